What follows belongs to an exercise in optimizing a design on an open flow for small area; a production flow would make more cautious choices. Where RTL was checked, it was by simulation tests only, not by an equivalence proof against the original. The runs stand in the order in which they began. Some may have run side by side, so a run need not build on the results above it, and the first need not be the original design. Some runs may be left out. An edit can pass the tests and still lose a function that they never use. Only the layout flow was run in run 1; the RTL was not checked for function there.

**flow/constraint.sdc**
```tcl
create_clock -name core_clock -period 20.0 [get_ports {clk}]
set_input_delay 4.0000 -clock core_clock [delete_from_list [all_inputs] [get_ports {clk}]]
set_output_delay 4.0000 -clock core_clock [all_outputs]
set_load 0.01 [all_outputs]
```
**flow/design.v**
```verilog
`timescale 1ns / 1ps
module counter 
(
    input  wire clk,
    input  wire reset,
    output wire hSync,
    output wire vSync,
    output reg  bright,
    output reg  [9:0] hCount,
    output reg  [9:0] vCount
);
    always @(posedge clk) 
    begin
        if (reset) 
        begin
            hCount <= 10'd0;
            vCount <= 10'd0;
        end else if (hCount < 10'd799) 
        begin
            hCount <= hCount +1'b1;
        end else if (vCount < 10'd524) 
        begin
            hCount <= 10'd0;
            vCount <= vCount +1'b1;
        end 
        else 
        begin
            hCount <= 10'd0;
            vCount <= 10'd0;
        end
    end
    assign hSync = (hCount < 10'd96 ) ? 1'b1 : 1'b0;
    assign vSync = (vCount < 10'd2 ) ? 1'b1 : 1'b0;
    always @(posedge clk) 
    begin
        if (reset)
            bright <= 1'b0;
        else if (hCount > 10'd143 && hCount < 10'd784 && vCount > 10'd34 && vCount < 10'd516 )
            bright <= 1'b1;
        else
            bright <= 1'b0;
    end
endmodule
`timescale 1ns / 1ps
module display_controller 
(
    input  wire clk,
    input  wire reset,
    input  wire bright,
    input  wire [9:0] hCount,
    input  wire [9:0] vCount,
    input  wire [1:0] edit_row,
    input  wire [1:0] edit_col,
    input  wire cell_locked,
    input  wire sw0,
    input  wire sw1,
    input  wire [63:0] matrix_a,
    input  wire [15:0] vector_v,
    input  wire fsm_done,
    input  wire [7:0] iteration_count,
    input  wire [15:0] v_old,
    input  wire [15:0] v_new,
    output reg  [11:0] rgb
);
    function font_bit;
        input [3:0] digit;
        input [2:0] x;
        input [2:0] y;
        reg [4:0] row_bits;
        begin
            row_bits = 5'b00000;
            case (digit)
                4'd0: case (y)
                    0: row_bits = 5'b01110;
                    1: row_bits = 5'b10001;
                    2: row_bits = 5'b10011;
                    3: row_bits = 5'b10101;
                    4: row_bits = 5'b11001;
                    5: row_bits = 5'b10001;
                    6: row_bits = 5'b01110;
                endcase
                4'd1: case (y)
                    0: row_bits = 5'b00100;
                    1: row_bits = 5'b01100;
                    2: row_bits = 5'b00100;
                    3: row_bits = 5'b00100;
                    4: row_bits = 5'b00100;
                    5: row_bits = 5'b00100;
                    6: row_bits = 5'b01110;
                endcase
                4'd2: case (y)
                    0: row_bits = 5'b01110;
                    1: row_bits = 5'b10001;
                    2: row_bits = 5'b00001;
                    3: row_bits = 5'b00110;
                    4: row_bits = 5'b01000;
                    5: row_bits = 5'b10000;
                    6: row_bits = 5'b11111;
                endcase
                4'd3: case (y)
                    0: row_bits = 5'b11110;
                    1: row_bits = 5'b00001;
                    2: row_bits = 5'b00001;
                    3: row_bits = 5'b01110;
                    4: row_bits = 5'b00001;
                    5: row_bits = 5'b00001;
                    6: row_bits = 5'b11110;
                endcase
                4'd4: case (y)
                    0: row_bits = 5'b00010;
                    1: row_bits = 5'b00110;
                    2: row_bits = 5'b01010;
                    3: row_bits = 5'b10010;
                    4: row_bits = 5'b11111;
                    5: row_bits = 5'b00010;
                    6: row_bits = 5'b00010;
                endcase
                4'd5: case (y)
                    0: row_bits = 5'b11111;
                    1: row_bits = 5'b10000;
                    2: row_bits = 5'b11110;
                    3: row_bits = 5'b00001;
                    4: row_bits = 5'b00001;
                    5: row_bits = 5'b10001;
                    6: row_bits = 5'b01110;
                endcase
                4'd6: case (y)
                    0: row_bits = 5'b01110;
                    1: row_bits = 5'b10000;
                    2: row_bits = 5'b11110;
                    3: row_bits = 5'b10001;
                    4: row_bits = 5'b10001;
                    5: row_bits = 5'b10001;
                    6: row_bits = 5'b01110;
                endcase
                4'd7: case (y)
                    0: row_bits = 5'b11111;
                    1: row_bits = 5'b00001;
                    2: row_bits = 5'b00010;
                    3: row_bits = 5'b00100;
                    4: row_bits = 5'b01000;
                    5: row_bits = 5'b10000;
                    6: row_bits = 5'b10000;
                endcase
                4'd8: case (y)
                    0: row_bits = 5'b01110;
                    1: row_bits = 5'b10001;
                    2: row_bits = 5'b10001;
                    3: row_bits = 5'b01110;
                    4: row_bits = 5'b10001;
                    5: row_bits = 5'b10001;
                    6: row_bits = 5'b01110;
                endcase
                4'd9: case (y)
                    0: row_bits = 5'b01110;
                    1: row_bits = 5'b10001;
                    2: row_bits = 5'b10001;
                    3: row_bits = 5'b01111;
                    4: row_bits = 5'b00001;
                    5: row_bits = 5'b00001;
                    6: row_bits = 5'b01110;
                endcase 
                default: row_bits = 5'b00000;
            endcase
            if ((x < FONT_BASE_W) && (y < FONT_BASE_H))
                font_bit = row_bits[FONT_BASE_W-1- x];
            else
                font_bit = 1'b0;
        end
    endfunction
    function digit_bitmap_pixel;
        input [3:0] digit;
        input [9:0] local_x;
        input [9:0] local_y;
        input [1:0] scale_shift;
        reg [2:0] glyph_x;
        reg [2:0] glyph_y;
        begin
            if ((local_x < (FONT_BASE_W << scale_shift)) && (local_y < (FONT_BASE_H << scale_shift)))
            begin
                glyph_x = local_x >> scale_shift;
                glyph_y = local_y >> scale_shift;
                digit_bitmap_pixel = font_bit(digit, glyph_x, glyph_y);
            end
            else
            begin
                digit_bitmap_pixel = 1'b0;
            end
        end
    endfunction
    parameter BLACK = 12'b0000_0000_0000;
    parameter WHITE = 12'b1111_1111_1111;
    parameter YELLOW = 12'b1111_1111_0000;
    parameter CYAN = 12'b0000_1111_1111;
    parameter GREEN =12'b0000_1111_0000;
    parameter RED = 12'b1111_0000_0000;
    parameter MAGENTA = 12'b1111_0000_1111;
    parameter GRAY =12'b0100_0100_0100;
    parameter BLUE = 12'b0011_0011_1111;
    parameter ORANGE = 12'b1111_1000_0000; 
    localparam integer FONT_BASE_W = 5;
    localparam integer FONT_BASE_H = 7;
    parameter VEC_V_X0 = 20;
    parameter VEC_V_X1 = 120;
    parameter VEC_V_Y0 = 30;
    parameter VEC_V_Y1 = 220;
    parameter VEC_V_CELL_H = 45;
    parameter CHART_X0 = 160;
    parameter CHART_X1 = 620;
    parameter CHART_Y0 = 30;
    parameter CHART_Y1 = 220;
    parameter BAR_WIDTH = 45;
    parameter BAR_SPACING =10;
    parameter BAR_MAX_HEIGHT = 160;
    parameter MATRIX_X0 = 10;
    parameter MATRIX_X1 = 190;
    parameter MATRIX_Y0 = 250;
    parameter MATRIX_Y1 = 470;
    parameter MATRIX_CELL_SIZE =42;
    parameter VEC_NEW_X0 = 220;
    parameter VEC_NEW_X1 = 540;
    parameter VEC_NEW_Y0 = 320;
    parameter VEC_NEW_Y1 = 390;
    parameter VEC_NEW_CELL_W = 75;
    parameter ITER_X0 = 560;
    parameter ITER_Y0 = 340;
    wire [9:0] px = hCount - 10'd144;
    wire [9:0] py_vga = vCount - 10'd35;
    wire [3:0] A [0:3][0:3];
    assign A[0][0] = matrix_a[3:0];
    assign A[0][1] = matrix_a[7:4];
    assign A[0][2] = matrix_a[11:8];
    assign A[0][3] = matrix_a[15:12];
    assign A[1][0] = matrix_a[19:16];
    assign A[1][1] = matrix_a[23:20];
    assign A[1][2] = matrix_a[27:24];
    assign A[1][3] = matrix_a[31:28];
    assign A[2][0] = matrix_a[35:32];
    assign A[2][1] = matrix_a[39:36];
    assign A[2][2] = matrix_a[43:40];
    assign A[2][3] = matrix_a[47:44];
    assign A[3][0] = matrix_a[51:48];
    assign A[3][1] = matrix_a[55:52];
    assign A[3][2] = matrix_a[59:56];
    assign A[3][3] = matrix_a[63:60];
    wire [3:0] v [0:3];
    assign v[0] = vector_v[3:0];
    assign v[1] = vector_v[7:4];
    assign v[2] = vector_v[11:8];
    assign v[3] = vector_v[15:12];
    wire [3:0] vo [0:3];
    assign vo[0] = v_old[3:0];
    assign vo[1] = v_old[7:4];
    assign vo[2] = v_old[11:8];
    assign vo[3] = v_old[15:12];
    wire [3:0] vn [0:3];
    assign vn[0] = v_new[3:0];
    assign vn[1] = v_new[7:4];
    assign vn[2] = v_new[11:8];
    assign vn[3] = v_new[15:12];
    wire state_edit = (sw0 == 1'b0);
    reg [3:0] mat_digit_tens [0:3][0:3];
    reg [3:0] mat_digit_ones [0:3][0:3];
    reg [3:0] vec_digit_tens [0:3];
    reg [3:0] vec_digit_ones [0:3];
    reg [3:0] vnew_digit_tens [0:3];
    reg [3:0] vnew_digit_ones [0:3];
    integer i, j;
    always @(*)
    begin
        for (i = 0; i < 4; i = i + 1)
        begin
            vec_digit_tens[i] = v[i] / 10;
            vec_digit_ones[i] = v[i] % 10;
            vnew_digit_tens[i] = vn[i] / 10;
            vnew_digit_ones[i] = vn[i] % 10;
            for (j = 0; j < 4; j = j + 1)
            begin
                mat_digit_tens[i][j] = A[i][j] / 10;
                mat_digit_ones[i][j] = A[i][j] % 10;
            end
        end
    end
    wire in_vec_v_region = (px >= VEC_V_X0) && (px < VEC_V_X1) &&(py_vga >= VEC_V_Y0) && (py_vga < VEC_V_Y1);
    wire in_chart_region = (px >= CHART_X0) && (px < CHART_X1) && (py_vga >= CHART_Y0) && (py_vga < CHART_Y1);
    wire in_matrix_region = (px >= MATRIX_X0) && (px < MATRIX_X1) && (py_vga >= MATRIX_Y0) && (py_vga < MATRIX_Y1);
    wire in_vec_new_region = (px >= VEC_NEW_X0) && (px < VEC_NEW_X1) && (py_vga >= VEC_NEW_Y0) && (py_vga < VEC_NEW_Y1);
    wire in_iter_region = (px >= ITER_X0) && (px < ITER_X0 + 70) &&(py_vga >= ITER_Y0) && (py_vga < ITER_Y0 + 30);
    wire [9:0] vec_v_local_x = px - VEC_V_X0;
    wire [9:0] vec_v_local_y = py_vga - VEC_V_Y0;
    wire [1:0] vec_v_idx = vec_v_local_y / VEC_V_CELL_H;
    wire [9:0] vec_v_cell_y = vec_v_local_y - (vec_v_idx * VEC_V_CELL_H);
    wire vec_v_valid_idx = (vec_v_idx < 4) && (vec_v_local_y < 4 * VEC_V_CELL_H);
    wire [9:0] vec_v_width = VEC_V_X1 - VEC_V_X0;
    wire [9:0] vec_v_height = 4 * VEC_V_CELL_H;
    wire vec_v_left_bracket = in_vec_v_region && (vec_v_local_x < 8) && vec_v_valid_idx && ((vec_v_local_y < 4) || (vec_v_local_y >= vec_v_height - 4) || (vec_v_local_x < 3));
    wire vec_v_right_bracket = in_vec_v_region && (vec_v_local_x >= vec_v_width - 8) && vec_v_valid_idx && ((vec_v_local_y < 4) || (vec_v_local_y >= vec_v_height - 4) || (vec_v_local_x >= vec_v_width - 3));
    localparam integer VEC_DIGIT_SCALE = 1;
    localparam integer VEC_DIGIT_WIDTH = FONT_BASE_W << VEC_DIGIT_SCALE;
    localparam integer VEC_DIGIT_HEIGHT = FONT_BASE_H << VEC_DIGIT_SCALE;
    localparam integer VEC_DIGIT_SPACING = 3;
    localparam integer VEC_DIGIT_X_START = 18;
    localparam integer VEC_DIGIT_Y_OFF = 10;
    wire vec_digit_band = in_vec_v_region && vec_v_valid_idx && (vec_v_cell_y >= VEC_DIGIT_Y_OFF) && (vec_v_cell_y < VEC_DIGIT_Y_OFF + VEC_DIGIT_HEIGHT);
    wire [9:0] vec_digit_local_y = vec_v_cell_y - VEC_DIGIT_Y_OFF;
    wire vec_digit0_pix = vec_digit_band && (vec_v_local_x >= VEC_DIGIT_X_START) && (vec_v_local_x < VEC_DIGIT_X_START + VEC_DIGIT_WIDTH) && digit_bitmap_pixel(vec_digit_tens[vec_v_idx], vec_v_local_x - VEC_DIGIT_X_START,vec_digit_local_y,VEC_DIGIT_SCALE);
    wire vec_digit1_pix = vec_digit_band && (vec_v_local_x >= VEC_DIGIT_X_START + (VEC_DIGIT_WIDTH + VEC_DIGIT_SPACING)) && (vec_v_local_x < VEC_DIGIT_X_START + (VEC_DIGIT_WIDTH + VEC_DIGIT_SPACING) + VEC_DIGIT_WIDTH) && digit_bitmap_pixel(vec_digit_ones[vec_v_idx], vec_v_local_x - (VEC_DIGIT_X_START + (VEC_DIGIT_WIDTH + VEC_DIGIT_SPACING)), vec_digit_local_y, VEC_DIGIT_SCALE);
    wire vec_digits_on = vec_digit0_pix | vec_digit1_pix;
    wire vec_v_cursor = state_edit && (sw1 == 1'b1) && (vec_v_idx == edit_row) && vec_v_valid_idx;
    wire vec_v_cursor_border = vec_v_cursor && in_vec_v_region && ((vec_v_cell_y < 5) || (vec_v_cell_y >= VEC_V_CELL_H - 5) || (vec_v_local_x < 13) || (vec_v_local_x >= vec_v_width - 13));
    wire [9:0] chart_local_x = px - CHART_X0;
    wire [9:0] chart_local_y = py_vga - CHART_Y0;
    wire [9:0] chart_width = CHART_X1 - CHART_X0;
    wire [9:0] chart_height = CHART_Y1 - CHART_Y0;
    wire [9:0] bar_bottom = chart_height - 15;
    wire [9:0] half_width = chart_width / 2;
    wire in_left_chart = in_chart_region && (chart_local_x < half_width);
    wire in_right_chart = in_chart_region && (chart_local_x >= half_width);
    wire [9:0] left_bar_base_x = 25;
    wire [9:0] right_bar_base_x = half_width + 25;
    wire [9:0] left_bar_offset = chart_local_x - left_bar_base_x;
    wire [9:0] right_bar_offset = chart_local_x - right_bar_base_x;
    wire [2:0] left_bar_idx = left_bar_offset / (BAR_WIDTH +BAR_SPACING);
    wire [2:0] right_bar_idx = right_bar_offset / (BAR_WIDTH + BAR_SPACING);
    wire [9:0] left_bar_local_x =left_bar_offset - (left_bar_idx* (BAR_WIDTH + BAR_SPACING));
    wire [9:0] right_bar_local_x = right_bar_offset- (right_bar_idx * (BAR_WIDTH + BAR_SPACING));
    localparam integer BAR_SCALE = 10;
    wire [9:0] vo_scaled [0:3];
    wire [9:0] vn_scaled [0:3];
    wire [9:0] vo_bar_h [0:3];
    wire [9:0] vn_bar_h [0:3];
    assign vo_scaled[0] = vo[0] * BAR_SCALE;
    assign vo_scaled[1] = vo[1] * BAR_SCALE;
    assign vo_scaled[2] = vo[2] * BAR_SCALE;
    assign vo_scaled[3] = vo[3] * BAR_SCALE;
    assign vn_scaled[0] = vn[0] * BAR_SCALE;
    assign vn_scaled[1] = vn[1] * BAR_SCALE;
    assign vn_scaled[2] = vn[2] * BAR_SCALE;
    assign vn_scaled[3] = vn[3] * BAR_SCALE;
    assign vo_bar_h[0] = (vo_scaled[0] > BAR_MAX_HEIGHT) ? BAR_MAX_HEIGHT : vo_scaled[0];
    assign vo_bar_h[1] = (vo_scaled[1] > BAR_MAX_HEIGHT) ? BAR_MAX_HEIGHT : vo_scaled[1];
    assign vo_bar_h[2] = (vo_scaled[2] > BAR_MAX_HEIGHT) ? BAR_MAX_HEIGHT : vo_scaled[2];
    assign vo_bar_h[3] = (vo_scaled[3] > BAR_MAX_HEIGHT) ? BAR_MAX_HEIGHT : vo_scaled[3];
    assign vn_bar_h[0] = (vn_scaled[0] > BAR_MAX_HEIGHT) ? BAR_MAX_HEIGHT : vn_scaled[0];
    assign vn_bar_h[1] = (vn_scaled[1] > BAR_MAX_HEIGHT) ? BAR_MAX_HEIGHT : vn_scaled[1];
    assign vn_bar_h[2] = (vn_scaled[2] > BAR_MAX_HEIGHT) ? BAR_MAX_HEIGHT : vn_scaled[2];
    assign vn_bar_h[3] = (vn_scaled[3] > BAR_MAX_HEIGHT) ? BAR_MAX_HEIGHT : vn_scaled[3];
    reg in_vo_bar;
    always @(*)
    begin
        in_vo_bar = 1'b0;
        if (in_left_chart && (left_bar_local_x < BAR_WIDTH) && (left_bar_idx < 4))
        begin
            case (left_bar_idx[1:0])
                2'd0: in_vo_bar = (chart_local_y >= bar_bottom - vo_bar_h[0]) && (chart_local_y < bar_bottom);
                2'd1: in_vo_bar = (chart_local_y >= bar_bottom - vo_bar_h[1]) && (chart_local_y < bar_bottom);
                2'd2: in_vo_bar = (chart_local_y >= bar_bottom - vo_bar_h[2]) && (chart_local_y < bar_bottom);
                2'd3: in_vo_bar = (chart_local_y >= bar_bottom - vo_bar_h[3]) && (chart_local_y < bar_bottom);
            endcase
        end
    end
    reg in_vn_bar;
    always @(*)
    begin
        in_vn_bar = 1'b0;
        if (in_right_chart && (right_bar_local_x < BAR_WIDTH) && (right_bar_idx < 4))
        begin
            case (right_bar_idx[1:0])
                2'd0: in_vn_bar = (chart_local_y >= bar_bottom -vn_bar_h[0]) && (chart_local_y < bar_bottom);
                2'd1: in_vn_bar = (chart_local_y >= bar_bottom -vn_bar_h[1]) && (chart_local_y < bar_bottom);
                2'd2: in_vn_bar = (chart_local_y >= bar_bottom -vn_bar_h[2]) && (chart_local_y < bar_bottom);
                2'd3: in_vn_bar = (chart_local_y >= bar_bottom -vn_bar_h[3]) && (chart_local_y < bar_bottom);
            endcase
        end
    end
    wire chart_border = in_chart_region && ((chart_local_x < 2) || (chart_local_x >= chart_width - 2) || (chart_local_y < 2) || (chart_local_y >= chart_height - 2));
    wire chart_divider = in_chart_region && (chart_local_x >= half_width - 1) && (chart_local_x < half_width + 1);
    wire chart_baseline = in_chart_region && (chart_local_y >= bar_bottom) && (chart_local_y < bar_bottom + 2);
    wire [9:0] mat_local_x = px - MATRIX_X0;
    wire [9:0] mat_local_y = py_vga - MATRIX_Y0;
    wire [9:0] mat_width = MATRIX_X1 - MATRIX_X0;
    wire [9:0] mat_height = MATRIX_Y1 - MATRIX_Y0;
    parameter MAT_BRACKET_W = 10;
    wire [9:0] mat_grid_x0 = MAT_BRACKET_W;
    wire [9:0] mat_grid_y0 = 20;
    wire [9:0] mat_grid_w = 4 * MATRIX_CELL_SIZE;
    wire [9:0] mat_grid_h = 4 * MATRIX_CELL_SIZE;
    wire in_mat_grid = in_matrix_region && (mat_local_x >= mat_grid_x0) && (mat_local_x < mat_grid_x0 + mat_grid_w) && (mat_local_y >= mat_grid_y0) && (mat_local_y < mat_grid_y0 + mat_grid_h);
    wire [9:0] mat_grid_rel_x = mat_local_x - mat_grid_x0;
    wire [9:0] mat_grid_rel_y = mat_local_y - mat_grid_y0;
    wire [1:0] mat_row = mat_grid_rel_y / MATRIX_CELL_SIZE;
    wire [1:0] mat_col = mat_grid_rel_x / MATRIX_CELL_SIZE;
    wire [9:0] mat_cell_x = mat_grid_rel_x - (mat_col * MATRIX_CELL_SIZE);
    wire [9:0] mat_cell_y = mat_grid_rel_y - (mat_row * MATRIX_CELL_SIZE);
    wire mat_left_bracket = in_matrix_region && (mat_local_x < MAT_BRACKET_W) && (mat_local_y >= mat_grid_y0) && (mat_local_y < mat_grid_y0 + mat_grid_h) && ((mat_local_y < mat_grid_y0 + 4) || (mat_local_y >= mat_grid_y0 + mat_grid_h - 4) || (mat_local_x < 3));
    wire mat_right_bracket = in_matrix_region && (mat_local_x >= mat_grid_x0 + mat_grid_w) && (mat_local_y >= mat_grid_y0) && (mat_local_y < mat_grid_y0 + mat_grid_h) && ((mat_local_y < mat_grid_y0 + 4) || (mat_local_y >= mat_grid_y0 + mat_grid_h - 4) || (mat_local_x >= mat_grid_x0 + mat_grid_w + MAT_BRACKET_W - 3));
    localparam integer MAT_DIGIT_SCALE = 0;
    localparam integer MAT_DIGIT_WIDTH = FONT_BASE_W << MAT_DIGIT_SCALE;
    localparam integer MAT_DIGIT_HEIGHT = FONT_BASE_H << MAT_DIGIT_SCALE;
    localparam integer MAT_DIGIT_SPACING = 1;
    localparam integer MAT_DIGIT_X_START = 4;
    localparam integer MAT_DIGIT_Y_OFF = 10;
    wire mat_digit_band = in_mat_grid && (mat_cell_y >= MAT_DIGIT_Y_OFF) && (mat_cell_y < MAT_DIGIT_Y_OFF + MAT_DIGIT_HEIGHT);
    wire [9:0] mat_digit_local_y = mat_cell_y - MAT_DIGIT_Y_OFF;
    wire mat_digit0_pix = mat_digit_band && (mat_cell_x >= MAT_DIGIT_X_START) && (mat_cell_x < MAT_DIGIT_X_START + MAT_DIGIT_WIDTH) && digit_bitmap_pixel(mat_digit_tens[mat_row][mat_col], mat_cell_x - MAT_DIGIT_X_START, mat_digit_local_y, MAT_DIGIT_SCALE);
    wire mat_digit1_pix = mat_digit_band && (mat_cell_x >= MAT_DIGIT_X_START + (MAT_DIGIT_WIDTH + MAT_DIGIT_SPACING)) && (mat_cell_x < MAT_DIGIT_X_START + (MAT_DIGIT_WIDTH + MAT_DIGIT_SPACING) + MAT_DIGIT_WIDTH) && digit_bitmap_pixel (mat_digit_ones[mat_row][mat_col], mat_cell_x - (MAT_DIGIT_X_START + (MAT_DIGIT_WIDTH + MAT_DIGIT_SPACING)), mat_digit_local_y, MAT_DIGIT_SCALE);
    wire mat_digits_on = mat_digit0_pix | mat_digit1_pix;
    wire mat_cell_border = in_mat_grid && ((mat_cell_x < 1) || (mat_cell_x >= MATRIX_CELL_SIZE - 1) || (mat_cell_y < 1) || (mat_cell_y >= MATRIX_CELL_SIZE - 1));
    wire mat_cursor = state_edit && (sw1 == 1'b0) && in_mat_grid && (mat_row == edit_row) && (mat_col == edit_col);
    wire mat_cursor_border = mat_cursor && ((mat_cell_x < 5) || (mat_cell_x >= MATRIX_CELL_SIZE - 5) || (mat_cell_y < 5) || (mat_cell_y >= MATRIX_CELL_SIZE - 5));
    wire [9:0] vnew_local_x = px - VEC_NEW_X0;
    wire [9:0] vnew_local_y = py_vga - VEC_NEW_Y0;
    wire [9:0] vnew_width = VEC_NEW_X1 - VEC_NEW_X0;
    wire [9:0] vnew_height = VEC_NEW_Y1 - VEC_NEW_Y0;
    wire [9:0] vnew_grid_x0 = 15;
    wire [2:0] vnew_idx = (vnew_local_x - vnew_grid_x0) / VEC_NEW_CELL_W;
    wire [9:0] vnew_cell_x = (vnew_local_x - vnew_grid_x0) - (vnew_idx * VEC_NEW_CELL_W);
    wire vnew_valid = (vnew_local_x >= vnew_grid_x0) && (vnew_idx < 4);
    wire vnew_left_bracket = in_vec_new_region && (vnew_local_x < 12) && ((vnew_local_y < 5) || (vnew_local_y >= vnew_height - 5) || (vnew_local_x < 3));
    wire vnew_right_bracket = in_vec_new_region && (vnew_local_x >= vnew_width - 12) && ((vnew_local_y < 5) || (vnew_local_y >= vnew_height - 5) || (vnew_local_x >= vnew_width - 3));
    localparam integer VNEW_DIGIT_SCALE = 1;
    localparam integer VNEW_DIGIT_WIDTH = FONT_BASE_W << VNEW_DIGIT_SCALE;
    localparam integer VNEW_DIGIT_HEIGHT = FONT_BASE_H << VNEW_DIGIT_SCALE;
    localparam integer VNEW_DIGIT_SPACING = 3;
    localparam integer VNEW_DIGIT_X_START = 18;
    localparam integer VNEW_DIGIT_Y_OFF = 18;
    wire vnew_digit_band = in_vec_new_region && vnew_valid && (vnew_local_y >= VNEW_DIGIT_Y_OFF) && (vnew_local_y < VNEW_DIGIT_Y_OFF + VNEW_DIGIT_HEIGHT);
    wire [9:0] vnew_digit_local_y = vnew_local_y - VNEW_DIGIT_Y_OFF;
    wire vnew_digit0_pix = vnew_digit_band && (vnew_cell_x >= VNEW_DIGIT_X_START) && (vnew_cell_x < VNEW_DIGIT_X_START + VNEW_DIGIT_WIDTH) && digit_bitmap_pixel(vnew_digit_tens[vnew_idx[1:0]], vnew_cell_x - VNEW_DIGIT_X_START, vnew_digit_local_y, VNEW_DIGIT_SCALE);
    wire vnew_digit1_pix = vnew_digit_band && (vnew_cell_x >= VNEW_DIGIT_X_START + (VNEW_DIGIT_WIDTH + VNEW_DIGIT_SPACING)) && (vnew_cell_x < VNEW_DIGIT_X_START + (VNEW_DIGIT_WIDTH + VNEW_DIGIT_SPACING) + VNEW_DIGIT_WIDTH) && digit_bitmap_pixel(vnew_digit_ones[vnew_idx[1:0]],vnew_cell_x - (VNEW_DIGIT_X_START + (VNEW_DIGIT_WIDTH + VNEW_DIGIT_SPACING)), vnew_digit_local_y, VNEW_DIGIT_SCALE);
    wire vnew_digits_on = vnew_digit0_pix | vnew_digit1_pix;
    wire vnew_border = in_vec_new_region && ((vnew_local_x < 2) || (vnew_local_x >= vnew_width - 2) || (vnew_local_y < 2) || (vnew_local_y >= vnew_height - 2));
    wire [3:0] iter_tens = iteration_count / 10;
    wire [3:0] iter_ones = iteration_count % 10;
    wire [9:0] iter_local_x = px - ITER_X0;
    wire [9:0] iter_local_y = py_vga - ITER_Y0;
    wire in_iter_tens = in_iter_region && (iter_local_x >= 5) && (iter_local_x < 30);
    wire in_iter_ones = in_iter_region && (iter_local_x >= 35) && (iter_local_x < 60);
    wire [9:0] iter_dig_x = in_iter_tens ? (iter_local_x - 5) : (iter_local_x - 35);
    wire [9:0] iter_dig_y = iter_local_y - 5;
    wire in_iter_digit_area = (in_iter_tens || in_iter_ones) && (iter_dig_y < 22);
    wire iter_seg_a = in_iter_digit_area && (iter_dig_y < 3) && (iter_dig_x >= 3) && (iter_dig_x < 20);
    wire iter_seg_b = in_iter_digit_area && (iter_dig_x >= 20) && (iter_dig_y >= 1) && (iter_dig_y < 10);
    wire iter_seg_c = in_iter_digit_area && (iter_dig_x >= 20) && (iter_dig_y >= 12) && (iter_dig_y < 21);
    wire iter_seg_d = in_iter_digit_area && (iter_dig_y >= 19) && (iter_dig_x >= 3) && (iter_dig_x < 20);
    wire iter_seg_e = in_iter_digit_area && (iter_dig_x < 3) && (iter_dig_y >= 12) && (iter_dig_y < 21);
    wire iter_seg_f = in_iter_digit_area && (iter_dig_x < 3) && (iter_dig_y >= 1) && (iter_dig_y < 10);
    wire iter_seg_g = in_iter_digit_area && (iter_dig_y >= 9) && (iter_dig_y < 13) && (iter_dig_x >= 3) && (iter_dig_x < 20);
    wire [3:0] iter_curr_digit = in_iter_tens ? iter_tens : iter_ones;
    reg [6:0] iter_seg_en;
    always @(*)
    begin
        case (iter_curr_digit)
            4'd0: iter_seg_en = 7'b1111110;
            4'd1: iter_seg_en = 7'b0110000;
            4'd2: iter_seg_en = 7'b1101101;
            4'd3: iter_seg_en = 7'b1111001;
            4'd4: iter_seg_en = 7'b0110011;
            4'd5: iter_seg_en = 7'b1011011;
            4'd6: iter_seg_en = 7'b1011111;
            4'd7: iter_seg_en = 7'b1110000;
            4'd8: iter_seg_en = 7'b1111111;
            4'd9: iter_seg_en = 7'b1111011;
            default: iter_seg_en = 7'b0000000;
        endcase
    end
    wire iter_digit_pixel = (iter_seg_en[6] && iter_seg_a) || (iter_seg_en[5] && iter_seg_b) || (iter_seg_en[4] && iter_seg_c) || (iter_seg_en[3] && iter_seg_d) || (iter_seg_en[2] && iter_seg_e) || (iter_seg_en[1] && iter_seg_f) || (iter_seg_en[0] && iter_seg_g);
    wire in_v_label = (px >= VEC_V_X0 + 35) && (px < VEC_V_X0 + 65) && (py_vga >= VEC_V_Y0 - 18) && (py_vga < VEC_V_Y0 - 5);
    wire in_A_label = (px >= MATRIX_X0 + 80) && (px < MATRIX_X0 +110) && (py_vga >= MATRIX_Y0 - 18) && (py_vga < MATRIX_Y0 - 5);
    wire in_vo_label = (px >= CHART_X0 + 70) && (px < CHART_X0 + 150) && (py_vga >= CHART_Y0 - 18) && (py_vga < CHART_Y0 - 5);
    wire in_vn_chart_label = (px >= CHART_X0 + half_width + 70) && (px < CHART_X0 + half_width + 150) && (py_vga >= CHART_Y0 - 18) && (py_vga < CHART_Y0 - 5);
    wire in_result_label = (px >= VEC_NEW_X0 +100) && (px < VEC_NEW_X0 + 200) && (py_vga >= VEC_NEW_Y0 - 18) && (py_vga < VEC_NEW_Y0 - 5);
    wire in_iter_label = (px >= ITER_X0) && (px < ITER_X0 + 50) && (py_vga >= ITER_Y0 - 18) && (py_vga < ITER_Y0 - 5);
    wire in_mode_area = (px >= 550) && (px < 630) && (py_vga >= 5) && (py_vga < 22);
    wire edit_pos_indicator = state_edit && ( 
        ((px >= 2) && (px < 6) && (py_vga >= 240 + edit_row * 10) && (py_vga < 248 + edit_row * 10)) ||
        ((sw1 == 1'b0) && (px >= 200 + edit_col * 10) && (px < 208 + edit_col * 10) && (py_vga >= 240) && (py_vga < 244))
    );
    wire sw0_indicator = (px >= 10) && (px < 60) && (py_vga >= 5) && (py_vga < 20);
    wire sw1_indicator = (px >= 70) && (px < 120) && (py_vga >= 5) && (py_vga < 20);
    wire row0_bar = (px >= 3) && (px < 8) && (py_vga >= 60) && (py_vga < 80) && (edit_row == 2'd0);
    wire row1_bar = (px >= 3) && (px < 8) && (py_vga >= 90) && (py_vga < 110) && (edit_row == 2'd1);
    wire row2_bar = (px >= 3) && (px < 8) && (py_vga >=120) && (py_vga < 140) && (edit_row == 2'd2);
    wire row3_bar = (px >= 3) && (px < 8) && (py_vga >= 150) && (py_vga < 170) && (edit_row == 2'd3);
    wire row_indicator = row0_bar || row1_bar || row2_bar || row3_bar;
    wire col0_bar = (px >= 200) && (px < 220) && (py_vga >= 235) && (py_vga < 240) && (edit_col == 2'd0);
    wire col1_bar = (px >= 230) && (px < 250) && (py_vga >= 235) && (py_vga < 240) && (edit_col == 2'd1);
    wire col2_bar = (px >= 260) && (px < 280) && (py_vga >= 235) && (py_vga < 240) && (edit_col ==  2'd2);
    wire col3_bar = (px >= 290) && (px <  310) && (py_vga >= 235) && (py_vga < 240) && (edit_col == 2'd3);
    wire col_indicator = col0_bar || col1_bar || col2_bar || col3_bar;
    wire vec_v_cursor_fill = vec_v_cursor && in_vec_v_region;
    wire mat_cursor_fill = mat_cursor && in_mat_grid;
    reg [19:0] blink_counter;
    wire cursor_blink;
    wire fast_blink;
    always @(posedge clk)
    begin
        if (reset)
            blink_counter <= 20'd0;
        else
            blink_counter <= blink_counter + 1'b1;
    end
    assign cursor_blink = blink_counter[19];
    assign fast_blink = blink_counter[18];
    wire blink_indicator = (px >= 630) && (px < 638) && (py_vga >= 2) && (py_vga < 10);
    wire test_cursor_pos = (px >= MATRIX_X0 + 5) && (px < MATRIX_X0 +15) && (py_vga >= MATRIX_Y0 + 5) && (py_vga < MATRIX_Y0 + 15);
    wire edit_row_debug = (py_vga >= 430) && (py_vga < 440) && (px >= 10 + edit_row * 20) && (px < 18 + edit_row * 20);
    wire edit_col_debug = (py_vga >= 450) && (py_vga <  460) && (px >= 10 + edit_col * 20) && (px < 18 + edit_col * 20);
    always @(posedge clk)
    begin
        if (~bright)
            rgb <= BLACK;
        else if (blink_indicator && fast_blink)
            rgb <= RED;
        else if (test_cursor_pos)
            rgb <= BLUE;
        else if (edit_row_debug)
            rgb <= CYAN;
        else if (edit_col_debug)
            rgb <= MAGENTA;
        else if (sw0_indicator)
            rgb <= sw0 ? GREEN : RED;
        else if (sw1_indicator)
            rgb <= sw1 ? CYAN : MAGENTA;
        else if (row_indicator)
            rgb <= YELLOW;
        else if (col_indicator)
            rgb <= YELLOW;
        else if ((vec_v_cursor_fill || mat_cursor_fill) && cell_locked)
            rgb <= GREEN;
        else if ((vec_v_cursor_fill || mat_cursor_fill) && cursor_blink)
            rgb <= YELLOW;
        else if (vec_v_cursor_border || mat_cursor_border)
            rgb <= cell_locked ? GREEN : ORANGE;
        else if (edit_pos_indicator)
            rgb <= ORANGE;
        else if (in_vo_bar)
            rgb <= CYAN;
        else if (in_vn_bar)
            rgb <= GREEN;
        else if (chart_border || chart_divider || chart_baseline)
            rgb <= GRAY;
        else if (vec_v_left_bracket || vec_v_right_bracket)
            rgb <= WHITE;
        else if (mat_left_bracket || mat_right_bracket)
            rgb <= WHITE;
        else if (vnew_left_bracket || vnew_right_bracket)
            rgb <= WHITE;
        else if (mat_cell_border)
            rgb <= GRAY;
        else if (vnew_border)
            rgb <= GRAY;
        else if (vec_digits_on)
            rgb <= CYAN;
        else if (mat_digits_on)
            rgb <= WHITE;
        else if (vnew_digits_on)
            rgb <= GREEN;
        else if (iter_digit_pixel)
            rgb <= MAGENTA;
        else if (in_v_label || in_A_label || in_vo_label || in_vn_chart_label || in_result_label || in_iter_label)
            rgb <= GRAY;
        else if (in_mode_area)
            rgb <= state_edit ? ORANGE : (fsm_done ? GREEN : RED);
        else
            rgb <= BLACK;
    end
endmodule
`timescale 1ns / 1ps
module vga_renderer (
    input  wire        clk,
    input  wire        reset,
    input  wire [1:0]  edit_row,
    input  wire [1:0]  edit_col,
    input  wire        cell_locked,
    input  wire        sw0,
    input  wire        sw1,
    input  wire [63:0] matrix_a,
    input  wire [15:0] vector_v,
    input  wire        fsm_done,
    input  wire [7:0]  iteration_count,
    input  wire [15:0] v_old,
    input  wire [15:0] v_new,
    output wire        vga_hsync,
    output wire        vga_vsync,
    output wire [3:0]  vga_red,
    output wire [3:0]  vga_green,
    output wire [3:0]  vga_blue
);
    wire bright;
    wire [9:0] hCount, vCount;
    wire [11:0] rgb;
    counter vga_counter (
        .clk(clk),
        .reset(reset),
        .hSync(vga_hsync),
        .vSync(vga_vsync),
        .bright(bright),
        .hCount(hCount),
        .vCount(vCount)
    );
    display_controller renderer (
        .clk(clk),
        .reset(reset),
        .bright(bright),
        .hCount(hCount),
        .vCount(vCount),
        .edit_row(edit_row),
        .edit_col(edit_col),
        .cell_locked(cell_locked),
        .sw0(sw0),
        .sw1(sw1),
        .matrix_a(matrix_a),
        .vector_v(vector_v),
        .fsm_done(fsm_done),
        .iteration_count(iteration_count),
        .v_old(v_old),
        .v_new(v_new),
        .rgb(rgb)
    );
    assign vga_red = rgb[11:8];
    assign vga_green = rgb[7:4];
    assign vga_blue = rgb[3:0];
endmodule
```
**flow/run.sh**
```bash
#!/bin/bash
# synth_recipe.tcl (not shown) runs the flow's synth.tcl, then flattens the netlist and writes it again
# the make line also repeats each setting of config.mk as NAME=value (left out here)
make -C /OpenROAD-flow-scripts/flow DESIGN_CONFIG=/design/flow/config.mk WORK_HOME=/design/flow/orfs CLKGATE_MAP_FILE= SYNTH_SCRIPT=/design/flow/synth_recipe.tcl finish
```
**flow/config.mk**
```make
export PLATFORM = sky130hd
export DESIGN_NAME = vga_renderer
export DESIGN_NICKNAME = vga_renderer
export VERILOG_FILES = /design/flow/design.v
export SDC_FILE = /design/flow/constraint.sdc
export NUM_CORES = 4
export LEC_CHECK = 0
export CAP_MARGIN = 20
export CORE_MARGIN = 2
export CORE_UTILIZATION = 40
export SLEW_MARGIN = 20
```
==> results of run 1 <==
kinds of logic after synthesis:
| family | synth area share, % |
|---|---|
| AOI/OAI and AO/OA | 33.31 |
| xor gates and xnor gates | 9.096 |
| adders and majority gates | 18.74 |
| buffers and inverters | 5.841 |
| DFF | 3.661 |
| muxes | 2.372 |
| other | 0.01399 |
| and+or+nand+nor | 26.97 |
registers in the layout, summed over array words and instances, names as in the netlist:
signal	count
renderer.blink_counter	20
vga_counter.hCount	10
vga_counter.vCount	10
renderer.rgb	8
vga_counter.bright	1
cells in the mapped netlist (all sizes together) (24+ instances only):
cell type  number
and2           38
o2111ai        24
nor2          325
buf            65
o21a           29
nand4          47
dfxtp          49
o22ai          28
xor2           79
clkbuf         98
o211ai         58
and3           39
nand2         392
nand2b         76
o31ai          31
a211oi         59
a21o           72
a31oi          75
a21oi         312
nor2b          88
mux2i          41
nor3          119
nand3         141
or3            36
xnor2         186
o21ai         273
ha            359
nor4           43
or2            35
inv           182
path summary, 6_finish.rpt:
check / cells past startpoint / slack (ps) / endpoint / start
worst max-delay path: 55 / 3900 / renderer.rgb[9]$_SDFF_PN0_ / vga_counter.vCount[1]$_SDFFE_PP0P_
worst min-delay path: 1 / 450 / renderer.blink_counter[0]$_SDFF_PP0_ / renderer.blink_counter[0]$_SDFF_PP0_
worst max register to register: 55 / 3900 / renderer.rgb[9]$_SDFF_PN0_ / vga_counter.vCount[1]$_SDFFE_PP0P_
worst min register to register: 1 / 450 / renderer.blink_counter[0]$_SDFF_PP0_ / renderer.blink_counter[0]$_SDFF_PP0_
through the flow:
stage          setup slack [ps]  util [%]  cells  hold slack [ps]  instance area, µm²
5_1_grt                    2811     44.08   4799            478.4               29140
6_report                   3901     44.08   4799            448.0               29140
3_3_place_gp               4692     43.84   4791            427.8               28980
2_1_floorplan              7713         -   3888            413.2               26820
3_5_place_dp               4336     43.84   4791            435.4               28980
4_1_cts                    4277     44.07   4799            452.4               29130
routing by layer:
layer | GRT usage [%] | up-vias | part of all wire, %
met5 | 0 | - | 0.012
met4 | 8.680 | 2 | 2.9
met3 | 4.535 | 176 | 7.6
met2 | 44.58 | 1307 | 44
met1 | 38.50 | 14360 | 46
li1 | - | 14640 | -
area by class of cell:
type	instances	share of cell area (%)
multi-input combinational	3484	83.46
timing repair buffer	202	6.433
tap	864	3.710
sequential	49	3.367
inverter	192	2.499
clock buffer	5	0.4294
clock inverter	3	0.09876
==> impl_metrics.yaml, run 1 <==
status:
  status: "finished clean"
cts:
  insertion_delay_ps: 350
  ctsResizeCount: 0
  htree_num_levels: 2
  cts_tree: "built"
  path_clk_slew_ps: 90
  cts_buffer_depth: 2
  cts-root-buf: "clkbuf_16"
  cts_hold_buf: 0
  cts_sinks: 49
  postCtsSetupBuffers: 0
  cts_buffers: 5
critical_path:
  worstSetupPathType: "flop to flop"
  critPathRequiredTime_ps: 20230
  crit_top_cell: "ha_1"
  path_buf_inv: 7
  path_max_fanout: 27
  cp-start-kind: "flop"
  worst_setup_path_end_kind: "flop"
  worstPathArrival_ps: 16320
  slowest_delay_ps: 880
  slowest_stage: "dfxtp_1"
  crit_family: "compound AO/OA/AOI/OAI gates"
grt:
  grt_max_degree: 34
  grt.overflow.total: 0
  antenna_found_initial: 2
  grt_pass1_wl_um: 158300
  grt_pass1_vias: 27750
  grt.total_usage_pct: 28.00
detailed_routing:
  drt_iter0_markers: 3491
  post_drt_wl_per_cell_um: 21.14
  drtAntennaViolNets: 0
  drt_pass1_iterations: 8
  via_per_inst: 6.351
  drc: 0
  vias: 30480
  routed_wirelength_um: 101500
run:
  maxCapViolations: 0
layout:
  mostFrequentLayoutCells: "nand2_1 (385), ha_1 (359), nor2_1 (324), a21oi_1 (308), o21ai_0 (250)"
  area_delta_synth_final_pct: 8.736
  drive_above_1_share_pct: 5.718
  seqCellArea_um2: 980.9
  nFillCells: 6995
  n_antenna_cell: 0
  final_common_cell: "nand2_1"
  multi_input_area_um2: 24320
  num-nets-final: 4445
die:
  initial_core_util_pct: 40.54
  row_count: 94
  die_area_um2: 69080
  core_um2: 66100
  dieWidth_um: 262.8
  pin_count: 144
  die_y_um: 262.8
timing:
  maxSlewViolCount: 0
  final-hold-violation-count: 0
  max_freq_ghz: 0.06211
  min_period_ps: 16100
  relSlewSlack_pct: 24.20
  fin_skew_ps: 18.65
  rsz0062_at_grt: "false"
  worst_pin_slew_ps: 1123
  fin_setup_tns_ps: 0
  finalCritPeriodShare_pct: 80.50
  finalSetupViolCount: 0
yosys:
  synth_area_um2: 26800
  synth_top_area_cell: "ha_1"
  synth-edff-count: 0
  yosysWarnings: 8
  ys_seq_elements: 49
  async_reset_ff_share_pct: 0
  yosys_most_used_dff: "dfxtp_1"
  netlist.area_leader.share_pct: 16.76
  ys_types: 138
  syn_inst: 3881
  ys_seq_area_share_pct: 3.661
  netlist_top_cells_area: "ha_1 (17%), xnor2_1 (5.9%), a21oi_1 (5.8%)"
  syn_area_per_cell_um2: 6.905
place:
  io_buffer_count: 143
  place_congestion: 1.039
  hpwl_um: 80010
min_path:
  min_path_type: "flop to flop"
Power of run 1 is not shown: the default activity estimate is doubtful for this run.
==> run 2: changes to the inputs <==
==> flow/design.v (replaced) <==
`timescale 1ns / 1ps
module counter
(
    input  wire clk,
    input  wire reset,
    output wire hSync,
    output wire vSync,
    output reg  [9:0] hCount,
    output reg  [9:0] vCount,
    output wire fast_blink,
    output wire cursor_blink
);
    reg [14:0] blink_hi;
    wire h_end = hCount[9] & hCount[8] & (&hCount[4:0]);    
    wire v_end = vCount[9] & vCount[3] & vCount[2];         
    always @(posedge clk)
    begin
        if (reset)
        begin
            hCount <= 10'd0;
            vCount <= 10'd0;
        end
        else if (h_end)
        begin
            hCount <= 10'd0;
            vCount <= v_end ? 10'd0 : vCount + 1'b1;
        end
        else
            hCount <= hCount + 1'b1;
    end
    always @(posedge clk)
    begin
        if (reset)
            blink_hi <= 15'd0;
        else if (&hCount[4:0])
            blink_hi <= blink_hi + 1'b1;
    end
    assign hSync = (hCount < 10'd96);
    assign vSync = (vCount < 10'd2);
    assign cursor_blink = blink_hi[14];
    assign fast_blink = blink_hi[13];
endmodule
`timescale 1ns / 1ps
module display_controller
(
    input  wire [9:0]  hCount,
    input  wire [9:0]  vCount,
    input  wire        fast_blink,
    input  wire        cursor_blink,
    input  wire [1:0]  edit_row,
    input  wire [1:0]  edit_col,
    input  wire        cell_locked,
    input  wire        sw0,
    input  wire        sw1,
    input  wire [63:0] matrix_a,
    input  wire [15:0] vector_v,
    input  wire        fsm_done,
    input  wire [7:0]  iteration_count,
    input  wire [15:0] v_old,
    input  wire [15:0] v_new,
    output wire [3:0]  code
);
    wire [9:0] h = hCount;
    wire [9:0] v = vCount;
    function automatic inr;
        input [9:0] x;
        input integer a;
        input integer b;
        begin
            inr = ({22'd0, x} >= a) && ({22'd0, x} < b);
        end
    endfunction
    function automatic [4:0] font_row;
        input       tens;
        input [3:0] val;
        input [2:0] y;
        reg   [3:0] d;
        begin
            if (tens)
                d = (val >= 4'd10) ? 4'd1 : 4'd0;
            else
                d = (val >= 4'd10) ? val - 4'd10 : val;
            font_row = 5'b00000;
            case (d)
                4'd0: case (y)
                    0: font_row = 5'b01110; 1: font_row = 5'b10001; 2: font_row = 5'b10011;
                    3: font_row = 5'b10101; 4: font_row = 5'b11001; 5: font_row = 5'b10001;
                    6: font_row = 5'b01110; default: font_row = 5'b00000;
                endcase
                4'd1: case (y)
                    0: font_row = 5'b00100; 1: font_row = 5'b01100; 2: font_row = 5'b00100;
                    3: font_row = 5'b00100; 4: font_row = 5'b00100; 5: font_row = 5'b00100;
                    6: font_row = 5'b01110; default: font_row = 5'b00000;
                endcase
                4'd2: case (y)
                    0: font_row = 5'b01110; 1: font_row = 5'b10001; 2: font_row = 5'b00001;
                    3: font_row = 5'b00110; 4: font_row = 5'b01000; 5: font_row = 5'b10000;
                    6: font_row = 5'b11111; default: font_row = 5'b00000;
                endcase
                4'd3: case (y)
                    0: font_row = 5'b11110; 1: font_row = 5'b00001; 2: font_row = 5'b00001;
                    3: font_row = 5'b01110; 4: font_row = 5'b00001; 5: font_row = 5'b00001;
                    6: font_row = 5'b11110; default: font_row = 5'b00000;
                endcase
                4'd4: case (y)
                    0: font_row = 5'b00010; 1: font_row = 5'b00110; 2: font_row = 5'b01010;
                    3: font_row = 5'b10010; 4: font_row = 5'b11111; 5: font_row = 5'b00010;
                    6: font_row = 5'b00010; default: font_row = 5'b00000;
                endcase
                4'd5: case (y)
                    0: font_row = 5'b11111; 1: font_row = 5'b10000; 2: font_row = 5'b11110;
                    3: font_row = 5'b00001; 4: font_row = 5'b00001; 5: font_row = 5'b10001;
                    6: font_row = 5'b01110; default: font_row = 5'b00000;
                endcase
                4'd6: case (y)
                    0: font_row = 5'b01110; 1: font_row = 5'b10000; 2: font_row = 5'b11110;
                    3: font_row = 5'b10001; 4: font_row = 5'b10001; 5: font_row = 5'b10001;
                    6: font_row = 5'b01110; default: font_row = 5'b00000;
                endcase
                4'd7: case (y)
                    0: font_row = 5'b11111; 1: font_row = 5'b00001; 2: font_row = 5'b00010;
                    3: font_row = 5'b00100; 4: font_row = 5'b01000; 5: font_row = 5'b10000;
                    6: font_row = 5'b10000; default: font_row = 5'b00000;
                endcase
                4'd8: case (y)
                    0: font_row = 5'b01110; 1: font_row = 5'b10001; 2: font_row = 5'b10001;
                    3: font_row = 5'b01110; 4: font_row = 5'b10001; 5: font_row = 5'b10001;
                    6: font_row = 5'b01110; default: font_row = 5'b00000;
                endcase
                4'd9: case (y)
                    0: font_row = 5'b01110; 1: font_row = 5'b10001; 2: font_row = 5'b10001;
                    3: font_row = 5'b01111; 4: font_row = 5'b00001; 5: font_row = 5'b00001;
                    6: font_row = 5'b01110; default: font_row = 5'b00000;
                endcase
                default: font_row = 5'b00000;
            endcase
        end
    endfunction
    wire state_edit = ~sw0;
    wire blink_ind = inr(h, (630) + 144, (638) + 144) & inr(v, (2) + 35, (10) + 35) & fast_blink;           
    wire test_pos  = inr(h, (15) + 144, (25) + 144) & inr(v, (255) + 35, (265) + 35);                        
    wire dbg_row_y = inr(v, (430) + 35, (440) + 35);
    wire dbg_col_y = inr(v, (450) + 35, (460) + 35);
    wire [1:0] dbg_sel = dbg_row_y ? edit_row : edit_col;
    reg dbg_x;
    always @(*)
        case (dbg_sel)
            2'd0: dbg_x = inr(h, (10) + 144, (18) + 144);
            2'd1: dbg_x = inr(h, (30) + 144, (38) + 144);
            2'd2: dbg_x = inr(h, (50) + 144, (58) + 144);
            default: dbg_x = inr(h, (70) + 144, (78) + 144);
        endcase
    wire dbg = (dbg_row_y | dbg_col_y) & dbg_x;                       
    wire sw_y = inr(v, (5) + 35, (20) + 35);
    wire sw0_ind = inr(h, (10) + 144, (60) + 144) & sw_y;                                  
    wire sw1_ind = inr(h, (70) + 144, (120) + 144) & sw_y;                                 
    reg row_y;
    always @(*)
        case (edit_row)
            2'd0: row_y = inr(v, (60) + 35, (80) + 35);
            2'd1: row_y = inr(v, (90) + 35, (110) + 35);
            2'd2: row_y = inr(v, (120) + 35, (140) + 35);
            default: row_y = inr(v, (150) + 35, (170) + 35);
        endcase
    reg col_x;
    always @(*)
        case (edit_col)
            2'd0: col_x = inr(h, (200) + 144, (220) + 144);
            2'd1: col_x = inr(h, (230) + 144, (250) + 144);
            2'd2: col_x = inr(h, (260) + 144, (280) + 144);
            default: col_x = inr(h, (290) + 144, (310) + 144);
        endcase
    wire rowcol_ind = (inr(h, (3) + 144, (8) + 144) & row_y) | (inr(v, (235) + 35, (240) + 35) & col_x);    
    reg ep_y;
    always @(*)
        case (edit_row)
            2'd0: ep_y = inr(v, (240) + 35, (248) + 35);
            2'd1: ep_y = inr(v, (250) + 35, (258) + 35);
            2'd2: ep_y = inr(v, (260) + 35, (268) + 35);
            default: ep_y = inr(v, (270) + 35, (278) + 35);
        endcase
    reg ep_x;
    always @(*)
        case (edit_col)
            2'd0: ep_x = inr(h, (200) + 144, (208) + 144);
            2'd1: ep_x = inr(h, (210) + 144, (218) + 144);
            2'd2: ep_x = inr(h, (220) + 144, (228) + 144);
            default: ep_x = inr(h, (230) + 144, (238) + 144);
        endcase
    wire edit_pos = state_edit & ((inr(h, (2) + 144, (6) + 144) & ep_y) | (~sw1 & inr(v, (240) + 35, (244) + 35) & ep_x));  
    reg vec_y;
    always @(*)
        case (edit_row)
            2'd0: vec_y = inr(v, (30) + 35, (75) + 35);
            2'd1: vec_y = inr(v, (75) + 35, (120) + 35);
            2'd2: vec_y = inr(v, (120) + 35, (165) + 35);
            default: vec_y = inr(v, (165) + 35, (210) + 35);
        endcase
    reg mat_y;
    always @(*)
        case (edit_row)
            2'd0: mat_y = inr(v, (270) + 35, (312) + 35);
            2'd1: mat_y = inr(v, (312) + 35, (354) + 35);
            2'd2: mat_y = inr(v, (354) + 35, (396) + 35);
            default: mat_y = inr(v, (396) + 35, (438) + 35);
        endcase
    reg mat_x;
    always @(*)
        case (edit_col)
            2'd0: mat_x = inr(h, (20) + 144, (62) + 144);
            2'd1: mat_x = inr(h, (62) + 144, (104) + 144);
            2'd2: mat_x = inr(h, (104) + 144, (146) + 144);
            default: mat_x = inr(h, (146) + 144, (188) + 144);
        endcase
    wire vec_edge_y = inr(v, (30) + 35, (35) + 35) | inr(v, (70) + 35, (80) + 35) | inr(v, (115) + 35, (125) + 35) | inr(v, (160) + 35, (170) + 35) | inr(v, (205) + 35, (210) + 35);
    wire mat_edge_y = inr(v, (270) + 35, (275) + 35) | inr(v, (307) + 35, (317) + 35) | inr(v, (349) + 35, (359) + 35) | inr(v, (391) + 35, (401) + 35) | inr(v, (433) + 35, (438) + 35);
    wire vec_edge_x = inr(h, (20) + 144, (33) + 144) | inr(h, (107) + 144, (120) + 144);
    wire mat_edge_x = inr(h, (20) + 144, (25) + 144) | inr(h, (57) + 144, (67) + 144) | inr(h, (99) + 144, (109) + 144) | inr(h, (141) + 144, (151) + 144) | inr(h, (183) + 144, (188) + 144);
    wire upper = ~v[9] & ~v[8];    
    wire cur_fill = state_edit & ~dbg &
                    (sw1 ? (vec_y & inr(h, (20) + 144, (120) + 144)) : (mat_y & mat_x));
    wire cur_edge = vec_edge_y | mat_edge_y | (upper ? vec_edge_x : mat_edge_x);
    wire cur_green  = cur_fill & cell_locked;
    wire cur_yellow = cur_fill & ~cell_locked & cursor_blink;
    wire cur_orange = cur_fill & ~cell_locked & ~cursor_blink & cur_edge;
    wire cur_any    = cur_green | cur_yellow | cur_orange;
    wire [3:0] bl0 = v_old[3:0],   bl1 = v_old[7:4],  bl2 = v_old[11:8],  bl3 = v_old[15:12];
    wire [3:0] br0 = v_new[3:0],   br1 = v_new[7:4],  br2 = v_new[11:8],  br3 = v_new[15:12];
    wire xl0 = inr(h, (185) + 144, (230) + 144), xl1 = inr(h, (240) + 144, (285) + 144), xl2 = inr(h, (295) + 144, (340) + 144), xl3 = inr(h, (350) + 144, (390) + 144);
    wire xr0 = inr(h, (415) + 144, (460) + 144), xr1 = inr(h, (470) + 144, (515) + 144), xr2 = inr(h, (525) + 144, (570) + 144), xr3 = inr(h, (580) + 144, (620) + 144);
    wire bar_left = xl0 | xl1 | xl2 | xl3;
    wire bar_right = xr0 | xr1 | xr2 | xr3;
    wire [3:0] bar_val = ({4{xl0}} & bl0) | ({4{xl1}} & bl1) | ({4{xl2}} & bl2) | ({4{xl3}} & bl3) |
                         ({4{xr0}} & br0) | ({4{xr1}} & br1) | ({4{xr2}} & br2) | ({4{xr3}} & br3);
    wire [15:0] bar_t;
    genvar gj;
    generate
        for (gj = 0; gj < 15; gj = gj + 1) begin : g_bar_t
            assign bar_t[gj] = (v >= 90 + 10 * gj);
        end
    endgenerate
    assign bar_t[15] = 1'b0;
    wire bar_on = bar_t[~bar_val] & inr(v, (55) + 35, (205) + 35);
    wire bar_cyan  = bar_on & bar_left;
    wire bar_green = bar_on & bar_right;
    wire chart = inr(h, (160) + 144, (620) + 144) & inr(v, (30) + 35, (220) + 35);
    wire chart_line = chart & (inr(h, (160) + 144, (162) + 144) | inr(h, (618) + 144, (620) + 144) | inr(v, (30) + 35, (32) + 35) | inr(v, (218) + 35, (220) + 35) |
                               inr(h, (389) + 144, (391) + 144) | inr(v, (205) + 35, (207) + 35)) & ~(bar_on & (bar_left | bar_right));
    wire vec_br = inr(v, (30) + 35, (210) + 35) & ((inr(h, (20) + 144, (28) + 144) & (inr(v, (30) + 35, (34) + 35) | inr(v, (206) + 35, (210) + 35) | inr(h, (20) + 144, (23) + 144))) |
                                 (inr(h, (112) + 144, (120) + 144) & (inr(v, (30) + 35, (34) + 35) | inr(v, (206) + 35, (210) + 35) | inr(h, (117) + 144, (120) + 144))));
    wire mat_br_y = inr(v, (270) + 35, (274) + 35) | inr(v, (434) + 35, (438) + 35);
    wire mat_br = (inr(h, (10) + 144, (20) + 144) & inr(v, (270) + 35, (438) + 35) & (mat_br_y | inr(h, (10) + 144, (13) + 144))) |
                  (inr(h, (188) + 144, (190) + 144) & mat_br_y);
    wire vn_area = inr(h, (220) + 144, (540) + 144) & inr(v, (320) + 35, (390) + 35);
    wire vn_br_y = inr(v, (320) + 35, (325) + 35) | inr(v, (385) + 35, (390) + 35);
    wire vn_br = vn_area & ((inr(h, (220) + 144, (232) + 144) & (vn_br_y | inr(h, (220) + 144, (223) + 144))) |
                            (inr(h, (528) + 144, (540) + 144) & (vn_br_y | inr(h, (537) + 144, (540) + 144))));
    wire vn_border = vn_area & (inr(h, (220) + 144, (222) + 144) | inr(h, (538) + 144, (540) + 144) | inr(v, (320) + 35, (322) + 35) | inr(v, (388) + 35, (390) + 35));
    wire mat_line = inr(h, (20) + 144, (188) + 144) & inr(v, (270) + 35, (438) + 35) &
                    (inr(h, (20) + 144, (21) + 144) | inr(h, (61) + 144, (63) + 144) | inr(h, (103) + 144, (105) + 144) | inr(h, (145) + 144, (147) + 144) | inr(h, (187) + 144, (188) + 144) |
                     inr(v, (270) + 35, (271) + 35) | inr(v, (311) + 35, (313) + 35) | inr(v, (353) + 35, (355) + 35) | inr(v, (395) + 35, (397) + 35) | inr(v, (437) + 35, (438) + 35));
    reg        row_vec, row_mat, row_vn;
    reg [1:0]  row_idx;
    reg [3:0]  offy;
    always @(*)
    begin
        row_vec = 1'b0; row_mat = 1'b0; row_vn = 1'b0; row_idx = 2'd0; offy = 4'd0;
        if (inr(v, (40) + 35, (54) + 35))        begin row_vec = 1'b1; row_idx = 2'd0; offy = 4'd11; end
        else if (inr(v, (85) + 35, (99) + 35))   begin row_vec = 1'b1; row_idx = 2'd1; offy = 4'd8;  end
        else if (inr(v, (130) + 35, (144) + 35)) begin row_vec = 1'b1; row_idx = 2'd2; offy = 4'd5;  end
        else if (inr(v, (175) + 35, (189) + 35)) begin row_vec = 1'b1; row_idx = 2'd3; offy = 4'd2;  end
        else if (inr(v, (280) + 35, (287) + 35)) begin row_mat = 1'b1; row_idx = 2'd0; offy = 4'd3;  end
        else if (inr(v, (322) + 35, (329) + 35)) begin row_mat = 1'b1; row_idx = 2'd1; offy = 4'd5;  end
        else if (inr(v, (364) + 35, (371) + 35)) begin row_mat = 1'b1; row_idx = 2'd2; offy = 4'd7;  end
        else if (inr(v, (406) + 35, (413) + 35)) begin row_mat = 1'b1; row_idx = 2'd3; offy = 4'd1;  end
        else if (inr(v, (338) + 35, (352) + 35)) begin row_vn  = 1'b1; row_idx = 2'd0; offy = 4'd5;  end
    end
    reg        col_on, col_tens;
    reg [1:0]  col_idx;
    reg [3:0]  offx;
    always @(*)
    begin
        col_on = 1'b0; col_tens = 1'b0; col_idx = 2'd0; offx = 4'd0;
        if (row_vec)
        begin
            if (inr(h, (38) + 144, (48) + 144))      begin col_on = 1'b1; col_tens = 1'b1; offx = 4'd6; end
            else if (inr(h, (51) + 144, (61) + 144)) begin col_on = 1'b1; col_tens = 1'b0; offx = 4'd3; end
        end
        else if (row_mat)
        begin
            if (inr(h, (24) + 144, (29) + 144))        begin col_on = 1'b1; col_tens = 1'b1; col_idx = 2'd0; offx = 4'd0; end
            else if (inr(h, (30) + 144, (35) + 144))   begin col_on = 1'b1; col_tens = 1'b0; col_idx = 2'd0; offx = 4'd6; end
            else if (inr(h, (66) + 144, (71) + 144))   begin col_on = 1'b1; col_tens = 1'b1; col_idx = 2'd1; offx = 4'd2; end
            else if (inr(h, (72) + 144, (77) + 144))   begin col_on = 1'b1; col_tens = 1'b0; col_idx = 2'd1; offx = 4'd0; end
            else if (inr(h, (108) + 144, (113) + 144)) begin col_on = 1'b1; col_tens = 1'b1; col_idx = 2'd2; offx = 4'd4; end
            else if (inr(h, (114) + 144, (119) + 144)) begin col_on = 1'b1; col_tens = 1'b0; col_idx = 2'd2; offx = 4'd2; end
            else if (inr(h, (150) + 144, (155) + 144)) begin col_on = 1'b1; col_tens = 1'b1; col_idx = 2'd3; offx = 4'd6; end
            else if (inr(h, (156) + 144, (161) + 144)) begin col_on = 1'b1; col_tens = 1'b0; col_idx = 2'd3; offx = 4'd4; end
        end
        else if (row_vn)
        begin
            if (inr(h, (253) + 144, (263) + 144))      begin col_on = 1'b1; col_tens = 1'b1; col_idx = 2'd0; offx = 4'd13; end
            else if (inr(h, (266) + 144, (276) + 144)) begin col_on = 1'b1; col_tens = 1'b0; col_idx = 2'd0; offx = 4'd10; end
            else if (inr(h, (328) + 144, (338) + 144)) begin col_on = 1'b1; col_tens = 1'b1; col_idx = 2'd1; offx = 4'd8;  end
            else if (inr(h, (341) + 144, (351) + 144)) begin col_on = 1'b1; col_tens = 1'b0; col_idx = 2'd1; offx = 4'd5;  end
            else if (inr(h, (403) + 144, (413) + 144)) begin col_on = 1'b1; col_tens = 1'b1; col_idx = 2'd2; offx = 4'd3;  end
            else if (inr(h, (416) + 144, (426) + 144)) begin col_on = 1'b1; col_tens = 1'b0; col_idx = 2'd2; offx = 4'd0;  end
            else if (inr(h, (478) + 144, (488) + 144)) begin col_on = 1'b1; col_tens = 1'b1; col_idx = 2'd3; offx = 4'd14; end
            else if (inr(h, (491) + 144, (501) + 144)) begin col_on = 1'b1; col_tens = 1'b0; col_idx = 2'd3; offx = 4'd11; end
        end
    end
    wire [3:0] dx = h[3:0] - offx;
    wire [3:0] dy = v[3:0] - offy;
    wire       scale2 = ~row_mat;
    wire [2:0] gx = scale2 ? dx[3:1] : dx[2:0];
    wire [2:0] gy = scale2 ? dy[3:1] : dy[2:0];
    reg  [3:0] dval;
    always @(*)
    begin
        if (row_vec)
            dval = vector_v[4*row_idx +: 4];
        else if (row_mat)
            dval = matrix_a[16*row_idx + 4*col_idx +: 4];
        else
            dval = v_new[4*col_idx +: 4];
    end
    wire [4:0] frow = font_row(col_tens, dval, gy);
    wire       fbit = frow[3'd4 - gx];
    wire       digit_on = col_on & fbit;
    wire vec_dig = digit_on & row_vec & ~cur_any;        
    wire mat_dig = digit_on & row_mat & ~cur_any;        
    wire vn_dig  = digit_on & row_vn;                    
    wire [3:0] it_tens = iteration_count / 8'd10;
    wire [3:0] it_ones = iteration_count % 8'd10;
    wire       it_t = inr(h, (565) + 144, (590) + 144);
    wire       it_o = inr(h, (595) + 144, (620) + 144);
    wire [3:0] it_digit = it_t ? it_tens : it_ones;
    reg  [6:0] seg;
    always @(*)
        case (it_digit)
            4'd0: seg = 7'b1111110;
            4'd1: seg = 7'b0110000;
            4'd2: seg = 7'b1101101;
            4'd3: seg = 7'b1111001;
            4'd4: seg = 7'b0110011;
            4'd5: seg = 7'b1011011;
            4'd6: seg = 7'b1011111;
            4'd7: seg = 7'b1110000;
            4'd8: seg = 7'b1111111;
            4'd9: seg = 7'b1111011;
            default: seg = 7'b0000000;
        endcase
    wire sL = inr(h, (565) + 144, (568) + 144) | inr(h, (595) + 144, (598) + 144);
    wire sM = inr(h, (568) + 144, (585) + 144) | inr(h, (598) + 144, (615) + 144);
    wire sR = inr(h, (585) + 144, (590) + 144) | inr(h, (615) + 144, (620) + 144);
    wire iter_dig =
        (seg[6] & sM & inr(v, (345) + 35, (348) + 35)) |
        (seg[5] & sR & inr(v, (346) + 35, (355) + 35)) |
        (seg[4] & sR & inr(v, (357) + 35, (366) + 35)) |
        (seg[3] & sM & inr(v, (364) + 35, (367) + 35)) |
        (seg[2] & sL & inr(v, (357) + 35, (366) + 35)) |
        (seg[1] & sL & inr(v, (346) + 35, (355) + 35)) |
        (seg[0] & sM & inr(v, (354) + 35, (358) + 35));                           
    wire lab_y = inr(v, (12) + 35, (25) + 35);
    wire labels = (lab_y & (inr(h, (55) + 144, (85) + 144) | inr(h, (230) + 144, (310) + 144) | inr(h, (460) + 144, (540) + 144))) |
                  (inr(h, (90) + 144, (120) + 144) & inr(v, (232) + 35, (245) + 35)) | (inr(h, (320) + 144, (420) + 144) & inr(v, (302) + 35, (315) + 35)) |
                  (inr(h, (560) + 144, (610) + 144) & inr(v, (322) + 35, (335) + 35));
    wire label_gray = labels & ~sw0_ind & ~sw1_ind;
    wire mode = inr(h, (550) + 144, (630) + 144) & inr(v, (5) + 35, (22) + 35);
    wire c_red     = blink_ind | (sw0_ind & ~sw0) | (mode & ~state_edit & ~fsm_done);
    wire c_blue    = test_pos;
    wire c_cyan    = (dbg & dbg_row_y) | (sw1_ind & sw1) | bar_cyan | vec_dig;
    wire c_magenta = (dbg & ~dbg_row_y) | (sw1_ind & ~sw1) | iter_dig;
    wire c_green   = (sw0_ind & sw0) | cur_green | bar_green | vn_dig | (mode & ~state_edit & fsm_done);
    wire c_yellow  = rowcol_ind | cur_yellow;
    wire c_orange  = cur_orange | edit_pos | (mode & state_edit);
    wire c_white   = (vec_br & ~cur_any) | (mat_br & ~dbg) | vn_br | mat_dig;
    wire c_gray    = chart_line | (mat_line & ~cur_any & ~dbg) | (vn_border & ~vn_br) | label_gray;
    assign code[3] = c_red | c_magenta | c_white | c_yellow | c_orange;    
    assign code[2] = c_green | c_cyan | c_white | c_yellow;                
    assign code[1] = c_cyan | c_magenta | c_white | c_blue;                
    assign code[0] = c_gray | c_blue | c_orange;                           
endmodule
`timescale 1ns / 1ps
module vga_renderer (
    input  wire        clk,
    input  wire        reset,
    input  wire [1:0]  edit_row,
    input  wire [1:0]  edit_col,
    input  wire        cell_locked,
    input  wire        sw0,
    input  wire        sw1,
    input  wire [63:0] matrix_a,
    input  wire [15:0] vector_v,
    input  wire        fsm_done,
    input  wire [7:0]  iteration_count,
    input  wire [15:0] v_old,
    input  wire [15:0] v_new,
    output wire        vga_hsync,
    output wire        vga_vsync,
    output wire [3:0]  vga_red,
    output wire [3:0]  vga_green,
    output wire [3:0]  vga_blue
);
    wire [9:0] hCount, vCount;
    wire fast_blink, cursor_blink;
    wire [3:0] code_next;
    reg  [3:0] code;
    counter vga_counter (
        .clk(clk),
        .reset(reset),
        .hSync(vga_hsync),
        .vSync(vga_vsync),
        .hCount(hCount),
        .vCount(vCount),
        .fast_blink(fast_blink),
        .cursor_blink(cursor_blink)
    );
    display_controller renderer (
        .hCount(hCount),
        .vCount(vCount),
        .fast_blink(fast_blink),
        .cursor_blink(cursor_blink),
        .edit_row(edit_row),
        .edit_col(edit_col),
        .cell_locked(cell_locked),
        .sw0(sw0),
        .sw1(sw1),
        .matrix_a(matrix_a),
        .vector_v(vector_v),
        .fsm_done(fsm_done),
        .iteration_count(iteration_count),
        .v_old(v_old),
        .v_new(v_new),
        .code(code_next)
    );
    always @(posedge clk)
        code <= code_next;
    wire rf = code[3], gf = code[2], bf = code[1], x = code[0];
    wire gray = x & ~rf & ~bf;
    wire r_low = rf | (x & bf);
    wire g_low = gf | (x & bf);
    assign vga_red   = {rf, rf | gray, r_low, r_low};
    assign vga_green = {gf | (x & rf), gf | gray, g_low, g_low};
    assign vga_blue  = {bf, bf | gray, bf, bf};
endmodule
==> run 2 against run 1 <==
Non-clock buffer count shrank 23. Maximum frequency grew 88%. Clock-buffer cell count is the same. Critical path depth shrank 37. Hold slack gained 36 ps. Utilization grew 4.3 points. Die area shrank 65%. Synthesized cell count shrank 63%. First-iteration DRC count shrank 48%. Largest cell class unchanged.
==> impl_metrics.yaml, run 2 <==
timing:
  hold_ws_ps: 484.1
  finalSetupViolCount: 0
  fin_skew_ps: 6.446
  rsz0062_at_grt: "false"
  relSlewSlack_pct: 25.34
  fin_setup_tns_ps: 0
  maxSlewViolCount: 0
  finalCritPeriodShare_pct: 42.76
  final-hold-violation-count: 0
  min_period_ps: 8552
  worst_pin_slew_ps: 1113
  max_freq_ghz: 0.1169
layout:
  largest_reg_flops: 15
  nFillCells: 2433
  n_antenna_cell: 0
  drive_above_1_share_pct: 6.449
  top_regs: "vga_counter.blink_hi x15, vga_counter.hCount x10, vga_counter.vCount x10"
  num-nets-final: 1656
  regMostFlops: "vga_counter.blink_hi"
  stdcell_count: 1789
  final_common_cell: "nand2_1"
  area_delta_synth_final_pct: 18.27
  mostFrequentLayoutCells: "nand2_1 (160), nor2_1 (146), clkdlybuf4s50_1 (143), o21ai_0 (109), a21oi_1 (99)"
  fin_area_um2: 10980
run:
  maxCapViolations: 0
yosys:
  yosys_most_used_dff: "dfxtp_1"
  synthAdderAreaFrac_pct: 3.261
  synth_compound_gate_area_share_pct: 38.44
  synthMuxAreaShare_pct: 4.178
  synth_top_area_cell: "dfxtp_1"
  netlist.area_leader.share_pct: 8.410
  netlist_top_cells_area: "dfxtp_1 (8.4%), nand2_1 (6.5%), nor2_1 (5.9%)"
  yosys-top-cells-count: "nand2_1 (160), nor2_1 (146), o21ai_0 (109)"
  synth-edff-count: 0
  ys_types: 103
  synth_top_family_by_area: "compound AO/OA/AOI/OAI gates"
  yosysWarnings: 3
  syn_area_per_cell_um2: 6.452
  yosysMostFrequentCell: "nand2_1"
  synth_area_um2: 9284
  ys_seq_area_share_pct: 8.410
  syn_inst: 1439
  synth_simple_gate_area_share_pct: 35.05
  async_reset_ff_share_pct: 0
  ys_seq_elements: 39
  synth_xor_area_share_pct: 3.113
critical_path:
  rr_endpoint: "code[2]$_DFF_P_"
  worst_setup_path_end_kind: "flop"
  cp-start-kind: "input pin"
  r2r_slack_ps: 12600
  path_max_fanout: 11
  ff2ff_path_depth: 21
  endpoint: "code[3]$_DFF_P_"
  crit_start: "iteration_count[5]"
  worstPathArrival_ps: 8730
  critPathRequiredTime_ps: 20180
  worstSetupPathType: "input pin to flop"
  worst_r2r_startpoint: "vga_counter.vCount[1]$_SDFFE_PP0P_"
status:
  status: "finished clean"
min_path:
  min_path_type: "flop to flop"
cts:
  cts_hold_buf: 0
  cts_sinks: 39
  path_clk_slew_ps: 80
  postCtsSetupBuffers: 0
  ctsResizeCount: 0
  cts_tree: "built"
  cts_buffers: 5
  insertion_delay_ps: 310
  cts_buffer_depth: 2
  cts-root-buf: "clkbuf_16"
  htree_num_levels: 2
place:
  place_congestion: 1.049
  numPlacedInstances: 1781
  placed_area_um2: 10780
  hpwl_um: 35440
  io_buffer_count: 143
detailed_routing:
  drc: 0
  via_per_inst: 6.965
  drt_pass1_iterations: 8
  drt_iter0_markers: 1819
  routed_wirelength_um: 46030
  vias: 12460
  post_drt_wl_per_cell_um: 25.73
  drtAntennaViolNets: 0
die:
  die_area_um2: 24440
  core_um2: 22710
  die_y_um: 156.3
  initial_core_util_pct: 40.88
  dieWidth_um: 156.3
  pin_count: 144
  row_count: 55
grt:
  grt_pass1_vias: 11240
  grt.overflow.total: 0
  grt_pass1_wl_um: 69190
  grt_max_degree: 49
  antenna_found_initial: 0
  grt.total_usage_pct: 36.48
[run 2: changes by cell type after synthesis, moves of 141 or more]
cell and delta:
ha_1 -338, nand2_1 -225, a21oi_1 -209, nor2_1 -178, xnor2_1 -159, o21ai_0 -141
[run 2: final cells by class]
type	count	area, µm²	area share [%]
well taps	285	356.6	3.248
clock inverters	3	71.32	0.6495
flip-flops and latches	39	780.7	7.110
clock buffers	5	125.1	1.139
repair buffers	179	1702	15.50
inverters	38	142.6	1.299
multi-input cells	1240	7802	71.06
[run 2: cells by family (layout without fill, tap and decap cells)]
family | Yosys count | in the layout
adder cells (fa/ha/maj) | 23 | 23
AND/OR/NAND/NOR | 634 | 634
flip-flops | 39 | 39
AO/OA/AOI/OAI | 515 | 515
multiplexers | 35 | 35
XOR/XNOR | 33 | 33
buffers and inverters | 160 | 225
[run 2: worst max-delay path, cell delays in order]
cell and delay (ps):
clkdlybuf4s50_1 680, nand2b_1 170, nor3b_1 310, o21ai_0 130, o221ai_1 120, o21ai_0 170, xnor2_1 270, o21ai_0 180
and3_1 220, o31ai_1 430, ha_1 330, and2_1 140, o311ai_0 270, a31oi_1 130, a41o_1 210, a221o_1 390
nor4_1 450, o21ai_1 130
[run 2: how the worst min path moves through the flow]
stage	startpoint	end	slack, ps	depth (start not counted)
after global routing	vga_counter.blink_hi[5]$_SDFFE_PP0P_	vga_counter.blink_hi[5]$_SDFFE_PP0P_	520	2
after floorplan	vga_counter.blink_hi[7]$_SDFFE_PP0P_	vga_counter.blink_hi[7]$_SDFFE_PP0P_	450	2
after CTS	vga_counter.blink_hi[5]$_SDFFE_PP0P_	vga_counter.blink_hi[5]$_SDFFE_PP0P_	490	2
after global placement	vga_counter.blink_hi[5]$_SDFFE_PP0P_	vga_counter.blink_hi[5]$_SDFFE_PP0P_	460	2
final	vga_counter.blink_hi[5]$_SDFFE_PP0P_	vga_counter.blink_hi[5]$_SDFFE_PP0P_	480	2
after detailed placement	vga_counter.blink_hi[5]$_SDFFE_PP0P_	vga_counter.blink_hi[5]$_SDFFE_PP0P_	480	2
[run 2: through the flow]
stage | setup WS, ps | util (%)
floorplan | 12310 | -
global placement | 11470 | 47.49
detailed placement | 11290 | 47.49
CTS | 11550 | 48.35
global route | 11160 | 48.35
finish | 11450 | 48.35
[run 2: routing by layer]
metal,vias to the layer above,track usage (%),wire length (µm)
met4,0,16.03,2421
met2,865,53.85,19330
met3,164,7.366,4964
met5,-,0,0
met1,5835,51.01,19320
li1,5596,-,-
Power of run 2 is not shown: the default activity estimate is doubtful for this run.
==> run 3: changes to the inputs <==
==> flow/flow/run.sh (new file) <==
#!/bin/bash
# Standard ORFS layout, except that synthesis maps the logic with an
# area-oriented ABC script (flow/abc_area.script) instead of ORFS's speed
# script. Everything before ABC (and so every register, its name and cell)
# is the standard synthesis's. Each tool's output goes to a log file here.
set -euo pipefail
W=$(pwd)
S=$FLOW_HOME/scripts
# synth.tcl with only its ABC call changed to use our script
sed 's|log_cmd abc {\*}$abc_args|log_cmd abc -script '"$W"'/flow/abc_area.script {*}[lrange $abc_args 2 end]|' \
    $S/synth.tcl > $W/own_synth_core.tcl
grep -q "flow/abc_area.script" $W/own_synth_core.tcl
# The standard flow's synthesis script, sourcing that copy
sed 's|source $::env(SCRIPTS_DIR)/synth.tcl|source '"$W"'/own_synth_core.tcl|' \
    $W/synth_recipe.tcl > $W/own_synth.tcl
grep -q "own_synth_core.tcl" $W/own_synth.tcl
bash $W/standard.sh SYNTH_SCRIPT=$W/own_synth.tcl finish > $W/orfs_flow.log 2>&1
==> flow/flow/abc_area.script (new file) <==
strash
dc2
dch -f
amap
topo
==> flow/standard.sh (new file) <==
#!/bin/bash
# synth_recipe.tcl (not shown) runs the flow's synth.tcl, then flattens the netlist and writes it again
# the make line also repeats each setting of config.mk as NAME=value (left out here)
make -C /OpenROAD-flow-scripts/flow DESIGN_CONFIG=/design/flow/config.mk WORK_HOME=/design/flow/orfs CLKGATE_MAP_FILE= SYNTH_SCRIPT=/design/flow/synth_recipe.tcl "${@:-finish}"
removed: flow/run.sh
==> run 3 against run 2 <==
Still clean. Non-clock buffer count shrank 17. Cell count grew 0.28%. Sequential cell count is the same. Maximum frequency shrank 14%. Highest routed layer unchanged. Clock skew grew 6.7 ps. Utilization grew 2.6 points. Worst setup slack lost 1400 ps.
==> impl_metrics.yaml, run 3 <==
layout:
  largest_reg_flops: 15
  multi_input_area_um2: 6351
  final_util_pct: 50.97
  num-nets-final: 1681
  top_regs: "vga_counter.blink_hi x15, vga_counter.hCount x10, vga_counter.vCount x10"
  final_common_cell: "nor2_1"
  mostFrequentLayoutCells: "nor2_1 (334), clkinv_1 (172), clkdlybuf4s50_1 (143), nor3_1 (104), o21ai_0 (96)"
  seqCellArea_um2: 780.7
  nFillCells: 2076
  drive_above_1_share_pct: 1.962
  area_delta_synth_final_pct: 26.05
  stdcell_count: 1794
  n_antenna_cell: 0
  regMostFlops: "vga_counter.blink_hi"
grt:
  grt_pass1_vias: 11310
  grt_pass1_wl_um: 65870
  grt_max_degree: 42
  grt.total_usage_pct: 41.96
  grt.overflow.total: 0
  antenna_found_initial: 1
detailed_routing:
  vias: 12340
  via_per_inst: 6.878
  post_drt_wl_per_cell_um: 24.92
  drtAntennaViolNets: 0
  drt_iter0_markers: 2043
  drt_pass1_iterations: 8
  drc: 0
  routed_wirelength_um: 44710
cts:
  cts_tree: "built"
  postCtsSetupBuffers: 0
  cts_buffers: 5
  path_clk_slew_ps: 80
  cts_buffer_depth: 2
  ctsResizeCount: 0
  cts_hold_buf: 0
  htree_num_levels: 2
  insertion_delay_ps: 310
  cts_sinks: 39
  cts-root-buf: "clkbuf_16"
timing:
  finalCritPeriodShare_pct: 50.01
  maxSlewViolCount: 0
  max_freq_ghz: 0.09999
  rsz0062_at_grt: "false"
  final-hold-violation-count: 0
  finalSetupViolCount: 0
  fin_setup_tns_ps: 0
  fin_skew_ps: 13.15
  worst_pin_slew_ps: 1266
  min_period_ps: 10000
  relSlewSlack_pct: 15.07
yosys:
  syn_area_per_cell_um2: 5.720
  synth_area_um2: 7819
  synth_simple_gate_area_share_pct: 39.14
  synthMuxAreaShare_pct: 0
  yosysMostFrequentCell: "nor2_1"
  synth_top_family_by_area: "simple AND/OR/NAND/NOR gates"
  yosysWarnings: 3
  netlist.area_leader.share_pct: 16.03
  async_reset_ff_share_pct: 0
  synth_xor_area_share_pct: 0.1120
  syn_inst: 1367
  yosys_most_used_dff: "dfxtp_1"
  synth_compound_gate_area_share_pct: 37.86
  yosys-top-cells-count: "nor2_1 (334), clkinv_1 (172), nor3_1 (105)"
  synth-edff-count: 0
  netlist_top_cells_area: "nor2_1 (16%), dfxtp_1 (10%), clkinv_1 (8.3%)"
  ys_seq_elements: 39
  ys_types: 50
  synth_top_area_cell: "nor2_1"
  ys_seq_area_share_pct: 9.986
  synthAdderAreaFrac_pct: 3.873
run:
  maxCapViolations: 0
critical_path:
  crit_start: "iteration_count[5]"
  crit_top_cell: "nor2_1"
  slowest_delay_ps: 500
  slowest_stage: "or4b_1"
  cp-start-kind: "input pin"
  path_max_fanout: 5
  worst_r2r_startpoint: "vga_counter.hCount[5]$_SDFF_PP0_"
  r2r_slack_ps: 10870
  worst_setup_path_end_kind: "flop"
  critPathRequiredTime_ps: 20190
  worstSetupPathType: "input pin to flop"
  worstPathArrival_ps: 10190
die:
  pin_count: 144
  die_y_um: 143.8
  row_count: 51
  die_area_um2: 20680
  initial_core_util_pct: 40.44
  dieWidth_um: 143.8
  core_um2: 19330
place:
  io_buffer_count: 143
  numPlacedInstances: 1786
  hpwl_um: 35410
  place_congestion: 1.200
min_path:
  min_path_type: "flop to flop"
  holdCritStartpoint: "vga_counter.blink_hi[2]$_SDFFE_PP0P_"
status:
  status: "finished clean"
run 3: cell types whose count changed after synthesis, sizes merged, moves of 33 or more:
cell and change:
nor3 +52, nand2b -33, nand3 -33, buf -46, clkbuf -68, clkinv +172, nand2 -69, inv -38
nor2 +187
run 3: worst max-delay path: cells and delay by family:
kind	cells	cell delay, ps
AND/OR/NAND/NOR	12	1930
buffers and inverters	6	1200
AO/OA/AOI/OAI	14	2810
adder cells (fa/ha/maj)	1	240
run 3: per-layer routing:
| metal | part of all wire, % | global-route usage (%) | vias to the layer above |
|---|---|---|---|
| met5 | 0 | 0 | - |
| met4 | 7.7 | 24.41 | 0 |
| met3 | 15 | 13.53 | 283 |
| met2 | 41 | 64.99 | 1071 |
| met1 | 37 | 50.88 | 5577 |
| li1 | - | - | 5408 |
run 3: worst paths after layout:
path / depth (start not counted) / endpoint
worst max-delay path: 33 / code[3]$_DFF_P_
worst min register to register: 1 / vga_counter.blink_hi[2]$_SDFFE_PP0P_
worst max register to register: 35 / code[2]$_DFF_P_
worst min-delay path: 1 / vga_counter.blink_hi[2]$_SDFFE_PP0P_
run 3: final cells by class:
type,count,share of cell area [%]
clock buffers,5,1.270
clock inverters,3,0.4824
inverters,172,6.551
multi-input cells,1148,64.44
flip-flops and latches,39,7.922
well taps,265,3.364
repair buffers,162,15.97
run 3: cell families after synthesis:
group,count (synthesis)
compound gates,442
flops,39
simple gates,682
fa+ha+maj,23
buf+inv,180
xor+xnor,1
run 3: metrics by stage:
step                hold slack (ps)  worst slack, ps  area, µm²
global route                  511.4             9533       9856
CTS                           479.8            10230       9854
floorplan                     431.9             9188       7819
global placement              447.7            10410       9682
detailed placement            463.1             9934       9682
finish                        476.8             9999       9856
Power of run 3 is not shown: the default activity estimate is doubtful for this run.
==> run 4: changes to the inputs <==
--- a/flow/design.v
+++ b/flow/design.v
@@ -224,14 +224,11 @@
     wire cur_yellow = cur_fill & ~cell_locked & cursor_blink;
     wire cur_orange = cur_fill & ~cell_locked & ~cursor_blink & cur_edge;
     wire cur_any    = cur_green | cur_yellow | cur_orange;
-    wire [3:0] bl0 = v_old[3:0],   bl1 = v_old[7:4],  bl2 = v_old[11:8],  bl3 = v_old[15:12];
-    wire [3:0] br0 = v_new[3:0],   br1 = v_new[7:4],  br2 = v_new[11:8],  br3 = v_new[15:12];
     wire xl0 = inr(h, (185) + 144, (230) + 144), xl1 = inr(h, (240) + 144, (285) + 144), xl2 = inr(h, (295) + 144, (340) + 144), xl3 = inr(h, (350) + 144, (390) + 144);
     wire xr0 = inr(h, (415) + 144, (460) + 144), xr1 = inr(h, (470) + 144, (515) + 144), xr2 = inr(h, (525) + 144, (570) + 144), xr3 = inr(h, (580) + 144, (620) + 144);
     wire bar_left = xl0 | xl1 | xl2 | xl3;
     wire bar_right = xr0 | xr1 | xr2 | xr3;
-    wire [3:0] bar_val = ({4{xl0}} & bl0) | ({4{xl1}} & bl1) | ({4{xl2}} & bl2) | ({4{xl3}} & bl3) |
-                         ({4{xr0}} & br0) | ({4{xr1}} & br1) | ({4{xr2}} & br2) | ({4{xr3}} & br3);
+    wire bar_y = inr(v, (55) + 35, (205) + 35);
     wire [15:0] bar_t;
     genvar gj;
     generate
@@ -240,12 +237,12 @@
         end
     endgenerate
     assign bar_t[15] = 1'b0;
-    wire bar_on = bar_t[~bar_val] & inr(v, (55) + 35, (205) + 35);
+    wire bar_on;       
     wire bar_cyan  = bar_on & bar_left;
     wire bar_green = bar_on & bar_right;
     wire chart = inr(h, (160) + 144, (620) + 144) & inr(v, (30) + 35, (220) + 35);
     wire chart_line = chart & (inr(h, (160) + 144, (162) + 144) | inr(h, (618) + 144, (620) + 144) | inr(v, (30) + 35, (32) + 35) | inr(v, (218) + 35, (220) + 35) |
-                               inr(h, (389) + 144, (391) + 144) | inr(v, (205) + 35, (207) + 35)) & ~(bar_on & (bar_left | bar_right));
+                               inr(h, (389) + 144, (391) + 144) | inr(v, (205) + 35, (207) + 35)) & ~bar_on;
     wire vec_br = inr(v, (30) + 35, (210) + 35) & ((inr(h, (20) + 144, (28) + 144) & (inr(v, (30) + 35, (34) + 35) | inr(v, (206) + 35, (210) + 35) | inr(h, (20) + 144, (23) + 144))) |
                                  (inr(h, (112) + 144, (120) + 144) & (inr(v, (30) + 35, (34) + 35) | inr(v, (206) + 35, (210) + 35) | inr(h, (117) + 144, (120) + 144))));
     wire mat_br_y = inr(v, (270) + 35, (274) + 35) | inr(v, (434) + 35, (438) + 35);
@@ -314,16 +311,27 @@
     wire       scale2 = ~row_mat;
     wire [2:0] gx = scale2 ? dx[3:1] : dx[2:0];
     wire [2:0] gy = scale2 ? dy[3:1] : dy[2:0];
-    reg  [3:0] dval;
+    wire hleft  = (h < 150 + 144);      
+    wire hright = (h >= 400 + 144);     
+    wire sel_v  = row_vec & hleft;
+    wire sel_o  = bar_y & ~hleft & ~hright;
+    wire sel_n  = row_vn | (bar_y & ~hleft & hright);
+    wire [3:0] sel_a = {4{row_mat}} & (4'b0001 << row_idx);
+    wire [15:0] cand = ({16{sel_a[0]}} & matrix_a[15:0])  | ({16{sel_a[1]}} & matrix_a[31:16]) |
+                       ({16{sel_a[2]}} & matrix_a[47:32]) | ({16{sel_a[3]}} & matrix_a[63:48]) |
+                       ({16{sel_v}} & vector_v) | ({16{sel_o}} & v_old) | ({16{sel_n}} & v_new);
+    reg [1:0] vsel;
     always @(*)
     begin
-        if (row_vec)
-            dval = vector_v[4*row_idx +: 4];
-        else if (row_mat)
-            dval = matrix_a[16*row_idx + 4*col_idx +: 4];
+        if (row_mat | row_vn)
+            vsel = col_idx;
+        else if (hleft)
+            vsel = row_idx;
         else
-            dval = v_new[4*col_idx +: 4];
+            vsel = {xl2 | xl3 | xr2 | xr3, xl1 | xl3 | xr1 | xr3};
     end
+    wire [3:0] dval = cand[4*vsel +: 4];
+    assign bar_on = bar_t[~dval] & bar_y & (bar_left | bar_right);
     wire [4:0] frow = font_row(col_tens, dval, gy);
     wire       fbit = frow[3'd4 - gx];
     wire       digit_on = col_on & fbit;
--- a/flow/flow/run.sh
+++ b/flow/flow/run.sh
@@ -14,4 +14,4 @@
 sed 's|source $::env(SCRIPTS_DIR)/synth.tcl|source '"$W"'/own_synth_core.tcl|' \
     $W/synth_recipe.tcl > $W/own_synth.tcl
 grep -q "own_synth_core.tcl" $W/own_synth.tcl
-bash $W/standard.sh SYNTH_SCRIPT=$W/own_synth.tcl finish > $W/orfs_flow.log 2>&1
+bash $W/standard.sh SYNTH_SCRIPT=$W/own_synth.tcl "BUFFER_PORTS_ARGS=-buffer_cell sky130_fd_sc_hd__buf_1" finish > $W/orfs_flow.log 2>&1
==> flow/flow/abc_area.script (replaced) <==
strash
&get -n
&st
&deepsyn -T 120
&put
dch -f
amap -F 200 -A 50 -m
topo
--- a/flow/config.mk
+++ b/flow/config.mk
@@ -7,5 +7,5 @@
 export LEC_CHECK = 0
 export CAP_MARGIN = 20
 export CORE_MARGIN = 2
-export CORE_UTILIZATION = 40
+export CORE_UTILIZATION = 45
 export SLEW_MARGIN = 20
==> run 4 against run 3 <==
Sequential cell count unchanged. Die area shrank 27%. Still clean. Synthesized cell count down 21%. Via count decreased by 20%.
==> impl_metrics.yaml, run 4 <==
detailed_routing:
  drt_iter0_markers: 1702
  drtAntennaViolNets: 0
  via_per_inst: 6.982
  post_drt_wl_per_cell_um: 24.23
  drt_pass1_iterations: 15
  vias: 9845
  routed_wirelength_um: 34160
  drc: 0
grt:
  grt_max_degree: 24
  grt_pass1_vias: 8832
  grt.total_usage_pct: 43.79
  grt_pass1_wl_um: 50010
  grt.overflow.total: 0
  antenna_found_initial: 0
timing:
  final-hold-violation-count: 0
  max_freq_ghz: 0.1094
  rsz0062_at_grt: "false"
  relSlewSlack_pct: 22.25
  finalCritPeriodShare_pct: 45.71
  finalSetupViolCount: 0
  hold_ws_ps: 459.7
  maxSlewViolCount: 0
  min_period_ps: 9142
  worst_pin_slew_ps: 1156
  fin_skew_ps: 5.117
  fin_setup_tns_ps: 0
layout:
  regMostFlops: "vga_counter.blink_hi"
  final_common_cell: "nor2_1"
  top_regs: "vga_counter.blink_hi x15, vga_counter.hCount x10, vga_counter.vCount x10"
  drive_above_1_share_pct: 2.114
  area_delta_synth_final_pct: 15.61
  largest_reg_flops: 15
  fin_area_um2: 7403
  n_antenna_cell: 0
  num-nets-final: 1382
  mostFrequentLayoutCells: "nor2_1 (201), clkinv_1 (167), buf_1 (143), o21ai_0 (117), nand2_1 (82)"
critical_path:
  ff2ff_path_depth: 36
  worst_r2r_startpoint: "vga_counter.vCount[6]$_SDFFE_PP0P_"
  worstSetupPathType: "input pin to flop"
  r2r_slack_ps: 11130
  worst_setup_path_end_kind: "flop"
  cp-start-kind: "input pin"
  worstPathArrival_ps: 9320
  rr_endpoint: "code[1]$_DFF_P_"
  path_max_fanout: 5
  critPathRequiredTime_ps: 20170
cts:
  postCtsSetupBuffers: 0
  cts-root-buf: "clkbuf_16"
  cts_buffer_depth: 2
  path_clk_slew_ps: 70
  cts_buffers: 5
  htree_num_levels: 2
  ctsResizeCount: 0
  insertion_delay_ps: 290
  cts_sinks: 39
  cts_tree: "built"
  cts_hold_buf: 0
yosys:
  async_reset_ff_share_pct: 0
  yosys-top-cells-count: "nor2_1 (202), clkinv_1 (167), o21ai_0 (118)"
  ys_types: 55
  ys_seq_area_share_pct: 12.19
  netlist_top_cells_area: "dfxtp_1 (12%), nor2_1 (12%), clkinv_1 (9.8%)"
  ys_seq_elements: 39
  synth_area_um2: 6404
  yosysMostFrequentCell: "nor2_1"
  yosysWarnings: 3
  netlist.area_leader.share_pct: 12.19
  synth-edff-count: 0
  yosys_most_used_dff: "dfxtp_1"
  synth_top_area_cell: "dfxtp_1"
  syn_area_per_cell_um2: 5.962
  syn_inst: 1074
run:
  maxCapViolations: 0
die:
  initial_core_util_pct: 46.13
  row_count: 43
  die_area_um2: 15200
  die_y_um: 123.3
  core_um2: 13880
  dieWidth_um: 123.3
  pin_count: 144
min_path:
  holdCritStartpoint: "vga_counter.blink_hi[8]$_SDFFE_PP0P_"
  holdPathStages: 1
  hold_end: "vga_counter.blink_hi[8]$_SDFFE_PP0P_"
  min_path_type: "flop to flop"
status:
  status: "finished clean"
place:
  place_congestion: 1.128
  placed_area_um2: 7223
  io_buffer_count: 143
  hpwl_um: 26890
## run 4: changes by cell type in the layout (fill, tap and decap cells not counted), moves of 17 or more
cell	change
or3_1	-23
a21oi_1	-22
nor2_1	-133
o22ai_1	-18
buf_1	+143
a222oi_1	+17
nor3_1	-55
clkdlybuf4s50_1	-143
o21ai_0	+21
## run 4: cell families (layout without fill, tap and decap cells)
| kind of cell | Yosys count | after routing | share of synthesized area (%) |
|---|---|---|---|
| AO/OA/AOI/OAI | 404 | 404 | 42.40 |
| AND/OR/NAND/NOR | 432 | 432 | 29.82 |
| buffers and inverters | 175 | 331 | 10.73 |
| adder cells (fa/ha/maj) | 23 | 23 | 4.728 |
| XOR/XNOR | 1 | 1 | 0.1368 |
| flip-flops | 39 | 39 | 12.19 |
## run 4: worst max path at each step
stage | start | slack [ps] | end
4_1_cts | iteration_count[6] | 11140 | code[1]$_DFF_P_
6_report | iteration_count[6] | 10860 | code[1]$_DFF_P_
3_3_place_gp | iteration_count[6] | 11010 | code[1]$_DFF_P_
3_5_place_dp | iteration_count[6] | 10840 | code[1]$_DFF_P_
5_1_grt | iteration_count[6] | 10450 | code[1]$_DFF_P_
2_1_floorplan | iteration_count[6] | 11900 | code[1]$_DFF_P_
## run 4: worst max-delay path, cell delays in order
cell and delay (ps):
buf_1 100, clkinv_1 130, nor2_1 270, o21a_1 200, nor2_1 80, or3_1 360, a31oi_1 290, clkinv_1 200
nor2_1 180, o22ai_1 120, o21ai_0 370, nor2_1 120, a21oi_1 170, a31oi_1 60, a31oi_1 420, clkinv_1 230
ha_1 340, nor2_1 130, nor2_1 60, a31oi_1 140, a211oi_1 60, nor3_1 180, o21ai_0 230, a221oi_1 470
or3b_1 400
## run 4: layer usage
layer  global-route usage (%)  vias to the layer above  wire length, µm
met5                        0                        -                0
li1                         -                     4354                -
met1                    51.35                     4277            11970
met3                    13.38                      284             4943
met4                    33.52                        0             3295
met2                    66.48                      930            13940
## run 4: area by class of cell
cell class	count	area, µm²
fill	1452	6477
inverter	167	626.9
multi-input combinational	860	4959
timing repair buffer	156	634.4
clock buffer	6	138.9
sequential	39	780.7
tap	180	225.2
clock inverter	2	38.79
## run 4: through the flow
stage | std cells | utilization, % | setup slack, ps
floorplan | 1074 | - | 11900
global placement | 1402 | 52.04 | 11010
detailed placement | 1402 | 52.04 | 10840
CTS | 1410 | 53.32 | 11140
global route | 1410 | 53.34 | 10450
finish | 1410 | 53.34 | 10860
Power of run 4 is not shown: the default activity estimate is doubtful for this run.
==> run 5: changes to the inputs <==
==> flow/config.mk (replaced) <==
export PLATFORM = sky130hd
export DESIGN_NAME = vga_renderer
export DESIGN_NICKNAME = vga_renderer
export VERILOG_FILES = /design/flow/design.v
export SDC_FILE = /design/flow/constraint.sdc
export NUM_CORES = 4
export LEC_CHECK = 0
export CAP_MARGIN = 10
export CORE_MARGIN = 2
export CORE_UTILIZATION = 50
export CTS_BUF_LIST = sky130_fd_sc_hd__clkbuf_8
export SLEW_MARGIN = 10
==> run 5 against run 4 <==
Still clean on timing, DRC and antenna. Clock skew is 2.9 ps higher. Register-to-register slack better by 40 ps. Synthesized area stayed put. Maximum frequency is 2.2% higher. Non-clock buffer count stayed put.
==> impl_metrics.yaml, run 5 <==
status:
  status: "finished clean"
critical_path:
  path_buf_inv: 5
  slowest_delay_ps: 440
  r2r_slack_ps: 11170
  ff2ff_path_depth: 31
  worstPathArrival_ps: 9140
  crit_family: "compound AO/OA/AOI/OAI gates"
  path_max_fanout: 5
  worst_setup_path_end_kind: "flop"
  cp-start-kind: "input pin"
  worstSetupPathType: "input pin to flop"
  critPathRequiredTime_ps: 20200
  slowest_stage: "a221oi_1"
  rr_endpoint: "code[2]$_DFF_P_"
  worst_r2r_startpoint: "vga_counter.hCount[5]$_SDFF_PP0_"
  crit_top_cell: "nor2_1"
die:
  die_y_um: 117.2
  die_area_um2: 13730
  initial_core_util_pct: 50.95
  core_um2: 12570
  row_count: 41
  dieWidth_um: 117.2
  pin_count: 144
yosys:
  ys_seq_area_share_pct: 12.19
  yosys-top-cells-count: "nor2_1 (202), clkinv_1 (167), o21ai_0 (118)"
  synth_top_area_cell: "dfxtp_1"
  yosysWarnings: 3
  async_reset_ff_share_pct: 0
  yosys_most_used_dff: "dfxtp_1"
  netlist_top_cells_area: "dfxtp_1 (12%), nor2_1 (12%), clkinv_1 (9.8%)"
  ys_seq_elements: 39
  syn_inst: 1074
  syn_area_per_cell_um2: 5.962
  netlist.area_leader.share_pct: 12.19
  yosysMostFrequentCell: "nor2_1"
  synth_area_um2: 6404
  synth-edff-count: 0
  ys_types: 55
layout:
  regMostFlops: "vga_counter.blink_hi"
  num-nets-final: 1382
  seqCellArea_um2: 780.7
  mostFrequentLayoutCells: "nor2_1 (202), clkinv_1 (167), buf_1 (143), o21ai_0 (117), nand2_1 (82)"
  multi_input_area_um2: 4956
  area_delta_synth_final_pct: 14.83
  top_regs: "vga_counter.blink_hi x15, vga_counter.hCount x10, vga_counter.vCount x10"
  largest_reg_flops: 15
  n_antenna_cell: 0
  nFillCells: 1286
  drive_above_1_share_pct: 2.033
  final_common_cell: "nor2_1"
cts:
  insertion_delay_ps: 310
  cts_tree: "built"
  path_clk_slew_ps: 90
  cts_buffers: 5
  htree_num_levels: 2
  cts_buffer_depth: 2
  cts-root-buf: "clkbuf_8"
  cts_hold_buf: 0
  ctsResizeCount: 0
  postCtsSetupBuffers: 0
  cts_sinks: 39
detailed_routing:
  vias: 10190
  post_drt_wl_per_cell_um: 24.22
  drtAntennaViolNets: 0
  drc: 0
  drt_iter0_markers: 1914
  via_per_inst: 7.271
  routed_wirelength_um: 33960
  drt_pass1_iterations: 13
grt:
  grt_pass1_wl_um: 48930
  grt_max_degree: 24
  grt_pass1_vias: 8801
  grt.overflow.total: 0
  antenna_found_initial: 0
  grt.total_usage_pct: 47.28
timing:
  fin_skew_ps: 8.048
  final-hold-violation-count: 0
  finalCritPeriodShare_pct: 44.72
  rsz0062_at_grt: "false"
  min_period_ps: 8945
  fin_setup_tns_ps: 0
  max_freq_ghz: 0.1118
  maxSlewViolCount: 0
  worst_pin_slew_ps: 1401
  finalSetupViolCount: 0
  relSlewSlack_pct: 5.724
place:
  hpwl_um: 26500
  io_buffer_count: 143
  place_congestion: 1.198
min_path:
  holdCritStartpoint: "vga_counter.blink_hi[8]$_SDFFE_PP0P_"
  min_path_type: "flop to flop"
  holdPathStages: 1
  hold_end: "vga_counter.blink_hi[8]$_SDFFE_PP0P_"
run:
  maxCapViolations: 0
-- run 5: cell counts after synthesis --
Identical to the previous run, type by type.
-- run 5: area by class of cell --
cell class                 instances  area share (%)
tap                              172           2.927
inverter                         167           8.525
clock inverter                     3          0.9699
timing repair buffer             156           8.627
sequential                        39           10.62
multi-input combinational        860           67.40
clock buffer                       5          0.9359
-- run 5: layer usage --
layer / GRT usage (%) / part of all wire (%) / vias up
li1: - / - / 4353
met1: 56.76 / 34 / 4481
met2: 70.88 / 41 / 1049
met3: 16.84 / 16 / 311
met4: 31.69 / 9.1 / 0
met5: 0 / 0 / -
-- run 5: worst max-delay path by stage --
stage,start,endpoint,cells after the start
detailed placement,iteration_count[6],code[1]$_DFF_P_,25
finish,iteration_count[6],code[1]$_DFF_P_,29
global placement,iteration_count[6],code[1]$_DFF_P_,25
global route,vga_counter.vCount[6]$_SDFFE_PP0P_,code[2]$_DFF_P_,38
CTS,iteration_count[6],code[1]$_DFF_P_,29
floorplan,iteration_count[6],code[1]$_DFF_P_,25
-- run 5: logic make-up (layout without fill, tap and decap cells) --
group                    Yosys count  in the layout  share of synthesized area (%)
AO/OA/AOI/OAI                    404            404                          42.40
XOR/XNOR                           1              1                         0.1368
adder cells (fa/ha/maj)           23             23                          4.728
buffers and inverters            175            331                          10.73
flip-flops                        39             39                          12.19
AND/OR/NAND/NOR                  432            432                          29.82
-- run 5: through the flow --
step	instances	worst slack [ps]	utilization, %	cell area (µm²)	hold WS [ps]
finish	1402	11060	58.51	7353	470.3
global route	1402	10640	58.51	7353	493.8
CTS	1402	11280	58.51	7353	468.7
detailed placement	1394	10970	57.39	7213	454.1
global placement	1394	11270	57.39	7213	444.6
floorplan	1074	11900	-	6404	431.4
Power of run 5 is not shown: the default activity estimate is doubtful for this run.
==> run 6: changes to the inputs <==
--- a/flow/flow/run.sh
+++ b/flow/flow/run.sh
@@ -14,4 +14,4 @@
 sed 's|source $::env(SCRIPTS_DIR)/synth.tcl|source '"$W"'/own_synth_core.tcl|' \
     $W/synth_recipe.tcl > $W/own_synth.tcl
 grep -q "own_synth_core.tcl" $W/own_synth.tcl
-bash $W/standard.sh SYNTH_SCRIPT=$W/own_synth.tcl "BUFFER_PORTS_ARGS=-buffer_cell sky130_fd_sc_hd__buf_1" finish > $W/orfs_flow.log 2>&1
+bash $W/standard.sh SYNTH_SCRIPT=$W/own_synth.tcl "BUFFER_PORTS_ARGS=-buffer_cell sky130_fd_sc_hd__buf_1" SYNTH_INSBUF=0 finish > $W/orfs_flow.log 2>&1
==> run 6 against run 5 <==
Critical path type unchanged. Global-route usage fell by 0.15 points. Worst setup slack improved by 88 ps. Still clean on timing, DRC and antenna. Routed wire length fell by 3.3%. Clock skew rose by 21 ps. Cell count barely moved. Critical endpoint unchanged. Synthesized cell count fell by 0.74%. Sequential share of layout area rose by 0.051 points.
==> impl_metrics.yaml, run 6 <==
layout:
  top_regs: "vga_counter.blink_hi x15, vga_counter.hCount x10, vga_counter.vCount x10"
  stdcell_count: 1401
  area_delta_synth_final_pct: 15.36
  regMostFlops: "vga_counter.blink_hi"
  drive_above_1_share_pct: 1.953
  mostFrequentLayoutCells: "nor2_1 (202), clkinv_1 (167), buf_1 (143), o21ai_0 (117), nand2_1 (82)"
  nFillCells: 1232
  multi_input_area_um2: 4956
  num-nets-final: 1381
  largest_reg_flops: 15
  fin_area_um2: 7318
  n_antenna_cell: 0
  final_common_cell: "nor2_1"
  seqCellArea_um2: 780.7
critical_path:
  slowest_stage: "a31oi_1"
  crit_family: "compound AO/OA/AOI/OAI gates"
  crit_top_cell: "nor2_1"
  cp-start-kind: "input pin"
  critPathRequiredTime_ps: 20200
  slowest_delay_ps: 460
  worst_setup_path_end_kind: "flop"
  worstSetupPathType: "input pin to flop"
  worstPathArrival_ps: 9060
  path_buf_inv: 5
  path_max_fanout: 5
place:
  numPlacedInstances: 1393
  placed_area_um2: 7206
  place_congestion: 1.149
  io_buffer_count: 143
  hpwl_um: 25910
die:
  core_um2: 12520
  row_count: 41
  pin_count: 144
  die_y_um: 116.6
  dieWidth_um: 116.6
  die_area_um2: 13600
  initial_core_util_pct: 50.68
grt:
  grt.overflow.total: 0
  antenna_found_initial: 0
  grt_pass1_vias: 9029
  grt_max_degree: 24
  grt.total_usage_pct: 47.12
  grt_pass1_wl_um: 48710
yosys:
  yosys-top-cells-count: "nor2_1 (202), clkinv_1 (167), o21ai_0 (118)"
  async_reset_ff_share_pct: 0
  synth_area_um2: 6344
  yosysWarnings: 3
  ys_seq_area_share_pct: 12.31
  yosysMostFrequentCell: "nor2_1"
  synth-edff-count: 0
  netlist.area_leader.share_pct: 12.31
  syn_inst: 1066
  ys_types: 54
  yosys_most_used_dff: "dfxtp_1"
  ys_seq_elements: 39
  synth_top_area_cell: "dfxtp_1"
  netlist_top_cells_area: "dfxtp_1 (12%), nor2_1 (12%), clkinv_1 (9.9%)"
  syn_area_per_cell_um2: 5.951
timing:
  fin_skew_ps: 28.98
  finalCritPeriodShare_pct: 44.28
  worst_pin_slew_ps: 1056
  relSlewSlack_pct: 29.21
  rsz0062_at_grt: "false"
  max_freq_ghz: 0.1129
  finalSetupViolCount: 0
  min_period_ps: 8856
  maxSlewViolCount: 0
  final-hold-violation-count: 0
  fin_setup_tns_ps: 0
cts:
  htree_num_levels: 2
  cts_buffers: 5
  insertion_delay_ps: 320
  cts_buffer_depth: 2
  postCtsSetupBuffers: 0
  cts-root-buf: "clkbuf_8"
  cts_tree: "built"
  cts_hold_buf: 0
  path_clk_slew_ps: 100
  ctsResizeCount: 0
  cts_sinks: 39
detailed_routing:
  drc: 0
  drt_pass1_iterations: 12
  via_per_inst: 7.193
  drt_iter0_markers: 1923
  post_drt_wl_per_cell_um: 23.44
  routed_wirelength_um: 32830
  drtAntennaViolNets: 0
  vias: 10080
run:
  maxCapViolations: 0
status:
  status: "finished clean"
min_path:
  min_path_type: "flop to flop"
[run 6: cell types whose count changed after synthesis]
cell / delta
buf_4: -8
[run 6: final timing paths]
kind / slack, ps / startpoint / depth (start not counted) / end
worst min-delay path: 470 / vga_counter.blink_hi[4]$_SDFFE_PP0P_ / 1 / vga_counter.blink_hi[4]$_SDFFE_PP0P_
worst max-delay path: 11140 / iteration_count[6] / 29 / code[1]$_DFF_P_
worst max register to register: 11330 / vga_counter.vCount[6]$_SDFFE_PP0P_ / 35 / code[1]$_DFF_P_
worst min register to register: 470 / vga_counter.blink_hi[4]$_SDFFE_PP0P_ / 1 / vga_counter.blink_hi[4]$_SDFFE_PP0P_
[run 6: logic make-up after synthesis]
kind of cell | Yosys count | synth area share, %
AO/OA/AOI/OAI | 404 | 42.80
flip-flops | 39 | 12.31
XOR/XNOR | 1 | 0.1381
buffers and inverters | 167 | 9.882
AND/OR/NAND/NOR | 432 | 30.10
adder cells (fa/ha/maj) | 23 | 4.773
[run 6: cell type report]
type,instances,share of cell area (%)
Timing Repair Buffer,155,8.566
Clock buffer,5,0.9403
Tap cell,172,2.941
Sequential cell,39,10.67
Multi-Input combinational cell,860,67.72
Clock inverter,3,0.5984
Inverter,167,8.566
[run 6: routing by layer]
metal	vias to the layer above	track usage, %	wire [µm]
met3	285	19.82	5312
li1	4355	-	-
met5	-	0	0
met4	0	30.75	2912
met1	4427	54.92	11500
met2	1010	70.93	13110
[run 6: stage by stage]
stage,setup slack [ps],hold WS [ps],util [%]
6_report,11140,471.4,58.47
5_1_grt,10660,486.3,58.47
4_1_cts,11360,474.4,58.47
3_5_place_dp,11050,461.7,57.57
3_3_place_gp,11420,444.8,57.57
2_1_floorplan,11900,431.4,-
Power of run 6 is not shown: the default activity estimate is doubtful for this run.
==> run 7: changes to the inputs <==
--- a/flow/flow/run.sh
+++ b/flow/flow/run.sh
@@ -14,4 +14,4 @@
 sed 's|source $::env(SCRIPTS_DIR)/synth.tcl|source '"$W"'/own_synth_core.tcl|' \
     $W/synth_recipe.tcl > $W/own_synth.tcl
 grep -q "own_synth_core.tcl" $W/own_synth.tcl
-bash $W/standard.sh SYNTH_SCRIPT=$W/own_synth.tcl "BUFFER_PORTS_ARGS=-buffer_cell sky130_fd_sc_hd__buf_1" SYNTH_INSBUF=0 finish > $W/orfs_flow.log 2>&1
+bash $W/standard.sh SYNTH_SCRIPT=$W/own_synth.tcl "BUFFER_PORTS_ARGS=-buffer_cell sky130_fd_sc_hd__buf_1" SYNTH_INSBUF=0 "CTS_ARGS=-sink_clustering_enable -repair_clock_nets -buf_list sky130_fd_sc_hd__clkbuf_8 -dont_use_dummy_load" finish > $W/orfs_flow.log 2>&1
--- a/flow/config.mk
+++ b/flow/config.mk
@@ -9,4 +9,5 @@
 export CORE_MARGIN = 2
 export CORE_UTILIZATION = 50
 export CTS_BUF_LIST = sky130_fd_sc_hd__clkbuf_8
+export GPL_TIMING_DRIVEN = 0
 export SLEW_MARGIN = 10
==> run 7 against run 6 <==
Clock-buffer cell count did not move. First-iteration DRC count up 2.6%. Sequential cell count unchanged. Utilization decreased by 0.48 points. Largest cell class unchanged.
==> impl_metrics.yaml, run 7 <==
yosys:
  ys_seq_elements: 39
  ys_types: 54
  synthMuxAreaShare_pct: 0
  syn_inst: 1066
  ys_seq_area_share_pct: 12.31
  synth_xor_area_share_pct: 0.1381
  yosysWarnings: 3
  synth_simple_gate_area_share_pct: 30.10
  syn_area_per_cell_um2: 5.951
  yosys_most_used_dff: "dfxtp_1"
  netlist.area_leader.share_pct: 12.31
  synth_top_family_by_area: "compound AO/OA/AOI/OAI gates"
  synth-edff-count: 0
  yosys-top-cells-count: "nor2_1 (202), clkinv_1 (167), o21ai_0 (118)"
  synth_area_um2: 6344
  async_reset_ff_share_pct: 0
  synthAdderAreaFrac_pct: 4.773
  synth_top_area_cell: "dfxtp_1"
  netlist_top_cells_area: "dfxtp_1 (12%), nor2_1 (12%), clkinv_1 (9.9%)"
  yosysMostFrequentCell: "nor2_1"
  synth_compound_gate_area_share_pct: 42.80
cts:
  cts_sinks: 39
  cts_hold_buf: 0
  cts-root-buf: "clkbuf_8"
  cts_tree: "built"
  insertion_delay_ps: 320
  cts_buffer_depth: 2
  htree_num_levels: 2
  path_clk_slew_ps: 90
  ctsResizeCount: 0
  cts_buffers: 5
  postCtsSetupBuffers: 0
detailed_routing:
  post_drt_wl_per_cell_um: 23.89
  drc: 0
  via_per_inst: 7.130
  drtAntennaViolNets: 0
  routed_wirelength_um: 33380
  drt_iter0_markers: 1973
  drt_pass1_iterations: 12
  vias: 9960
layout:
  regMostFlops: "vga_counter.blink_hi"
  num-nets-final: 1375
  mostFrequentLayoutCells: "nor2_1 (202), clkinv_1 (167), buf_1 (143), o21ai_0 (117), nand2_1 (82)"
  drive_above_1_share_pct: 1.311
  area_delta_synth_final_pct: 14.42
  largest_reg_flops: 15
  top_regs: "vga_counter.blink_hi x15, vga_counter.hCount x10, vga_counter.vCount x10"
  final_common_cell: "nor2_1"
timing:
  fin_skew_ps: 18.13
  finalSetupViolCount: 0
  maxSlewViolCount: 0
  worst_pin_slew_ps: 1342
  relSlewSlack_pct: 9.696
  fin_setup_tns_ps: 0
  max_freq_ghz: 0.09788
  final-hold-violation-count: 0
  finalCritPeriodShare_pct: 51.08
  rsz0062_at_grt: "false"
  min_period_ps: 10220
grt:
  grt.total_usage_pct: 47.11
  antenna_found_initial: 2
  grt_pass1_wl_um: 48670
  grt_pass1_vias: 8881
  grt_max_degree: 24
  grt.overflow.total: 0
die:
  row_count: 41
  dieWidth_um: 116.6
  core_um2: 12520
  initial_core_util_pct: 50.68
  die_area_um2: 13600
  die_y_um: 116.6
  pin_count: 144
critical_path:
  cp-start-kind: "flop"
  crit_family: "simple AND/OR/NAND/NOR gates"
  crit_top_cell: "clkinv_1"
  path_buf_inv: 8
  slowest_stage: "dfxtp_1"
  critPathRequiredTime_ps: 20240
  worst_setup_path_end_kind: "flop"
  slowest_delay_ps: 850
  worstSetupPathType: "flop to flop"
  worstPathArrival_ps: 10450
  path_max_fanout: 16
run:
  maxCapViolations: 0
status:
  status: "finished clean"
min_path:
  min_path_type: "flop to flop"
place:
  hpwl_um: 26100
  place_congestion: 1.141
  io_buffer_count: 143
## run 7: cell counts after synthesis
Identical to the previous run, type by type.
## run 7: kinds of logic (layout without fill, tap and decap cells)
group                    Yosys count  in the layout
AND/OR/NAND/NOR                  432            432
other                              0              5
AO/OA/AOI/OAI                    404            404
XOR/XNOR                           1              1
buffers and inverters            167            321
adder cells (fa/ha/maj)           23             23
flip-flops                        39             39
## run 7: metrics by stage
step           util [%]  area [µm²]  std cells  hold WS, ps  setup slack [ps]
2_1_floorplan         -        6344       1066        431.4             11900
3_3_place_gp      56.69        7096       1381        444.9              9547
3_5_place_dp      57.24        7164       1386        460.4              9926
4_1_cts           57.79        7233       1391        474.9              9898
5_1_grt           57.93        7251       1394        494.3              9302
6_report          57.99        7258       1397        479.5              9784
## run 7: worst paths after layout
check	cells after the start	end	slack [ps]	startpoint
hold reg to reg	1	vga_counter.blink_hi[3]$_SDFFE_PP0P_	480	vga_counter.blink_hi[3]$_SDFFE_PP0P_
setup / recovery	35	code[2]$_DFF_P_	9780	vga_counter.vCount[6]$_SDFFE_PP0P_
setup reg to reg	35	code[2]$_DFF_P_	9780	vga_counter.vCount[6]$_SDFFE_PP0P_
hold / removal	1	vga_counter.blink_hi[3]$_SDFFE_PP0P_	480	vga_counter.blink_hi[3]$_SDFFE_PP0P_
## run 7: metal layers
metal	wire length [µm]	global-route usage, %
met4	2719	29.41
met3	5341	19.15
met1	11710	55.43
met5	46	0.7407
met2	13570	71.36
## run 7: layout make-up
cell class | instances | area, µm²
fill | 1259 | 5259
multi-input combinational | 860 | 4971
sequential | 39 | 780.7
inverter | 167 | 626.9
timing repair buffer | 149 | 583.1
tap | 172 | 215.2
clock buffer | 5 | 68.82
antenna | 5 | 12.51
Power of run 7 is not shown: the default activity estimate is doubtful for this run.
==> run 8: changes to the inputs <==
--- a/flow/flow/run.sh
+++ b/flow/flow/run.sh
@@ -1,8 +1,13 @@
 #!/bin/bash
-# Standard ORFS layout, except that synthesis maps the logic with an
-# area-oriented ABC script (flow/abc_area.script) instead of ORFS's speed
-# script. Everything before ABC (and so every register, its name and cell)
-# is the standard synthesis's. Each tool's output goes to a log file here.
+# Standard ORFS layout with these changes, all aimed at cell area:
+#  - synthesis maps the logic with an area-oriented ABC script
+#    (flow/abc_area.script) instead of ORFS's speed script; everything before
+#    ABC (so every register, its name and cell) is the standard synthesis's;
+#  - no pass-through buffers in synthesis (SYNTH_INSBUF=0): the ports get
+#    their buffers from buffer_ports, as in the standard flow, here buf_1;
+#  - clock tree of clkbuf_8 without dummy loads.
+# make's output (every tool's) goes to orfs_flow.log here; ORFS also keeps
+# each step's log under orfs/logs.
 set -euo pipefail
 W=$(pwd)
 S=$FLOW_HOME/scripts
==> run 8 against run 7 <==
Synthesized area unchanged. Highest routed layer unchanged. Largest cell class unchanged. Worst setup slack stayed put. Critical path depth unchanged. Utilization stayed put. Routed wire length is the same. First-iteration DRC count is the same. Critical endpoint unchanged. Hold slack stayed put. Die area stayed put. Clock skew is the same.
==> impl_metrics.yaml, run 8 <==
grt:
  grt_pass1_wl_um: 48670
  grt_max_degree: 24
  antenna_found_initial: 2
  grt.total_usage_pct: 47.11
  grt.overflow.total: 0
  grt_pass1_vias: 8881
cts:
  postCtsSetupBuffers: 0
  cts_buffers: 5
  ctsResizeCount: 0
  cts_buffer_depth: 2
  cts-root-buf: "clkbuf_8"
  insertion_delay_ps: 320
  cts_sinks: 39
  cts_hold_buf: 0
  cts_tree: "built"
  htree_num_levels: 2
  path_clk_slew_ps: 90
timing:
  max_freq_ghz: 0.09788
  rsz0062_at_grt: "false"
  worst_pin_slew_ps: 1342
  relSlewSlack_pct: 9.696
  finalCritPeriodShare_pct: 51.08
  finalSetupViolCount: 0
  min_period_ps: 10220
  maxSlewViolCount: 0
  fin_setup_tns_ps: 0
  hold_ws_ps: 479.5
  final-hold-violation-count: 0
  fin_skew_ps: 18.13
critical_path:
  rr_endpoint: "code[2]$_DFF_P_"
  worst_setup_path_end_kind: "flop"
  crit_top_cell: "clkinv_1"
  ff2ff_path_depth: 35
  cp-start-kind: "flop"
  slowest_stage: "dfxtp_1"
  worstSetupPathType: "flop to flop"
  worstPathArrival_ps: 10450
  worst_r2r_startpoint: "vga_counter.vCount[6]$_SDFFE_PP0P_"
  r2r_slack_ps: 9780
  critPathRequiredTime_ps: 20240
  slowest_delay_ps: 850
  path_max_fanout: 16
die:
  die_y_um: 116.6
  die_area_um2: 13600
  dieWidth_um: 116.6
  initial_core_util_pct: 50.68
  core_um2: 12520
  pin_count: 144
  row_count: 41
place:
  hpwl_um: 26100
  place_congestion: 1.141
  io_buffer_count: 143
  numPlacedInstances: 1386
yosys:
  netlist_top_cells_area: "dfxtp_1 (12%), nor2_1 (12%), clkinv_1 (9.9%)"
  yosys_most_used_dff: "dfxtp_1"
  syn_area_per_cell_um2: 5.951
  synth-edff-count: 0
  synth_top_area_cell: "dfxtp_1"
  yosysMostFrequentCell: "nor2_1"
  syn_inst: 1066
  synth_area_um2: 6344
  async_reset_ff_share_pct: 0
  yosys-top-cells-count: "nor2_1 (202), clkinv_1 (167), o21ai_0 (118)"
  ys_types: 54
  yosysWarnings: 3
  ys_seq_elements: 39
  ys_seq_area_share_pct: 12.31
  netlist.area_leader.share_pct: 12.31
layout:
  regMostFlops: "vga_counter.blink_hi"
  drive_above_1_share_pct: 1.311
  largest_reg_flops: 15
  nFillCells: 1259
  num-nets-final: 1375
  top_regs: "vga_counter.blink_hi x15, vga_counter.hCount x10, vga_counter.vCount x10"
  stdcell_count: 1397
  area_delta_synth_final_pct: 14.42
  mostFrequentLayoutCells: "nor2_1 (202), clkinv_1 (167), buf_1 (143), o21ai_0 (117), nand2_1 (82)"
  final_common_cell: "nor2_1"
run:
  maxCapViolations: 0
min_path:
  holdCritStartpoint: "vga_counter.blink_hi[3]$_SDFFE_PP0P_"
  min_path_type: "flop to flop"
  hold_end: "vga_counter.blink_hi[3]$_SDFFE_PP0P_"
  holdPathStages: 1
detailed_routing:
  drt_pass1_iterations: 12
  drt_iter0_markers: 1973
  drtAntennaViolNets: 0
  post_drt_wl_per_cell_um: 23.89
  drc: 0
  via_per_inst: 7.130
  routed_wirelength_um: 33380
  vias: 9960
status:
  status: "finished clean"
-- run 8: cell counts after synthesis --
Identical to the previous run, type by type.
-- run 8: layout make-up --
| class | instances | area (µm²) | share of cell area [%] |
|---|---|---|---|
| antenna | 5 | 12.51 | 0.1724 |
| clock buffer | 5 | 68.82 | 0.9481 |
| inverter | 167 | 626.9 | 8.636 |
| multi-input combinational | 860 | 4971 | 68.49 |
| sequential | 39 | 780.7 | 10.76 |
| tap | 172 | 215.2 | 2.965 |
| timing repair buffer | 149 | 583.1 | 8.033 |
-- run 8: metrics by stage --
| stage | setup WS (ps) | cell area (µm²) | util (%) |
|---|---|---|---|
| CTS | 9898 | 7233 | 57.79 |
| global placement | 9547 | 7096 | 56.69 |
| global route | 9302 | 7251 | 57.93 |
| finish | 9784 | 7258 | 57.99 |
| detailed placement | 9926 | 7164 | 57.24 |
| floorplan | 11900 | 6344 | - |
-- run 8: worst max path at each step --
stage,start,to,slack (ps),depth (start not counted)
after floorplan,iteration_count[6],code[1]$_DFF_P_,11900,25
after global placement,vga_counter.vCount[6]$_SDFFE_PP0P_,code[2]$_DFF_P_,9550,35
after detailed placement,vga_counter.vCount[6]$_SDFFE_PP0P_,code[1]$_DFF_P_,9930,35
after CTS,vga_counter.vCount[6]$_SDFFE_PP0P_,code[1]$_DFF_P_,9900,35
after global routing,vga_counter.vCount[6]$_SDFFE_PP0P_,code[1]$_DFF_P_,9300,32
final,vga_counter.vCount[6]$_SDFFE_PP0P_,code[2]$_DFF_P_,9780,35
-- run 8: routing by layer --
| layer | wire (µm) | up-vias | GRT usage (%) |
|---|---|---|---|
| li1 | - | 4349 | - |
| met1 | 11710 | 4404 | 55.43 |
| met2 | 13570 | 969 | 71.36 |
| met3 | 5341 | 236 | 19.15 |
| met4 | 2719 | 2 | 29.41 |
| met5 | 46 | - | 0.7407 |
-- run 8: critical path, delay by kind of cell, from the launching register on --
kind / cells / cell delay (ps)
simple gates: 12 / 3440
compound gates: 15 / 3420
buf+inv: 8 / 2410
flops: 1 / 850
-- run 8: cell families (layout without fill, tap and decap cells) --
group	count (synthesis)	after routing	synth area share [%]
AND/OR/NAND/NOR	432	432	30.10
AO/OA/AOI/OAI	404	404	42.80
buffers and inverters	167	321	9.882
flip-flops	39	39	12.31
adder cells (fa/ha/maj)	23	23	4.773
XOR/XNOR	1	1	0.1381
other	0	5	0
Power of run 8 is not shown: the default activity estimate is doubtful for this run.
==> run 9: changes to the inputs <==
==> flow/flow/abc_area.script (replaced) <==
strash
&get -n
&st
&deepsyn -T 200
&put
dch -f
amap -F 200 -A 50 -m
strash
dch -f
amap -F 200 -A 50 -m
topo
==> run 9 against run 8 <==
Sequential cell count did not move. Register-to-register slack got worse by 170 ps. Non-clock buffer count fell by 2. Still clean. Hold slack got worse by 15 ps. Worst setup slack got worse by 170 ps.
==> impl_metrics.yaml, run 9 <==
layout:
  regMostFlops: "vga_counter.blink_hi"
  num-nets-final: 1353
  final_common_cell: "nor2_1"
  drive_above_1_share_pct: 1.085
  nFillCells: 1267
  mostFrequentLayoutCells: "nor2_1 (189), clkinv_1 (170), buf_1 (143), o21ai_0 (112), a21oi_1 (70)"
  area_delta_synth_final_pct: 13.96
  top_regs: "vga_counter.blink_hi x15, vga_counter.hCount x10, vga_counter.vCount x10"
  largest_reg_flops: 15
timing:
  maxSlewViolCount: 0
  final-hold-violation-count: 0
  finalCritPeriodShare_pct: 51.91
  rsz0062_at_grt: "false"
  min_period_ps: 10380
  finalSetupViolCount: 0
  worst_pin_slew_ps: 1217
  fin_setup_tns_ps: 0
  fin_skew_ps: 28.42
  relSlewSlack_pct: 18.25
  max_freq_ghz: 0.09632
cts:
  postCtsSetupBuffers: 0
  cts_sinks: 39
  cts_hold_buf: 0
  cts-root-buf: "clkbuf_8"
  cts_buffer_depth: 2
  insertion_delay_ps: 340
  htree_num_levels: 2
  cts_tree: "built"
  ctsResizeCount: 0
  path_clk_slew_ps: 90
  cts_buffers: 5
detailed_routing:
  drc: 0
  drt_pass1_iterations: 13
  routed_wirelength_um: 32320
  drtAntennaViolNets: 0
  via_per_inst: 7.149
  post_drt_wl_per_cell_um: 23.64
  vias: 9773
  drt_iter0_markers: 1848
grt:
  grt.overflow.total: 0
  antenna_found_initial: 2
  grt_pass1_vias: 8806
  grt.total_usage_pct: 48.27
  grt_pass1_wl_um: 49200
  grt_max_degree: 21
yosys:
  yosysMostFrequentCell: "nor2_1"
  syn_area_per_cell_um2: 5.980
  netlist.area_leader.share_pct: 12.48
  synth-edff-count: 0
  syn_inst: 1046
  yosysWarnings: 3
  synth_top_area_cell: "dfxtp_1"
  async_reset_ff_share_pct: 0
  yosys-top-cells-count: "nor2_1 (189), clkinv_1 (170), o21ai_0 (113)"
  ys_seq_area_share_pct: 12.48
  synth_area_um2: 6255
  ys_types: 52
  netlist_top_cells_area: "dfxtp_1 (12%), nor2_1 (11%), clkinv_1 (10%)"
  ys_seq_elements: 39
  yosys_most_used_dff: "dfxtp_1"
critical_path:
  critPathRequiredTime_ps: 20170
  worstSetupPathType: "flop to flop"
  path_max_fanout: 14
  cp-start-kind: "flop"
  ff2ff_path_depth: 32
  worstPathArrival_ps: 10550
  worst_setup_path_end_kind: "flop"
  slowest_delay_ps: 790
  slowest_stage: "nor2_1"
die:
  core_um2: 12110
  dieWidth_um: 115.8
  row_count: 40
  die_area_um2: 13420
  pin_count: 144
  initial_core_util_pct: 51.64
  die_y_um: 115.8
place:
  io_buffer_count: 143
  hpwl_um: 24860
  place_congestion: 1.134
min_path:
  holdPathStages: 1
  min_path_type: "flop to flop"
run:
  maxCapViolations: 0
status:
  status: "finished clean"
-- run 9: cell count changes in the layout (fill, tap and decap cells not counted), sizes merged, moves of 5 or more --
cell and change:
a22oi +7, nand2 -20, a221oi -8, o21ai -5
a21oi +10, or2 +5, o2111ai +5, o22ai +10
nor2 -13
-- run 9: layout make-up --
| cell class | instances | area (µm²) | area share [%] |
|---|---|---|---|
| flip-flops and latches | 39 | 780.7 | 10.95 |
| well taps | 168 | 210.2 | 2.949 |
| multi-input cells | 837 | 4860 | 68.18 |
| diodes | 1 | 2.502 | 0.03511 |
| inverters | 170 | 638.1 | 8.952 |
| clock buffers | 5 | 68.82 | 0.9654 |
| repair buffers | 147 | 568.0 | 7.969 |
-- run 9: layer usage --
layer	global-route usage (%)	wire, µm	vias to the layer above
li1	-	-	4284
met1	55.90	11140	4240
met2	70.60	13120	958
met3	23.06	5154	287
met4	31.83	2869	4
met5	2.222	34	-
-- run 9: path summary, 6_finish.rpt --
path | start | endpoint | slack (ps)
worst max register to register | vga_counter.vCount[4]$_SDFFE_PP0P_ | code[1]$_DFF_P_ | 9620
worst min register to register | vga_counter.blink_hi[7]$_SDFFE_PP0P_ | vga_counter.blink_hi[7]$_SDFFE_PP0P_ | 460
worst max-delay path | vga_counter.vCount[4]$_SDFFE_PP0P_ | code[1]$_DFF_P_ | 9620
worst min-delay path | vga_counter.blink_hi[7]$_SDFFE_PP0P_ | vga_counter.blink_hi[7]$_SDFFE_PP0P_ | 460
-- run 9: metrics by stage --
| step | instances | worst slack [ps] | hold slack, ps | util (%) | cell area (µm²) |
|---|---|---|---|---|---|
| 5_1_grt | 1366 | 9409 | 494.8 | 58.83 | 7126 |
| 2_1_floorplan | 1046 | 12260 | 431.3 | - | 6255 |
| 3_3_place_gp | 1357 | 8805 | 445.3 | 57.81 | 7002 |
| 4_1_cts | 1366 | 10420 | 465.2 | 58.77 | 7118 |
| 3_5_place_dp | 1361 | 10460 | 457.0 | 58.20 | 7049 |
| 6_report | 1367 | 9618 | 464.9 | 58.85 | 7128 |
-- run 9: kinds of logic after synthesis --
| logic type | after synthesis | synth area share, % |
|---|---|---|
| AO/OA/AOI/OAI | 409 | 43.37 |
| flip-flops | 39 | 12.48 |
| adder cells (fa/ha/maj) | 23 | 4.841 |
| buffers and inverters | 170 | 10.20 |
| AND/OR/NAND/NOR | 405 | 29.11 |
-- run 9: worst max-delay path, delay by kind of cell, from the launching register on --
kind / cells / cell delay, ps
AND/OR/NAND/NOR: 13 / 3800
AO/OA/AOI/OAI: 10 / 2930
buffers and inverters: 9 / 2740
flip-flops: 1 / 730
Power of run 9 is not shown: the default activity estimate is doubtful for this run.

afterwards: timing with drivers on the ports:
In the flow no input, the clock included, has a driving cell. The finished layouts below were timed again as built, in two steps. Step 1: set_driving_cell puts a clkbuf_16 on clk and a buf_2 on each other input, an assumption about the parent block. Step 2 moves the port delays by t, midway between the first and last clock arrival at a register: inputs arrive t later, outputs are due t later. That takes back most of the time a late clock gives input paths. Three values: ideal ports, drivers, drivers and shift; two values: the first two.
| run | shift t [ns] | setup WS [ns] | worst hold slack (ns) |
|---|---|---|---|
| run 1 | 0.399 | 3.901 / 3.901 / 3.901 | 0.448 / 0.448 / 0.448 |
| run 2 | 0.352 | 11.448 / 11.463 / 11.110 | 0.484 / 0.484 / 0.484 |
| run 3 | 0.353 | 9.999 / 10.021 / 9.668 | 0.477 / 0.477 / 0.477 |
| run 4 | 0.330 | 10.858 / 10.875 / 10.546 | 0.460 / 0.460 / 0.460 |
| run 5 | 0.340 | 11.055 / 11.073 / 10.733 | 0.470 / 0.470 / 0.470 |
| run 6 | 0.346 | 11.144 / 11.158 / 10.812 | 0.471 / 0.471 / 0.471 |
| run 7 | 0.345 | 9.784 / 9.784 / 9.784 | 0.479 / 0.479 / 0.479 |
| run 8 | 0.345 | 9.784 / 9.784 / 9.784 | 0.479 / 0.479 / 0.479 |
| run 9 | 0.363 | 9.618 / 9.618 / 9.618 | 0.465 / 0.465 / 0.465 |
After both steps every run listed still meets setup and hold. The setup slack of run 2, which loses most, moves by +0.015 ns with the drivers and by -0.338 ns with both steps.
